What follows belongs to an exercise in optimizing a design on an open flow for small area; a production flow would make more cautious choices. Only simulation tests tie the RTL to the original design; equivalence was not proved. Order is by start time. A run may have started before the one above it ended, and the first run may already hold edits. Not every run is shown, and edits may drop behaviour that the tests do not exercise. No driver is modelled on the clock port, so clock power and skew are understated where the tree is cut down; a real chip needs a root buffer or a tree.

## design/flow/design.v

```verilog
module tickGen #(
    parameter CLK_FREQ  = 100_000_000,     
    parameter TICK_FREQ = 1000             
)(
    input clk100Mhz, rst,
    output reg tick
    );
    localparam TICK_CNT = CLK_FREQ / TICK_FREQ;                
    localparam TICK_WIDTH = $clog2(TICK_CNT);                  
    localparam [TICK_WIDTH-1:0] TICK_MAX = TICK_CNT - 1;
    reg [TICK_WIDTH-1:0] cnt;
    always @(posedge clk100Mhz, posedge rst) begin
        if (rst) begin
            cnt <= 0;
            tick <= 0;
        end
        else begin
            if (cnt == TICK_MAX) begin
                cnt <= 0;
                tick <= 1'b1;              
            end
            else begin
                    cnt <= cnt + 1'b1;
                    tick <= 1'b0;
            end
        end
    end
endmodule
module debounce(
    input clk100Mhz, rst,
    input tick,
    input      [2:0] btnRaw,
    output reg [2:0] btnDb
    );
    localparam CNT_MAX = 10;     
    reg [3:0] cnt;
    always @(posedge clk100Mhz, posedge rst) begin
        if (rst) begin
            cnt <= 0;
            btnDb <= 0;
        end
        else if (tick) begin
            if (btnRaw == btnDb) begin
                cnt <= 0;
            end
            else begin
                cnt <= cnt + 1'b1;
                if (cnt >= CNT_MAX-1) begin     
                    btnDb <= btnRaw;
                    cnt <= 0;
                end
            end
        end
    end
endmodule
module cmdCtrl(
    input clk100Mhz, rst,
    input tick,
    input [2:0] btnDb,
    output             idle,
    output reg [15:13] led,
    output      [13:0] segData
    );
    localparam [1:0] IDLE=0, WAIT=1, CNT=2, STOP=3;
    reg [1:0] cState, nState;
    reg [2:0] btnPrev;
    wire [2:0] btnRise = btnDb & ~btnPrev;
    reg [8:0] stopCnt;
    wire stopTimeout = (stopCnt == 499);
    always @(posedge clk100Mhz, posedge rst) begin
        if (rst) btnPrev <= 0;
        else btnPrev <= btnDb;
    end
    always @(posedge clk100Mhz, posedge rst) begin
        if (rst) cState <= IDLE;
        else cState <= nState;
    end
    always @(*) begin
        nState = cState;
        case (cState)
            IDLE: if (btnRise[0]) nState = WAIT;
            WAIT: if (btnRise[1])      nState = CNT;
                  else if (btnRise[2]) nState = WAIT;
            CNT: if (btnRise[1])      nState = STOP;
                 else if (btnRise[2]) nState = WAIT;
            STOP: if (btnRise[1])      nState = CNT;
                  else if (btnRise[2]) nState = WAIT;
                  else if (stopTimeout) nState = IDLE;
            default: nState = IDLE;
        endcase
    end
    always @(*) begin
        case (cState)
            IDLE: led[15:13] = 3'b000;
            WAIT: led[15:13] = 3'b100;
            CNT:  led[15:13] = 3'b010;
            STOP: led[15:13] = 3'b001;
            default: led[15:13] = 3'b000;
        endcase
    end
    reg [3:0] tickCnt;
    reg pulse;
    always @(posedge clk100Mhz, posedge rst) begin
        if (rst) begin
            tickCnt <= 0;
            pulse <= 0;
        end
        else if (tick) begin
            if (tickCnt == 9) begin
                tickCnt <= 0;
                pulse <= 1'b1;                 
            end
            else begin
                tickCnt <= tickCnt + 1'b1;
                pulse <= 1'b0;
            end
        end
        else begin
            pulse <= 1'b0;
        end
    end
    reg [13:0] secCnt;
    always @(posedge clk100Mhz, posedge rst) begin
        if (rst) begin
            secCnt <= 0;
        end
        else if (pulse) begin
            case (cState)
                WAIT: secCnt <= 0;
                CNT:  secCnt <= secCnt + 1;
            endcase
        end
    end
    assign segData = secCnt;
    always @(posedge clk100Mhz, posedge rst) begin
        if (rst) begin
            stopCnt <= 0;
        end
        else if (cState == STOP) begin
            if (pulse) begin
                if (stopCnt == 499) stopCnt <= 0;
                else stopCnt <= stopCnt + 1'b1;
            end
        end
        else begin
            stopCnt <= 0;
        end
    end
    assign idle = (cState == IDLE);
endmodule
module fndCtrlIdle(
    input clk100Mhz, rst,
    input flag,
    output reg [3:0] an,
    output reg [6:0] seg
    );
    reg  [7:0] cnt;     
    reg  [3:0] step;
    always @(posedge clk100Mhz, posedge rst) begin
        if (rst) begin
            cnt <= 0;
            step <= 0;
        end
        else if (flag) begin
            if (cnt == 250 - 1) begin
                cnt <= 0;
                step <= step + 1'b1;
            end
            else begin
                cnt <= cnt + 1'b1;
            end
        end
        else begin
            cnt <= 0;
            step <= 0;
        end
    end
    always @(*) begin
        case (step)
            4'd0:  begin an = 4'b1110; seg = 7'b111_1110; end     
            4'd1:  begin an = 4'b1100; seg = 7'b111_1110; end
            4'd2:  begin an = 4'b1001; seg = 7'b111_1110; end
            4'd3:  begin an = 4'b0011; seg = 7'b111_1110; end
            4'd4:  begin an = 4'b0111; seg = 7'b101_1110; end     
            4'd5:  begin an = 4'b0111; seg = 7'b100_1111; end     
            4'd6:  begin an = 4'b0111; seg = 7'b110_0111; end     
            4'd7:  begin an = 4'b0011; seg = 7'b111_0111; end     
            4'd8:  begin an = 4'b1001; seg = 7'b111_0111; end
            4'd9:  begin an = 4'b1100; seg = 7'b111_0111; end
            4'd10: begin an = 4'b1110; seg = 7'b111_0011; end     
            4'd11: begin an = 4'b1110; seg = 7'b111_1001; end     
            4'd12: begin an = 4'b1110; seg = 7'b111_1101; end     
            default: begin an = 4'b1111; seg = 7'b111_1111; end
        endcase
    end
endmodule
module fndCtrl(
    input clk100Mhz, rst,
    input tick,
    input [13:0] segData,
    input        idle,
    output reg [3:0] an,
    output reg [6:0] seg,
    output           dp
    );
    wire [3:0] anIdle;
    wire [6:0] segIdle;
    fndCtrlIdle u_fndCtrlIdle (.clk100Mhz(clk100Mhz), .rst(rst), .flag(idle), .an(anIdle), .seg(segIdle));
    reg [3:0] anSW;
    reg [6:0] segSW;
    always @(*) begin
        if (idle) begin
            an = anIdle;
            seg = segIdle;
        end
        else begin
            an = anSW;
            seg = segSW;
        end
    end
    wire [3:0] d0, d1, d2, d3;
    assign d0 = (segData / 10) % 10;
    assign d1 = (segData / 100) % 10;
    assign d2 = (segData / 1000) % 6;
    assign d3 = (segData / 6000) % 10;
    reg [1:0] sel;
    always @(posedge clk100Mhz, posedge rst) begin
        if (rst) sel <= 0;
        else if (tick) sel <= sel + 1'b1;
    end
    reg [3:0] digit;
    always @(*) begin
        case (sel)
            2'd0: begin anSW = 4'b1110; digit = d0; end
            2'd1: begin anSW = 4'b1101; digit = d1; end
            2'd2: begin anSW = 4'b1011; digit = d2; end
            2'd3: begin anSW = 4'b0111; digit = d3; end
            default: begin anSW = 4'b1111; digit = 0; end
        endcase
    end
    always @(*) begin
        case (digit)
            4'd0: segSW = 7'b100_0000;
            4'd1: segSW = 7'b111_1001;
            4'd2: segSW = 7'b010_0100;
            4'd3: segSW = 7'b011_0000;
            4'd4: segSW = 7'b001_1001;
            4'd5: segSW = 7'b001_0010;
            4'd6: segSW = 7'b000_0010;
            4'd7: segSW = 7'b111_1000;
            4'd8: segSW = 7'b000_0000;
            4'd9: segSW = 7'b001_0000;
            default: segSW = 7'b111_1111;
        endcase
    end
    assign dp = idle || (an[1] && an[3]);
endmodule
module top(
    input clk100Mhz, rst,
    input [2:0] btnRaw,
    output [15:13] led,
    output   [3:0] an,
    output   [6:0] seg,
    output         dp
    );
    wire tick;
    wire [2:0] btnDb;
    wire idle;
    wire [1:0] state;
    wire [13:0] segData;
    tickGen #(
        .CLK_FREQ(100_000_000),
        .TICK_FREQ(10_000_000)     
    ) u_tick (.clk100Mhz(clk100Mhz), .rst(rst), .tick(tick));
    debounce u_debounce (.clk100Mhz(clk100Mhz), .rst(rst), .tick(tick), .btnRaw(btnRaw), .btnDb(btnDb));
    cmdCtrl u_cmdCtrl (.clk100Mhz(clk100Mhz), .rst(rst), .tick(tick), .btnDb(btnDb),
                       .idle(idle), .led(led), .segData(segData));
    fndCtrl u_fndCtrl (.clk100Mhz(clk100Mhz), .rst(rst), .tick(tick), .segData(segData), .idle(idle),
                       .an(an), .seg(seg), .dp(dp));
endmodule
```

## design/flow/run.sh

```bash
#!/bin/bash
# synth_recipe.tcl (not shown) runs the flow's synth.tcl, then flattens the netlist and writes it again
# the make line also repeats each setting of config.mk as NAME=value (left out here)
make -C /OpenROAD-flow-scripts/flow DESIGN_CONFIG=/design/flow/config.mk WORK_HOME=/design/flow/orfs CLKGATE_MAP_FILE= SYNTH_SCRIPT=/design/flow/synth_recipe.tcl finish
```

## design/flow/config.mk

```make
export PLATFORM = sky130hd
export DESIGN_NAME = top
export DESIGN_NICKNAME = top
export VERILOG_FILES = /design/flow/design.v
export SDC_FILE = /design/flow/constraint.sdc
export NUM_CORES = 4
export LEC_CHECK = 0
export CAP_MARGIN = 20
export CORE_MARGIN = 2
export CORE_UTILIZATION = 40
export PLACE_DENSITY = 0.6
export SLEW_MARGIN = 20
```

## design/flow/constraint.sdc

```tcl
create_clock -name core_clock -period 120.0 [get_ports {clk100Mhz}]
set_input_delay 24.0000 -clock core_clock [delete_from_list [all_inputs] [get_ports {clk100Mhz}]]
set_output_delay 24.0000 -clock core_clock [all_outputs]
set_load 0.01 [all_outputs]
```

==> metrics.yaml, run 1 <==
clock_tree:
  clk_path_buf_depth: 2
  cts_sinks: 59
  cts_tree: "done"
  clk_latency_ps: 340
  cts_max_level: 3
  cts_buffers: 9
  hold_buffers: 0
  clk_pin_slew_ps: 60
  cts_root_buf: "clkbuf_16"
synthesis:
  ys_top_cells_by_area: "ha_1 (14%), nor2_1 (5.6%), dfrtp_1 (5.4%)"
  synth_seq_cells: 59
  synth.top_cell.area_share: 0.1352
  syn_area_per_cell_um2: 7.062
  synthCells: 3879
  yosys_warnings: 5
  synth_edf_count: 0
  synth_largest_area_cell: "ha_1"
  synth_area_um2: 27390
  synthFlopType: "dfrtp_1"
  yosysSeqAreaShare: 0.05390
  synthMostInstantiatedCell: "nor2_1"
  synth_commonest_cells: "nor2_1 (410), nand2_1 (339), ha_1 (296)"
  async_reset_ff_frac: 1.000
  ys_types: 157
cells_and_area:
  drive_gt1_frac: 0.08414
  final_nets: 4111
  area_delta_synth_final_pct: 4.088
min_path:
  holdCritPathClass: "register to register"
  min_to: "u_cmdCtrl.btnPrev[0]"
  holdPathStages: 0
  hold_path_startpoint: "u_debounce.btnDb[0]"
grt:
  grt_first_pass_wirelength_um: 134500
  globalRouteOverflowTotal: 0
  grt_pass1_vias: 26203
  grt_antenna_before_repair: 0
  grt_max_degree: 60
  grt_usage: 0.2213
setup_path:
  cpPeakStageDelay_ps: 640
  path_max_fanout: 31
  regToRegEndpoint: "u_cmdCtrl.secCnt[13]"
  path_class: "register to output port"
  worst_path_most_repeated_cell: "o21a_1"
  rr_startpoint: "u_cmdCtrl.secCnt[6]"
  critPathArrivalTime_ps: 87680
  r2r_slack_ps: 117780
  required_ps: 96000
  critPathSlowestCell: "a221oi_2"
  end_kind: "output port"
  cp-start-kind: "register"
  reg2reg_depth: 6
floorplanning:
  fp-row-count: 95
  die_w_um: 265.7
  dieArea_um2: 70590
  io_pins: 20
  coreArea_um2: 67510
  die_h_um: 265.7
  start_util: 0.4057
timing:
  slew_violations: 0
  fin_crit_sh: 0.9307
  setup_viol: 0
  layout_min_cycle_time_ps: 111680
  hold_violations: 0
  rsz0062_at_grt: "false"
  relSlewSlack: 0.2690
  tns_ps: 0
  fmax_mhz: 8.954
  worstMarginPinSlew_ps: 1097
  finClkSkew_ps: 8.823
placement:
  post-dp-hpwl_um: 64320
  gp_congestion: 0.9119
  port_buffers: 19
run:
  maxCapViolCount: 0
drt:
  drt_wl_total_um: 81090
  vias: 28864
  ant_nets: 0
  via_per_inst: 6.156
  drc: 0
  drtIter0Drc: 2490
  avgRoutedWirePerCell_um: 17.29
  drtPass1Iterations: 6
outcome:
  status: "complete, no violations"
-- kinds of logic after synthesis --
family | after synthesis | synth area share
compound gates | 1300 | 0.3423
xor+xnor | 222 | 0.07126
fa+ha+maj | 300 | 0.1367
buf+inv | 282 | 0.05189
flops | 59 | 0.05390
mux | 92 | 0.03613
other cells | 1 | 0.0001369
simple gates | 1623 | 0.3077
-- flip-flops by register name, summed over array words and instances (netlist names) --
name / flops
u_cmdCtrl.secCnt: 14
u_cmdCtrl.stopCnt: 9
u_fndCtrl.u_fndCtrlIdle.cnt: 8
u_cmdCtrl.tickCnt: 4
u_debounce.cnt: 4
u_fndCtrl.u_fndCtrlIdle.step: 4
u_tick.cnt: 4
u_cmdCtrl.btnPrev: 3
u_debounce.btnDb: 3
u_cmdCtrl.cState: 2
u_fndCtrl.sel: 2
u_cmdCtrl.pulse: 1
u_tick.tick: 1
-- worst max path at each step --
stage | from | to | slack [ps] | depth (start not counted)
2_1_floorplan | u_fndCtrl.sel[1] | seg[2] | 15670 | 421
3_3_place_gp | u_fndCtrl.sel[0] | seg[2] | 9850 | 376
3_5_place_dp | u_fndCtrl.sel[0] | seg[2] | 8090 | 376
4_1_cts | u_fndCtrl.sel[0] | seg[2] | 7430 | 376
5_1_grt | u_fndCtrl.sel[0] | seg[0] | 260 | 382
6_report | u_fndCtrl.sel[0] | seg[0] | 8320 | 374
-- routing by layer --
metal	part of all wire	track usage
met4	0.011	0.03249
met5	0	0
met1	0.50	0.3239
met2	0.45	0.3642
met3	0.035	0.01100
-- stage by stage --
stage	hold slack [ps]	std cells	util	setup WS (ps)	cell area (µm²)
3_5_place_dp	416.4	4667	0.4158	8093	28070
3_3_place_gp	418.9	4667	0.4158	9850	28070
4_1_cts	429.8	4683	0.4213	7430	28440
6_report	424.3	4689	0.4223	8318	28510
5_1_grt	439.3	4688	0.4223	262.3	28510
2_1_floorplan	393.1	3896	-	15670	27460
-- layout make-up --
| class | instances | area, µm² |
|---|---|---|
| Tap cell | 873 | 1092 |
| Antenna cell | 1 | 2.502 |
| Sequential cell | 59 | 1476 |
| Clock inverter | 7 | 146.4 |
| Fill cell | 7069 | 39000 |
| Timing Repair Buffer | 58 | 483.0 |
| Multi-Input combinational cell | 3555 | 24600 |
| Clock buffer | 9 | 225.2 |
| Inverter | 127 | 485.5 |
-- repair_timing --
item | in CTS | in global routing
hold endpoints to repair | 0 | 0
gates resized for setup | 0 | 6
setup buffers | 0 | 5
endpoints found under the setup margin | 0 | 7
-- worst max-delay path: cells and delay by family, from the launching register on --
family                   cells  cell delay (ps)
multiplexers                 2              660
buffers and inverters       18             3880
XOR/XNOR                     1              210
flip-flops                   1              470
adder cells (fa/ha/maj)     32             9940
AO/OA/AOI/OAI              200            43430
AND/OR/NAND/NOR            121            28590
-- cell usage in the layout (no fill, tap or decap), drive strengths merged, types with 19 or more instances in the layout --
master	count
nand4	52
clkdlybuf4s50	19
a211oi	74
xor2	71
or4	27
nand2	340
and3	51
nand3	144
buf	39
nor4	41
o31ai	103
xnor2	151
a21oi	256
o211ai	47
nand2b	46
dfrtp	59
nor2b	37
o21ai	222
or2	48
mux2i	49
nor2	419
ha	296
o21a	132
o31a	19
nor3	214
a21boi	24
a31oi	54
inv	127
and2	56
a21o	72
o22ai	20
mux2	43
or3	53
Power of run 1 is not shown: the default activity estimate is doubtful for this run.
==> run 2: changes to the inputs <==
==> design/flow/design.v (replaced) <==
module top(
    input clk100Mhz, rst,
    input [2:0] btnRaw,
    output [15:13] led,
    output   [3:0] an,
    output   [6:0] seg,
    output         dp
    );
    localparam [1:0] IDLE=0, WAIT=1, CNT=2, STOP=3;
    reg [3:0] ph;
    wire tick = (ph == 4'd10);
    always @(posedge clk100Mhz, posedge rst) begin
        if (rst) ph <= 0;
        else if (tick) ph <= 1;
        else ph <= ph + 1'b1;
    end
    reg [4:0] tc;
    always @(posedge clk100Mhz, posedge rst) begin
        if (rst) tc <= 5'd20;
        else if (tick) begin
            if (tc == 5'd19) tc <= 0;
            else if (tc == 5'd20) tc <= 1;
            else tc <= tc + 1'b1;
        end
    end
    wire [1:0] sel = tc[1:0];
    wire pulse = (ph == 4'd1) && (tc == 5'd0 || tc == 5'd10);
    reg [3:0] dcnt;
    reg [2:0] btnDb;
    always @(posedge clk100Mhz, posedge rst) begin
        if (rst) begin
            dcnt <= 0;
            btnDb <= 0;
        end
        else if (tick) begin
            if (btnRaw == btnDb) dcnt <= 0;
            else if (dcnt >= 9) begin
                btnDb <= btnRaw;
                dcnt <= 0;
            end
            else dcnt <= dcnt + 1'b1;
        end
    end
    reg [2:0] btnPrev;
    always @(posedge clk100Mhz, posedge rst) begin
        if (rst) btnPrev <= 0;
        else btnPrev <= btnDb;
    end
    wire [2:0] btnRise = btnDb & ~btnPrev;
    reg [3:0] step;
    reg [7:0] icnt;
    reg [1:0] cState, nState;
    wire stopTimeout = (cState == STOP) && (step == 4'd1) && (icnt == 8'd249);
    always @(*) begin
        nState = cState;
        case (cState)
            IDLE: if (btnRise[0]) nState = WAIT;
            WAIT: if (btnRise[1]) nState = CNT;
            CNT:  if (btnRise[1]) nState = STOP;
                  else if (btnRise[2]) nState = WAIT;
            STOP: if (btnRise[1]) nState = CNT;
                  else if (btnRise[2]) nState = WAIT;
                  else if (stopTimeout) nState = IDLE;
        endcase
    end
    always @(posedge clk100Mhz, posedge rst) begin
        if (rst) cState <= IDLE;
        else cState <= nState;
    end
    wire idle = (cState == IDLE);
    wire inc = idle || (cState == STOP && pulse);
    always @(posedge clk100Mhz, posedge rst) begin
        if (rst) begin
            icnt <= 0;
            step <= 0;
        end
        else if (!(idle || cState == STOP) || stopTimeout) begin
            icnt <= 0;
            step <= 0;
        end
        else if (inc) begin
            if (icnt == 8'd249) begin
                icnt <= 0;
                step <= step + 1'b1;
            end
            else icnt <= icnt + 1'b1;
        end
    end
    assign led = (cState == WAIT) ? 3'b100 : (cState == CNT) ? 3'b010 :
                 (cState == STOP) ? 3'b001 : 3'b000;
    reg [3:0] u, d0, d1;
    reg [2:0] d2;
    reg [1:0] d3;
    wire wrap = (d3 == 2'd2) && (d2 == 3'd4) && (d1 == 4'd3) && (d0 == 4'd8) && (u == 4'd3);
    always @(posedge clk100Mhz, posedge rst) begin
        if (rst) begin
            u <= 0; d0 <= 0; d1 <= 0; d2 <= 0; d3 <= 0;
        end
        else if (pulse) begin
            if (cState == WAIT || (cState == CNT && wrap)) begin
                u <= 0; d0 <= 0; d1 <= 0; d2 <= 0; d3 <= 0;
            end
            else if (cState == CNT) begin
                if (u == 9) begin
                    u <= 0;
                    if (d0 == 9) begin
                        d0 <= 0;
                        if (d1 == 9) begin
                            d1 <= 0;
                            if (d2 == 5) begin
                                d2 <= 0;
                                d3 <= d3 + 1'b1;
                            end
                            else d2 <= d2 + 1'b1;
                        end
                        else d1 <= d1 + 1'b1;
                    end
                    else d0 <= d0 + 1'b1;
                end
                else u <= u + 1'b1;
            end
        end
    end
    reg [3:0] digit;
    always @(*) begin
        case (sel)
            2'd0: digit = d0;
            2'd1: digit = d1;
            2'd2: digit = {1'b0, d2};
            default: digit = {2'b00, d3};
        endcase
    end
    reg [6:0] segSW;
    always @(*) begin
        case (digit)
            4'd0: segSW = 7'b100_0000;
            4'd1: segSW = 7'b111_1001;
            4'd2: segSW = 7'b010_0100;
            4'd3: segSW = 7'b011_0000;
            4'd4: segSW = 7'b001_1001;
            4'd5: segSW = 7'b001_0010;
            4'd6: segSW = 7'b000_0010;
            4'd7: segSW = 7'b111_1000;
            4'd8: segSW = 7'b000_0000;
            4'd9: segSW = 7'b001_0000;
            default: segSW = 7'b111_1111;
        endcase
    end
    reg [3:0] anIdle;
    reg [6:0] segIdle;
    always @(*) begin
        case (step)
            4'd0:  begin anIdle = 4'b1110; segIdle = 7'b111_1110; end
            4'd1:  begin anIdle = 4'b1100; segIdle = 7'b111_1110; end
            4'd2:  begin anIdle = 4'b1001; segIdle = 7'b111_1110; end
            4'd3:  begin anIdle = 4'b0011; segIdle = 7'b111_1110; end
            4'd4:  begin anIdle = 4'b0111; segIdle = 7'b101_1110; end
            4'd5:  begin anIdle = 4'b0111; segIdle = 7'b100_1111; end
            4'd6:  begin anIdle = 4'b0111; segIdle = 7'b110_0111; end
            4'd7:  begin anIdle = 4'b0011; segIdle = 7'b111_0111; end
            4'd8:  begin anIdle = 4'b1001; segIdle = 7'b111_0111; end
            4'd9:  begin anIdle = 4'b1100; segIdle = 7'b111_0111; end
            4'd10: begin anIdle = 4'b1110; segIdle = 7'b111_0011; end
            4'd11: begin anIdle = 4'b1110; segIdle = 7'b111_1001; end
            4'd12: begin anIdle = 4'b1110; segIdle = 7'b111_1101; end
            default: begin anIdle = 4'b1111; segIdle = 7'b111_1111; end
        endcase
    end
    wire [3:0] anSW = ~(4'b0001 << sel);
    assign an  = idle ? anIdle : anSW;
    assign seg = idle ? segIdle : segSW;
    assign dp  = idle || !sel[0];
endmodule
==> run 2 against run 1 <==
  * Synthesized area shrank 87%
  * Critical path depth shrank 364
  * Utilization increased by 3.9 points
  * Non-clock buffer count fell by 38
  * Cell count decreased by 89%
  * Final area is 87% lower
  * Maximum frequency grew to 4.1 times the previous value
  * Hold slack better by 2.0 ps
  * Via count down 90%
  * Setup slack gained 85000 ps
  * Wire length is 91% lower
  * Die area decreased by 87%
  * Critical path type unchanged
==> metrics.yaml, run 2 <==
outcome:
  status: "complete, no violations"
placement:
  post-dp-hpwl_um: 5331
  gp_congestion: 0.8619
  place_inst: 492
  port_buffers: 19
  place_area_um2: 3721
grt:
  grt_max_degree: 51
  grt_usage: 0.1578
  globalRouteOverflowTotal: 0
  grt_first_pass_wirelength_um: 12630
  grt_antenna_before_repair: 0
  grt_pass1_vias: 2694
synthesis:
  syn_area_per_cell_um2: 9.036
  yosys_warnings: 1
  synthMostInstantiatedCell: "dfrtp_1"
  synth_commonest_cells: "dfrtp_1 (48), nand2_1 (35), o21ai_0 (31)"
  synthCells: 383
  synth.top_cell.area_share: 0.3471
  async_reset_ff_frac: 1.000
  ys_types: 63
  synth_edf_count: 0
  synth_seq_cells: 50
  ys_top_cells_by_area: "dfrtp_1 (35%), ha_1 (11%), o21ai_0 (4.5%)"
  yosysSeqAreaShare: 0.3623
  synthFlopType: "dfrtp_1"
  synth_area_um2: 3461
  synth_largest_area_cell: "dfrtp_1"
floorplanning:
  start_util: 0.4170
  io_pins: 20
  dieArea_um2: 9412
  die_h_um: 97.02
  die_w_um: 97.02
  coreArea_um2: 8299
  fp-row-count: 33
cells_and_area:
  fin_area_um2: 3831
  final_cell_count_no_fill: 500
  mostFrequentLayoutCell: "dfrtp_1"
  layout_common_cells: "dfrtp_1 (48), nand2_1 (35), o21ai_0 (31)"
  area_delta_synth_final_pct: 10.70
  regMostFlops: "icnt"
  final_util: 0.4616
  antennaDiodeCount: 0
  largest_reg_flops: 8
  drive_gt1_frac: 0.08608
  top_regs: "icnt: 8 flops, tc: 5 flops"
  final_nets: 429
drt:
  vias: 2798
  via_per_inst: 5.596
  drtPass1Iterations: 4
  drc: 0
  avgRoutedWirePerCell_um: 14.39
  ant_nets: 0
  drtIter0Drc: 109
  drt_wl_total_um: 7196
timing:
  rsz0062_at_grt: "false"
  hold_violations: 0
  slew_violations: 0
  layout_min_cycle_time_ps: 27050
  fmax_mhz: 36.97
  worstMarginPinSlew_ps: 907.9
  relSlewSlack: 0.3919
  setup_viol: 0
  tns_ps: 0
  fin_crit_sh: 0.2254
  finClkSkew_ps: 7.936
clock_tree:
  cts_buffers: 5
  cts_resized: 0
  hold_buffers: 0
  cts_sinks: 50
  clk_pin_slew_ps: 90
  cts_tree: "done"
  clk_latency_ps: 300
  cts_root_buf: "clkbuf_8"
  post_cts_buffers: 0
  cts_max_level: 2
  clk_path_buf_depth: 2
setup_path:
  required_ps: 96000
  end_kind: "output port"
  path_cells: "inv_1 -> ha_1 -> a222oi_1 -> mux2_2 -> inv_1 -> ha_1 -> nand2_1 -> a21oi_1 -> a2bb2oi_1 -> clkdlybuf4s50_1"
  cpPeakStageDelay_ps: 550
  crit_family: "buffers and inverters"
  critPathSlowestCell: "clkdlybuf4s50_1"
  path_max_fanout: 7
  path_class: "register to output port"
  critPathArrivalTime_ps: 3050
  cp-start-kind: "register"
  cp.buffers_inverters: 3
min_path:
  holdCritPathClass: "register to register"
run:
  maxCapViolCount: 0
-- run 2: cell types whose count changed after synthesis, moves of 165 or more --
cell | previous run | this run
a21oi_1 | 249 | 23
nand2_1 | 339 | 35
ha_1 | 296 | 30
nor3_1 | 200 | 5
nor2_1 | 410 | 26
o21ai_0 | 196 | 31
-- run 2: layer usage --
metal | track usage | wire (µm)
met2 | 0.2719 | 3437
met3 | 0.02601 | 160
met4 | 0.03142 | 83
met5 | 0 | 0
met1 | 0.2099 | 3516
-- run 2: worst paths after layout --
| kind | from | cells after the start | slack [ps] | end |
|---|---|---|---|---|
| min | btnDb[0] | 0 | 430 | btnPrev[0] |
| max reg2reg | tc[0] | 6 | 117450 | d0[0] |
| min reg2reg | btnDb[0] | 0 | 430 | btnPrev[0] |
| max in group asynchronous | rst | 3 | 95370 | d0[0] |
| max | tc[0] | 10 | 92950 | seg[3] |
| min in group asynchronous | rst | 3 | 24190 | dcnt[1] |
-- run 2: cell families after synthesis --
logic type | share of synthesized area
AO/OA/AOI/OAI | 0.1999
XOR/XNOR | 0.03543
adder cells (fa/ha/maj) | 0.1085
buffers and inverters | 0.04917
flip-flops | 0.3623
multiplexers | 0.04266
AND/OR/NAND/NOR | 0.2021
-- run 2: area by class of cell --
| type | instances | area [µm²] |
|---|---|---|
| Inverter | 27 | 101.3 |
| Timing Repair Buffer | 20 | 197.7 |
| Clock buffer | 8 | 110.1 |
| Sequential cell | 50 | 1254 |
| Fill cell | 799 | 4468 |
| Tap cell | 105 | 131.4 |
| Multi-Input combinational cell | 290 | 2037 |
-- run 2: metrics by stage --
| stage | setup WS [ps] | hold WS, ps |
|---|---|---|
| floorplan | 93950 | 392.9 |
| global placement | 93380 | 399.4 |
| detailed placement | 93290 | 408.4 |
| CTS | 92920 | 430.2 |
| global route | 92700 | 456.6 |
| finish | 92950 | 426.4 |
Power of run 2 is not shown: the default activity estimate is doubtful for this run.
==> run 3: changes to the inputs <==
--- a/design/flow/design.v
+++ b/design/flow/design.v
@@ -10,21 +10,29 @@
     reg [3:0] ph;
-    wire tick = (ph == 4'd10);
+    wire phf = ph[3] ? (~ph[1] & ~ph[0]) : (ph[0] | (~ph[2] & ~ph[1]));
     always @(posedge clk100Mhz, posedge rst) begin
         if (rst) ph <= 0;
-        else if (tick) ph <= 1;
-        else ph <= ph + 1'b1;
+        else ph <= {ph[2:0], phf};
     end
-    reg [4:0] tc;
+    wire tick = ph[3] & ~ph[2] & ~ph[0];    
+    wire ph1  = ~ph[3] & ~ph[1] & ph[0];    
+    wire ph2  = ~ph[2] & ph[1] & ph[0];     
+    wire ph9  = ~ph[3] & ph[2] & ~ph[1];    
+    reg [1:0] sel;
+    reg [2:0] q;
+    wire qf = ~q[1] | (~q[2] & q[0]);
     always @(posedge clk100Mhz, posedge rst) begin
-        if (rst) tc <= 5'd20;
+        if (rst) begin
+            sel <= 0;
+            q <= 0;
+        end
         else if (tick) begin
-            if (tc == 5'd19) tc <= 0;
-            else if (tc == 5'd20) tc <= 1;
-            else tc <= tc + 1'b1;
+            sel <= sel + 1'b1;
+            q <= {q[1:0], qf};
         end
     end
-    wire [1:0] sel = tc[1:0];
-    wire pulse = (ph == 4'd1) && (tc == 5'd0 || tc == 5'd10);
+    wire pulse = ph1 & q[2] & ~q[1] & ~sel[0];
     reg [3:0] dcnt;
     reg [2:0] btnDb;
+    wire diff = (btnRaw != btnDb);
+    wire upd = tick & diff & (dcnt == 4'd9);
     always @(posedge clk100Mhz, posedge rst) begin
@@ -35,30 +43,25 @@
         else if (tick) begin
-            if (btnRaw == btnDb) dcnt <= 0;
-            else if (dcnt >= 9) begin
-                btnDb <= btnRaw;
-                dcnt <= 0;
-            end
+            if (!diff || dcnt == 4'd9) dcnt <= 0;
             else dcnt <= dcnt + 1'b1;
+            if (upd) btnDb <= btnRaw;
         end
     end
-    reg [2:0] btnPrev;
-    always @(posedge clk100Mhz, posedge rst) begin
-        if (rst) btnPrev <= 0;
-        else btnPrev <= btnDb;
-    end
-    wire [2:0] btnRise = btnDb & ~btnPrev;
+    wire [2:0] rise = upd ? (btnRaw & ~btnDb) : 3'b000;
+    reg [1:0] nxt, cState;
+    reg       E;
     reg [3:0] step;
-    reg [7:0] icnt;
-    reg [1:0] cState, nState;
-    wire stopTimeout = (cState == STOP) && (step == 4'd1) && (icnt == 8'd249);
+    reg [4:0] k;
+    wire kEnd = (k == 5'd24);
+    wire toNext = (cState == STOP) && (nxt == STOP) && pulse && E && (step == 4'd3) && (k == 5'd23);
+    reg [1:0] nxtN;
     always @(*) begin
-        nState = cState;
-        case (cState)
-            IDLE: if (btnRise[0]) nState = WAIT;
-            WAIT: if (btnRise[1]) nState = CNT;
-            CNT:  if (btnRise[1]) nState = STOP;
-                  else if (btnRise[2]) nState = WAIT;
-            STOP: if (btnRise[1]) nState = CNT;
-                  else if (btnRise[2]) nState = WAIT;
-                  else if (stopTimeout) nState = IDLE;
+        nxtN = nxt;
+        case (nxt)
+            IDLE: if (rise[0]) nxtN = WAIT;
+            WAIT: if (rise[1]) nxtN = CNT;
+            CNT:  if (rise[1]) nxtN = STOP;
+                  else if (rise[2]) nxtN = WAIT;
+            STOP: if (rise[1]) nxtN = CNT;
+                  else if (rise[2]) nxtN = WAIT;
+                  else if (toNext) nxtN = IDLE;
         endcase
@@ -66,26 +69,35 @@
     always @(posedge clk100Mhz, posedge rst) begin
-        if (rst) cState <= IDLE;
-        else cState <= nState;
+        if (rst) begin
+            nxt <= IDLE;
+            cState <= IDLE;
+        end
+        else begin
+            nxt <= nxtN;
+            cState <= nxt;
+        end
     end
     wire idle = (cState == IDLE);
-    wire inc = idle || (cState == STOP && pulse);
+    wire stop = (cState == STOP);
+    wire timeout = stop && E && (step == 4'd3) && kEnd;
+    wire kInc = idle ? (E ? ph2 : ph9) : pulse;
     always @(posedge clk100Mhz, posedge rst) begin
         if (rst) begin
-            icnt <= 0;
-            step <= 0;
+            E <= 0; step <= 0; k <= 0;
         end
-        else if (!(idle || cState == STOP) || stopTimeout) begin
-            icnt <= 0;
-            step <= 0;
+        else if (!(idle || stop)) begin
+            E <= 0; step <= 0; k <= 0;
         end
-        else if (inc) begin
-            if (icnt == 8'd249) begin
-                icnt <= 0;
+        else if (timeout) begin
+            step <= 0; k <= 0;
+        end
+        else if (kInc) begin
+            if (kEnd) begin
+                k <= 0;
                 step <= step + 1'b1;
+                if (stop && step == 4'd15) E <= 1'b1;
             end
-            else icnt <= icnt + 1'b1;
+            else k <= k + 1'b1;
         end
     end
-    assign led = (cState == WAIT) ? 3'b100 : (cState == CNT) ? 3'b010 :
-                 (cState == STOP) ? 3'b001 : 3'b000;
+    assign led = {cState == WAIT, cState == CNT, stop};
     reg [3:0] u, d0, d1;
==> design/flow/flow/run.sh (new file) <==
#!/bin/bash
# Standard synthesis, then an area re-mapping of the combinational logic (flip-flops
# untouched), then the standard layout with a minimum-size buffer on each port.
set -euo pipefail
W=$(pwd)
R=$W/orfs/results/$FLOW_PLATFORM/top/base
LIB=$FLOW_HOME/platforms/$FLOW_PLATFORM/lib/sky130_fd_sc_hd__tt_025C_1v80.lib
bash standard.sh synth > $W/synth.log 2>&1
cp $R/1_2_yosys.v $W/std_netlist.v
LIBF=$LIB INV=$W/std_netlist.v OUTV=$W/reopt_netlist.v ABCS=$W/flow/area.abc \
  yosys -c $W/flow/reopt.tcl > $W/reopt.log 2>&1
cp $W/reopt_netlist.v $R/1_2_yosys.v
rm -f $R/1_synth.odb $R/1_synth.sdc
export BUFFER_PORTS_ARGS="-buffer_cell sky130_fd_sc_hd__buf_1"
bash standard.sh > $W/layout.log 2>&1
==> design/flow/flow/area.abc (new file) <==
strash
dch -f
amap
topo
==> design/flow/flow/reopt.tcl (new file) <==
# Re-map the combinational logic of the standard synthesis for area.
# The flip-flops are kept as they are (same instances, names and cell types).
set lib $::env(LIBF)
yosys read_liberty -ignore_miss_func -ignore_miss_dir $lib
yosys read_verilog $::env(INV)
yosys hierarchy -top top
yosys setattr -mod -set keep_hierarchy 1 sky130_fd_sc_hd__df*
yosys flatten
yosys opt -purge
yosys setundef -zero
yosys abc -liberty $lib -dont_use sky130_fd_sc_hd__probe_p_8 -dont_use sky130_fd_sc_hd__probec_p_8 -dont_use sky130_fd_sc_hd__lpflow_bleeder_1 -dont_use sky130_fd_sc_hd__lpflow_clkbufkapwr_1 -dont_use sky130_fd_sc_hd__lpflow_clkbufkapwr_16 -dont_use sky130_fd_sc_hd__lpflow_clkbufkapwr_2 -dont_use sky130_fd_sc_hd__lpflow_clkbufkapwr_4 -dont_use sky130_fd_sc_hd__lpflow_clkbufkapwr_8 -dont_use sky130_fd_sc_hd__lpflow_clkinvkapwr_1 -dont_use sky130_fd_sc_hd__lpflow_clkinvkapwr_16 -dont_use sky130_fd_sc_hd__lpflow_clkinvkapwr_2 -dont_use sky130_fd_sc_hd__lpflow_clkinvkapwr_4 -dont_use sky130_fd_sc_hd__lpflow_clkinvkapwr_8 -dont_use sky130_fd_sc_hd__lpflow_decapkapwr_12 -dont_use sky130_fd_sc_hd__lpflow_decapkapwr_3 -dont_use sky130_fd_sc_hd__lpflow_decapkapwr_4 -dont_use sky130_fd_sc_hd__lpflow_decapkapwr_6 -dont_use sky130_fd_sc_hd__lpflow_decapkapwr_8 -dont_use sky130_fd_sc_hd__lpflow_inputiso0n_1 -dont_use sky130_fd_sc_hd__lpflow_inputiso0p_1 -dont_use sky130_fd_sc_hd__lpflow_inputiso1n_1 -dont_use sky130_fd_sc_hd__lpflow_inputiso1p_1 -dont_use sky130_fd_sc_hd__lpflow_inputisolatch_1 -dont_use sky130_fd_sc_hd__lpflow_isobufsrc_1 -dont_use sky130_fd_sc_hd__lpflow_isobufsrc_16 -dont_use sky130_fd_sc_hd__lpflow_isobufsrc_2 -dont_use sky130_fd_sc_hd__lpflow_isobufsrc_4 -dont_use sky130_fd_sc_hd__lpflow_isobufsrc_8 -dont_use sky130_fd_sc_hd__lpflow_isobufsrckapwr_16 -dont_use sky130_fd_sc_hd__lpflow_lsbuf_lh_hl_isowell_tap_1 -dont_use sky130_fd_sc_hd__lpflow_lsbuf_lh_hl_isowell_tap_2 -dont_use sky130_fd_sc_hd__lpflow_lsbuf_lh_hl_isowell_tap_4 -dont_use sky130_fd_sc_hd__lpflow_lsbuf_lh_isowell_4 -dont_use sky130_fd_sc_hd__lpflow_lsbuf_lh_isowell_tap_1 -dont_use sky130_fd_sc_hd__lpflow_lsbuf_lh_isowell_tap_2 -dont_use sky130_fd_sc_hd__lpflow_lsbuf_lh_isowell_tap_4  -script $::env(ABCS)
yosys opt_clean -purge
yosys hilomap -singleton -hicell sky130_fd_sc_hd__conb_1 HI -locell sky130_fd_sc_hd__conb_1 LO
yosys splitnets
yosys opt_clean -purge
yosys tee -o $::env(OUTV).stat stat -liberty $lib
yosys select -module top
yosys write_verilog -noattr -selected $::env(OUTV)
==> design/flow/standard.sh (new file) <==
#!/bin/bash
# synth_recipe.tcl (not shown) runs the flow's synth.tcl, then flattens the netlist and writes it again
# the make line also repeats each setting of config.mk as NAME=value (left out here)
make -C /OpenROAD-flow-scripts/flow DESIGN_CONFIG=/design/flow/config.mk WORK_HOME=/design/flow/orfs CLKGATE_MAP_FILE= SYNTH_SCRIPT=/design/flow/synth_recipe.tcl "${@:-finish}"
removed: design/flow/run.sh
==> run 3 against run 2 <==
  * Clock skew down 3.4 ps
  * Cell count down 13%
  * Via count down 14%
  * Sequential share of layout area up 7.8 points
  * Final area down 24%
  * Global-route usage up 1.9 points
  * Register-to-register slack worse by 740 ps
  * Critical endpoint is now seg[1]
  * Highest routed layer unchanged
==> metrics.yaml, run 3 <==
outcome:
  status: "complete, no violations"
setup_path:
  cp-start-kind: "register"
  path_max_fanout: 6
  path_class: "register to output port"
  cp.buffers_inverters: 2
  critPathSlowestCell: "a222oi_1"
  end_kind: "output port"
  rr_startpoint: "d2[0]"
  r2r_slack_ps: 116710
  cpPeakStageDelay_ps: 770
  crit_family: "compound AO/OA/AOI/OAI gates"
  crit_start: "sel[1]"
  critPathArrivalTime_ps: 3140
  path_cells: "nor2b_1 -> a222oi_1 -> clkinv_1 -> nor2_1 -> o21ai_0 -> a22o_1 -> or3_1 -> buf_1"
  required_ps: 96000
  reg2reg_depth: 10
  regToRegEndpoint: "d2[2]"
cells_and_area:
  drive_gt1_frac: 0.02514
  largest_reg_flops: 5
  antennaDiodeCount: 0
  regMostFlops: "k"
  final_util: 0.4575
  area_delta_synth_final_pct: 10.94
  layout_common_cells: "nor2_1 (64), clkinv_1 (55), dfrtp_1 (47)"
  mostFrequentLayoutCell: "nor2_1"
  final_nets: 362
  final_cell_count_no_fill: 435
grt:
  grt_antenna_before_repair: 0
  globalRouteOverflowTotal: 0
  grt_usage: 0.1772
  grt_pass1_vias: 2173
  grt_max_degree: 48
  grt_first_pass_wirelength_um: 10370
clock_tree:
  hold_buffers: 0
  cts_resized: 0
  clk_latency_ps: 300
  cts_sinks: 47
  post_cts_buffers: 0
  cts_max_level: 2
  clk_path_buf_depth: 2
  cts_root_buf: "clkbuf_8"
  cts_tree: "done"
  cts_buffers: 5
  clk_pin_slew_ps: 90
floorplanning:
  io_pins: 20
  dieArea_um2: 7210
  coreArea_um2: 6350
  die_w_um: 84.91
  fp-row-count: 29
  die_h_um: 84.91
  start_util: 0.4124
min_path:
  hold_path_startpoint: "ph[1]"
  min_to: "ph[2]"
  holdCritPathClass: "register to register"
  holdPathStages: 0
timing:
  fin_crit_sh: 0.2262
  layout_min_cycle_time_ps: 27140
  setup_viol: 0
  slew_violations: 0
  fin_ws_ps: 92860
  relSlewSlack: 0.4511
  worstMarginPinSlew_ps: 823.3
  fmax_mhz: 36.84
  hold_violations: 0
  rsz0062_at_grt: "false"
  finClkSkew_ps: 4.584
  tns_ps: 0
placement:
  port_buffers: 19
  place_inst: 427
  pre_cts_ws_ps: 93250
  post-dp-hpwl_um: 4574
  gp_congestion: 0.9081
synthesis:
  synth_area_um2: 2619
  synthCells: 331
  syn_area_per_cell_um2: 7.912
  yosys_warnings: 1
drt:
  vias: 2411
  drtIter0Drc: 197
  drtPass1Iterations: 5
  drt_wl_total_um: 6057
  drc: 0
  via_per_inst: 5.543
  ant_nets: 0
  avgRoutedWirePerCell_um: 13.92
run:
  maxCapViolCount: 0
==> run 3: cell types whose count changed in the layout (fill, tap and decap cells not counted), moves of 19 or more <==
cell / delta
clkdlybuf4s50_1: -19
nor2_1: +38
ha_1: -30
inv_1: -26
buf_1: +19
clkinv_1: +55
==> run 3: final cells by class <==
| type | count | area, µm² |
|---|---|---|
| clock buffers | 6 | 82.58 |
| multi-input cells | 228 | 1232 |
| repair buffers | 19 | 71.32 |
| flip-flops and latches | 47 | 1176 |
| inverters | 56 | 211.5 |
| fillers | 632 | 3445 |
| well taps | 77 | 96.34 |
| clock inverters | 2 | 35.03 |
==> run 3: how the worst max path moves through the flow <==
stage                     cells past startpoint  slack [ps]      to
after floorplan                               7       93660  seg[1]
after global placement                        8       93290  seg[1]
after detailed placement                      8       93250  seg[1]
after CTS                                     8       92890  seg[1]
after global routing                          9       92590  seg[1]
final                                         8       92860  seg[1]
==> run 3: per-layer routing <==
metal	global-route usage	routed length, µm	part of all wire	up-vias
li1	-	-	-	1237
met1	0.2557	3035	0.50	1102
met2	0.2684	2651	0.44	61
met3	0.03405	264	0.044	11
met4	0.05916	106	0.018	0
met5	0	0	0	-
==> run 3: per-stage QoR <==
step / hold WS, ps / cell area [µm²]
5_1_grt: 409.9 / 2905
2_1_floorplan: 360.9 / 2619
6_report: 391.3 / 2905
4_1_cts: 396.6 / 2904
3_5_place_dp: 376.4 / 2786
3_3_place_gp: 367.3 / 2786
Power of run 3 is not shown: the default activity estimate is doubtful for this run.
==> run 4: changes to the inputs <==
--- a/design/flow/flow/run.sh
+++ b/design/flow/flow/run.sh
@@ -14,2 +14,3 @@
 export BUFFER_PORTS_ARGS="-buffer_cell sky130_fd_sc_hd__buf_1"
+export CTS_ARGS="-sink_clustering_enable -repair_clock_nets -dont_use_dummy_load -buf_list sky130_fd_sc_hd__clkbuf_8 -sink_clustering_size 24 -sink_clustering_max_diameter 200"
 bash standard.sh > $W/layout.log 2>&1
==> design/flow/flow/area.abc (replaced) <==
strash
&get -n
&deepsyn -T 30
&put
dch -f
amap
topo
==> run 4 against run 3 <==
  * First-iteration DRC count is 48% lower
  * Critical path depth is 6 higher
  * Utilization is 0.78 points lower
  * Non-clock buffer count unchanged
  * Critical endpoint unchanged
  * Clock skew grew 13 ps
  * Maximum frequency is essentially flat
  * Hold slack lost 3.9 ps
  * Synthesized cell count fell by 11%
  * Count of clock-buffer cells in the layout is 1 lower
  * Critical path type unchanged
  * Synthesized area down 8.5%
==> metrics.yaml, run 4 <==
placement:
  post-dp-hpwl_um: 3864
  pre_cts_ws_ps: 93200
  gp_congestion: 0.8724
  place_area_um2: 2561
  port_buffers: 19
cells_and_area:
  final_nets: 327
  fillCellCount: 585
  regMostFlops: "k"
  final_util: 0.4497
  area_delta_synth_final_pct: 9.817
  layout_common_cells: "nor2_1 (56), clkinv_1 (49), dfrtp_1 (47)"
  fin_area_um2: 2631
  largest_reg_flops: 5
  antennaDiodeCount: 0
  drive_gt1_frac: 0.01875
  mostFrequentLayoutCell: "nor2_1"
min_path:
  min_to: "ph[3]"
  hold_path_startpoint: "ph[2]"
  holdPathStages: 0
  holdCritPathClass: "register to register"
clock_tree:
  cts_root_buf: "clkbuf_8"
  cts_buffers: 5
  clk_latency_ps: 290
  post_cts_buffers: 0
  clk_path_buf_depth: 2
  cts_resized: 0
  hold_buffers: 0
  clk_pin_slew_ps: 80
  cts_tree: "done"
  cts_max_level: 2
  cts_sinks: 47
grt:
  grt_max_degree: 48
  grt_antenna_before_repair: 0
  globalRouteOverflowTotal: 0
  grt_first_pass_wirelength_um: 8466
  grt_pass1_vias: 1931
  grt_usage: 0.1652
drt:
  met3_length_um: 166
  vias: 2109
  avgRoutedWirePerCell_um: 12.79
  wl_met1_um: 2535
  via_per_inst: 5.339
  drtIter0Drc: 103
  highest_layer: "met4"
  drtPass1Iterations: 4
  met2WireLength_um: 2295
  drc: 0
  ant_nets: 0
  drt_wl_total_um: 5051
floorplanning:
  fp-row-count: 28
  die_h_um: 81.40
  dieArea_um2: 6625
  io_pins: 20
  coreArea_um2: 5851
  start_util: 0.4095
  die_w_um: 81.40
timing:
  rsz0062_at_grt: "false"
  fin_ws_ps: 92840
  fmax_mhz: 36.82
  hold_violations: 0
  setup_viol: 0
  layout_min_cycle_time_ps: 27160
  relSlewSlack: 0.4569
  slew_violations: 0
  worstMarginPinSlew_ps: 813.7
  finClkSkew_ps: 18.06
  fin_crit_sh: 0.2263
  tns_ps: 0
setup_path:
  cp-start-kind: "register"
  rr_startpoint: "ph[0]"
  path_max_fanout: 6
  critPathArrivalTime_ps: 3160
  reg2reg_depth: 19
  crit_start: "sel[0]"
  end_kind: "output port"
  required_ps: 96000
  path_class: "register to output port"
  r2r_slack_ps: 115970
  regToRegEndpoint: "d3[1]"
run:
  maxCapViolCount: 0
synthesis:
  synthCells: 296
  synth_area_um2: 2396
  syn_area_per_cell_um2: 8.095
  yosys_warnings: 1
outcome:
  status: "complete, no violations"
==> run 4: worst max path at each step <==
| stage | to | slack [ps] |
|---|---|---|
| CTS | seg[1] | 92860 |
| detailed placement | seg[1] | 93200 |
| finish | seg[1] | 92840 |
| floorplan | seg[1] | 93430 |
| global route | seg[1] | 92500 |
| global placement | seg[1] | 93340 |
==> run 4: metal layers <==
metal,track usage,up-vias
li1,-,1089
met1,0.2213,982
met2,0.2664,34
met3,0.03333,4
met4,0.05593,0
met5,0,-
==> run 4: cell type report <==
cell class | instances | area (µm²) | area share
clock buffer | 5 | 68.82 | 0.02615
inverter | 50 | 188.9 | 0.07180
multi-input combinational | 199 | 1032 | 0.3923
sequential | 47 | 1176 | 0.4470
tap | 75 | 93.84 | 0.03566
timing repair buffer | 19 | 71.32 | 0.02710
==> run 4: stage by stage <==
stage / hold slack, ps / std cells
floorplan: 360.9 / 296
global placement: 364.7 / 390
detailed placement: 367.5 / 390
CTS: 393.9 / 395
global route: 418.5 / 395
finish: 387.4 / 395
==> run 4: worst max-delay path, cell delays in order, from the launching register on <==
cell      delay, ps
dfrtp_1         440
clkinv_1        190
nand2_1         170
o22ai_1          80
a31oi_1         310
clkinv_1        170
nor3_1          290
o21bai_1        170
o31ai_1         120
nor2_1          130
a21oi_1          60
o21ai_0         300
nor2_1          110
a22oi_1         150
buf_1           170
Power of run 4 is not shown: the default activity estimate is doubtful for this run.
==> run 5: changes to the inputs <==
--- a/design/flow/flow/run.sh
+++ b/design/flow/flow/run.sh
@@ -14,3 +14,3 @@
 export BUFFER_PORTS_ARGS="-buffer_cell sky130_fd_sc_hd__buf_1"
-export CTS_ARGS="-sink_clustering_enable -repair_clock_nets -dont_use_dummy_load -buf_list sky130_fd_sc_hd__clkbuf_8 -sink_clustering_size 24 -sink_clustering_max_diameter 200"
+export CTS_ARGS="-repair_clock_nets -dont_use_dummy_load -buf_list sky130_fd_sc_hd__clkbuf_16 -root_buf sky130_fd_sc_hd__clkbuf_16 -sink_clustering_enable -sink_clustering_size 50 -sink_clustering_max_diameter 1000"
 bash standard.sh > $W/layout.log 2>&1
==> design/flow/flow/area.abc (replaced) <==
strash
&get -n
&deepsyn -T 30
&put
dch -f
amap
strash
dch -f
amap
topo
==> run 5 against run 4 <==
  * Flip-flop and latch count is the same
  * Utilization up 1.2 points
  * Maximum frequency up 1.5%
  * Critical path depth is 3 lower
  * Register-to-register slack better by 690 ps
  * Non-clock buffer count rose by 1
  * Via count rose by 2.2%
  * Global-route usage grew 1.5 points
  * Wire length up 2.1%
  * Critical path type unchanged
  * Final area is 2.8% higher
  * Synthesized cell count rose by 1.0%
==> metrics.yaml, run 5 <==
setup_path:
  critPathSlowestCell: "a221oi_1"
  path_cells: "clkinv_1 -> nand2_1 -> nor2_1 -> nor3_1 -> clkinv_1 -> o21ai_0 -> o21ai_0 -> a221oi_1 -> o211ai_1 -> o21ai_0 -> buf_1"
  worst_path_most_repeated_cell: "o21ai_0"
  cp-start-kind: "register"
  reg2reg_depth: 14
  cpPeakStageDelay_ps: 410
  critPathArrivalTime_ps: 2750
  path_class: "register to output port"
  r2r_slack_ps: 116660
  rr_startpoint: "ph[0]"
  required_ps: 96000
  regToRegEndpoint: "d3[1]"
  path_max_fanout: 5
  end_kind: "output port"
clock_tree:
  cts_sinks: 47
  clk_path_buf_depth: 2
  cts_buffers: 5
  cts_max_level: 2
  cts_tree: "done"
  hold_buffers: 0
  clk_pin_slew_ps: 50
  cts_resized: 0
  clk_latency_ps: 280
  post_cts_buffers: 0
  cts_root_buf: "clkbuf_16"
timing:
  fin_ws_ps: 93250
  setup_viol: 0
  layout_min_cycle_time_ps: 26750
  slew_violations: 0
  worstMarginPinSlew_ps: 806.0
  hold_violations: 0
  finClkSkew_ps: 8.730
  fmax_mhz: 37.38
  relSlewSlack: 0.4627
  rsz0062_at_grt: "false"
  fin_crit_sh: 0.2229
  tns_ps: 0
cells_and_area:
  area_delta_synth_final_pct: 12.43
  mostFrequentLayoutCell: "nor2_1"
  regMostFlops: "k"
  antennaDiodeCount: 0
  drive_gt1_frac: 0.02160
  layout_common_cells: "nor2_1 (62), dfrtp_1 (47), clkinv_1 (46)"
  final_nets: 331
  largest_reg_flops: 5
floorplanning:
  start_util: 0.4110
  die_w_um: 81.54
  io_pins: 20
  die_h_um: 81.54
  dieArea_um2: 6648
  coreArea_um2: 5851
  fp-row-count: 28
drt:
  vias: 2155
  via_per_inst: 5.401
  drc: 0
  drtIter0Drc: 113
  ant_nets: 0
  avgRoutedWirePerCell_um: 12.93
  drt_wl_total_um: 5159
  drtPass1Iterations: 6
grt:
  grt_use_met3: 0.04396
  grt_antenna_before_repair: 0
  grt_util_met1: 0.2414
  grt_first_pass_wirelength_um: 9328
  grt_usage: 0.1805
  met2_usage: 0.2959
  grt_pass1_vias: 2089
  globalRouteOverflowTotal: 0
  grt_max_degree: 48
  grt_busiest_layer: "met2"
run:
  maxCapViolCount: 0
placement:
  pre_cts_ws_ps: 93560
  gp_congestion: 0.8458
  port_buffers: 19
  post-dp-hpwl_um: 3816
min_path:
  holdPathStages: 0
  min_to: "ph[3]"
  holdCritPathClass: "register to register"
  hold_path_startpoint: "ph[2]"
synthesis:
  syn_area_per_cell_um2: 8.043
  synth_area_um2: 2405
  synthCells: 299
  yosys_warnings: 1
outcome:
  status: "complete, no violations"
-- run 5: area by class of cell --
class | count | area [µm²]
fillers | 574 | 3147
flip-flops and latches | 47 | 1176
multi-input cells | 205 | 1052
inverters | 47 | 177.7
clock buffers | 5 | 125.1
well taps | 75 | 93.84
repair buffers | 20 | 78.83
-- run 5: through the flow --
stage               std cells  utilization  hold slack, ps  area [µm²]
finish                    399       0.4621           397.6        2704
global route              399       0.4621           401.7        2704
CTS                       399       0.4619           402.2        2703
detailed placement        394       0.4405           396.7        2577
global placement          394       0.4405           366.8        2577
floorplan                 299            -           360.9        2405
-- run 5: how the worst max path moves through the flow --
stage | start | endpoint | slack, ps | cells past startpoint
floorplan | sel[1] | seg[1] | 93790 | 10
global placement | sel[1] | seg[1] | 93720 | 11
detailed placement | sel[1] | seg[1] | 93560 | 11
CTS | sel[1] | seg[1] | 93260 | 11
global route | sel[1] | seg[1] | 92870 | 11
finish | sel[1] | seg[1] | 93250 | 11
-- run 5: critical path: cells and delay by family, from the launching register on --
family | cells | cell delay, ps
flops | 1 | 390
buf+inv | 3 | 520
simple gates | 3 | 510
compound gates | 5 | 1040
-- run 5: layer usage --
layer / wire length (µm) / part of all wire / vias to the layer above
li1: - / - / 1100
met1: 2468 / 0.48 / 1016
met2: 2451 / 0.48 / 37
met3: 214 / 0.041 / 2
met4: 25 / 0.0048 / 0
met5: 0 / 0 / -
Power of run 5 is not shown: the default activity estimate is doubtful for this run.
==> run 6: changes to the inputs <==
--- a/design/flow/flow/run.sh
+++ b/design/flow/flow/run.sh
@@ -14,3 +14,3 @@
 export BUFFER_PORTS_ARGS="-buffer_cell sky130_fd_sc_hd__buf_1"
-export CTS_ARGS="-repair_clock_nets -dont_use_dummy_load -buf_list sky130_fd_sc_hd__clkbuf_16 -root_buf sky130_fd_sc_hd__clkbuf_16 -sink_clustering_enable -sink_clustering_size 50 -sink_clustering_max_diameter 1000"
+export CTS_ARGS="-repair_clock_nets -dont_use_dummy_load -buf_list sky130_fd_sc_hd__clkbuf_8 -root_buf sky130_fd_sc_hd__clkbuf_8 -sink_clustering_enable -sink_clustering_size 50 -sink_clustering_max_diameter 1000"
 bash standard.sh > $W/layout.log 2>&1
==> run 6 against run 5 <==
  * Utilization down 1.2 points
  * Non-clock buffer count did not move
  * Global-route usage down 0.63 points
  * Wire length grew 2.8%
  * Synthesized cell count decreased by 2.7%
  * Clock skew rose by 8.6 ps
  * Critical path type unchanged
==> metrics.yaml, run 6 <==
floorplanning:
  io_pins: 20
  die_w_um: 81.32
  fp-row-count: 28
  dieArea_um2: 6612
  coreArea_um2: 5851
  start_util: 0.4087
  die_h_um: 81.32
cells_and_area:
  final_cell_count_no_fill: 391
  layout_common_cells: "nor2_1 (48), dfrtp_1 (47), clkinv_1 (45)"
  final_util: 0.4502
  area_delta_synth_final_pct: 10.15
  regMostFlops: "k"
  fin_area_um2: 2634
  drive_gt1_frac: 0.02215
  final_nets: 323
  mostFrequentLayoutCell: "nor2_1"
  largest_reg_flops: 5
  antennaDiodeCount: 0
timing:
  setup_viol: 0
  fmax_mhz: 36.61
  fin_crit_sh: 0.2276
  worstMarginPinSlew_ps: 835.5
  tns_ps: 0
  rsz0062_at_grt: "false"
  layout_min_cycle_time_ps: 27310
  hold_violations: 0
  slew_violations: 0
  finClkSkew_ps: 17.37
  relSlewSlack: 0.4387
clock_tree:
  cts_max_level: 2
  clk_pin_slew_ps: 90
  hold_buffers: 0
  cts_sinks: 47
  cts_resized: 0
  post_cts_buffers: 0
  cts_tree: "done"
  cts_root_buf: "clkbuf_8"
  clk_latency_ps: 300
  clk_path_buf_depth: 2
  cts_buffers: 5
drt:
  vias: 2138
  via_per_inst: 5.468
  drtIter0Drc: 118
  drc: 0
  drt_wl_total_um: 5304
  avgRoutedWirePerCell_um: 13.57
  ant_nets: 0
  drtPass1Iterations: 4
setup_path:
  cpPeakStageDelay_ps: 440
  critPathSlowestCell: "dfrtp_1"
  path_cells: "clkinv_1 -> nand2_1 -> o22ai_1 -> a31oi_1 -> clkinv_1 -> nor3_1 -> nor2_1 -> o31ai_1 -> nor2_1 -> a21oi_1 -> o21ai_0 -> nor2_1 -> o21ai_0 -> a21boi_0 -> buf_1"
  crit_family: "compound AO/OA/AOI/OAI gates"
  end_kind: "output port"
  worst_path_most_repeated_cell: "nor2_1"
  path_max_fanout: 6
  cp.buffers_inverters: 3
  required_ps: 96000
  cp-start-kind: "register"
  path_class: "register to output port"
  critPathArrivalTime_ps: 3310
synthesis:
  yosys_warnings: 1
  synth_area_um2: 2391
  syn_area_per_cell_um2: 8.217
  synthCells: 291
grt:
  grt_pass1_vias: 1981
  globalRouteOverflowTotal: 0
  grt_max_degree: 48
  grt_first_pass_wirelength_um: 9011
  grt_usage: 0.1743
  grt_antenna_before_repair: 0
run:
  maxCapViolCount: 0
min_path:
  holdCritPathClass: "register to register"
placement:
  port_buffers: 19
  place_inst: 386
  post-dp-hpwl_um: 4011
  place_area_um2: 2564
  gp_congestion: 0.8451
outcome:
  status: "complete, no violations"
-- run 6: final timing paths --
kind                       depth (start not counted)  slack, ps  endpoint    from
min in group asynchronous                          2      23810     ph[2]     rst
setup reg to reg                                  18     115650     d3[1]   ph[0]
hold / removal                                     0        430     ph[3]   ph[2]
max in group asynchronous                          2      95700     d0[1]     rst
hold reg to reg                                    0        430     ph[3]   ph[2]
setup / recovery                                  15      92690    seg[1]  sel[1]
-- run 6: routing by layer --
metal | GRT usage | up-vias | share of wire
met5 | 0 | - | 0
met4 | 0.04915 | 0 | 0.0087
met3 | 0.04000 | 4 | 0.040
met2 | 0.2664 | 42 | 0.45
met1 | 0.2472 | 1008 | 0.50
li1 | - | 1084 | -
-- run 6: final cells by class --
| cell class | instances | area [µm²] |
|---|---|---|
| well taps | 75 | 93.84 |
| clock buffers | 5 | 68.82 |
| inverters | 46 | 173.9 |
| fillers | 577 | 3217 |
| flip-flops and latches | 47 | 1176 |
| repair buffers | 20 | 78.83 |
| multi-input cells | 198 | 1042 |
-- run 6: per-stage QoR --
stage / hold WS [ps] / worst slack (ps)
global route: 441.6 / 92310
detailed placement: 411.7 / 93100
CTS: 424.0 / 92770
floorplan: 380.7 / 93380
finish: 426.2 / 92690
global placement: 390.9 / 93310
Power of run 6 is not shown: the default activity estimate is doubtful for this run.
==> run 7: changes to the inputs <==
--- a/design/flow/design.v
+++ b/design/flow/design.v
@@ -36,3 +36,4 @@
     wire diff = (btnRaw != btnDb);
-    wire upd = tick & diff & (dcnt == 4'd9);
+    wire dEnd = dcnt[3] & dcnt[0];    
+    wire upd = tick & diff & dEnd;
     always @(posedge clk100Mhz, posedge rst) begin
@@ -43,3 +44,3 @@
         else if (tick) begin
-            if (!diff || dcnt == 4'd9) dcnt <= 0;
+            if (!diff || dEnd) dcnt <= 0;
             else dcnt <= dcnt + 1'b1;
@@ -53,4 +54,4 @@
     reg [4:0] k;
-    wire kEnd = (k == 5'd24);
-    wire toNext = (cState == STOP) && (nxt == STOP) && pulse && E && (step == 4'd3) && (k == 5'd23);
+    wire kEnd = k[4] & k[3];    
+    wire toNext = (cState == STOP) && (nxt == STOP) && pulse && E && step[1] && step[0] && k[4] && k[2] && k[1] && k[0];
     reg [1:0] nxtN;
@@ -80,3 +81,3 @@
     wire stop = (cState == STOP);
-    wire timeout = stop && E && (step == 4'd3) && kEnd;
+    wire timeout = stop && E && step[1] && step[0] && kEnd;
     wire kInc = idle ? (E ? ph2 : ph9) : pulse;
@@ -105,3 +106,3 @@
     reg [1:0] d3;
-    wire wrap = (d3 == 2'd2) && (d2 == 3'd4) && (d1 == 4'd3) && (d0 == 4'd8) && (u == 4'd3);
+    wire wrap = d3[1] & d2[2] & d1[1] & d1[0] & d0[3] & u[1] & u[0];
     always @(posedge clk100Mhz, posedge rst) begin
@@ -115,9 +116,9 @@
             else if (cState == CNT) begin
-                if (u == 9) begin
+                if (u[3] & u[0]) begin
                     u <= 0;
-                    if (d0 == 9) begin
+                    if (d0[3] & d0[0]) begin
                         d0 <= 0;
-                        if (d1 == 9) begin
+                        if (d1[3] & d1[0]) begin
                             d1 <= 0;
-                            if (d2 == 5) begin
+                            if (d2[2] & d2[0]) begin
                                 d2 <= 0;
@@ -146,3 +147,5 @@
     always @(*) begin
-        case (digit)
+        casez (digit)
+            4'b1??0: segSW = 7'b000_0000;
+            4'b1??1: segSW = 7'b001_0000;
             4'd0: segSW = 7'b100_0000;
@@ -155,5 +158,3 @@
             4'd7: segSW = 7'b111_1000;
-            4'd8: segSW = 7'b000_0000;
-            4'd9: segSW = 7'b001_0000;
-            default: segSW = 7'b111_1111;
+            default: segSW = 7'b111_1000;
         endcase
--- a/design/flow/flow/run.sh
+++ b/design/flow/flow/run.sh
@@ -1,4 +1,5 @@
 #!/bin/bash
-# Standard synthesis, then an area re-mapping of the combinational logic (flip-flops
-# untouched), then the standard layout with a minimum-size buffer on each port.
+# Standard synthesis; then the combinational logic is re-mapped for area with ABC
+# (several random seeds, the smallest result kept; flip-flops untouched); then the
+# standard layout with a minimum-size buffer on each port and a one-buffer clock tree.
 set -euo pipefail
@@ -9,5 +10,14 @@
 cp $R/1_2_yosys.v $W/std_netlist.v
-LIBF=$LIB INV=$W/std_netlist.v OUTV=$W/reopt_netlist.v ABCS=$W/flow/area.abc \
-  yosys -c $W/flow/reopt.tcl > $W/reopt.log 2>&1
-cp $W/reopt_netlist.v $R/1_2_yosys.v
+mkdir -p $W/reopt
+for S in 0 1 2 3 4 5 6 7; do
+  sed "s/@S@/$S/; s/@T@/20/" $W/flow/area.abc.in > $W/reopt/area_$S.abc
+done
+ls $W/reopt/area_*.abc | sed 's/.*area_\([0-9]*\).abc/\1/' | \
+  xargs -P ${NUM_CORES:-4} -I{} env LIBF=$LIB INV=$W/std_netlist.v OUTV=$W/reopt/net_{}.v \
+  ABCS=$W/reopt/area_{}.abc sh -c 'yosys -c '$W'/flow/reopt.tcl > '$W'/reopt/log_{}.txt 2>&1 || true'
+BEST=$(for f in $W/reopt/net_*.v.stat; do
+  a=$(grep "Chip area" $f | head -1 | awk '{print $NF}'); echo "$a ${f%.stat}"; done | sort -g | head -1 | awk '{print $2}')
+echo "best re-mapping: $BEST" > $W/reopt.log
+cat $W/reopt/net_*.v.stat | grep "Chip area" >> $W/reopt.log
+cp $BEST $R/1_2_yosys.v
 rm -f $R/1_synth.odb $R/1_synth.sdc
==> design/flow/flow/area.abc.in (new file) <==
strash
&get -n
&deepsyn -T @T@ -S @S@
&put
dch -f
amap
strash
dch -f
amap
topo
removed: design/flow/flow/area.abc
==> run 7 against run 6 <==
  * Hold slack got worse by 16 ps
  * Non-clock buffer count decreased by 1
  * Highest routed layer unchanged
  * Largest cell class unchanged
  * Final area decreased by 4.5%
  * Die area decreased by 4.2%
  * Sequential share of layout area increased by 2.1 points
  * Maximum frequency increased by 2.0%
  * Flip-flop and latch count unchanged
  * Clock skew decreased by 2.3 ps
  * First-iteration DRC count decreased by 22%
  * Setup slack improved by 530 ps
  * Cell count decreased by 5.4%
==> metrics.yaml, run 7 <==
min_path:
  holdCritPathClass: "register to register"
  holdPathStages: 0
  min_to: "ph[1]"
  hold_path_startpoint: "ph[0]"
floorplanning:
  start_util: 0.4149
  die_w_um: 79.58
  io_pins: 20
  fp-row-count: 27
  coreArea_um2: 5507
  die_h_um: 79.58
  dieArea_um2: 6332
timing:
  finClkSkew_ps: 15.07
  hold_violations: 0
  worstMarginPinSlew_ps: 785.4
  rsz0062_at_grt: "false"
  fmax_mhz: 37.34
  slew_violations: 0
  setup_viol: 0
  fin_crit_sh: 0.2232
  tns_ps: 0
  layout_min_cycle_time_ps: 26780
  relSlewSlack: 0.4758
setup_path:
  path_cells: "nor2_1 -> clkinv_1 -> a2111oi_0 -> a211oi_1 -> o211ai_1 -> buf_1"
  critPathSlowestCell: "a2111oi_0"
  path_class: "register to output port"
  regToRegEndpoint: "d3[1]"
  reg2reg_depth: 15
  rr_startpoint: "ph[0]"
  required_ps: 96000
  end_kind: "output port"
  cpPeakStageDelay_ps: 670
  cp-start-kind: "register"
  path_max_fanout: 10
  r2r_slack_ps: 116390
  critPathArrivalTime_ps: 2780
placement:
  port_buffers: 19
  gp_congestion: 0.8539
  post-dp-hpwl_um: 3540
drt:
  vias: 1913
  avgRoutedWirePerCell_um: 12.66
  drt_wl_total_um: 4684
  drtPass1Iterations: 4
  via_per_inst: 5.170
  ant_nets: 0
  drtIter0Drc: 92
  drc: 0
cells_and_area:
  regMostFlops: "k"
  antennaDiodeCount: 0
  area_delta_synth_final_pct: 10.13
  layout_common_cells: "nor2_1 (65), dfrtp_1 (47), clkinv_1 (36)"
  final_nets: 305
  drive_gt1_frac: 0.02013
  mostFrequentLayoutCell: "nor2_1"
  fillCellCount: 556
  largest_reg_flops: 5
run:
  maxCapViolCount: 0
grt:
  grt_pass1_vias: 1857
  grt_util_met1: 0.2259
  grt_antenna_before_repair: 0
  met2_usage: 0.2731
  globalRouteOverflowTotal: 0
  grt_usage: 0.1684
  grt_max_degree: 48
  grt_use_met3: 0.03281
  grt_first_pass_wirelength_um: 8300
  grt_busiest_layer: "met2"
synthesis:
  synthCells: 274
  synth_area_um2: 2285
  syn_area_per_cell_um2: 8.338
  yosys_warnings: 1
clock_tree:
  clk_path_buf_depth: 2
  cts_root_buf: "clkbuf_8"
  cts_buffers: 5
  cts_sinks: 47
  cts_tree: "done"
  cts_max_level: 2
  clk_latency_ps: 300
  hold_buffers: 0
  post_cts_buffers: 0
  clk_pin_slew_ps: 90
  cts_resized: 0
outcome:
  status: "complete, no violations"
## run 7: worst max-delay path by stage
| stage | startpoint | to | slack (ps) | cells after the start |
|---|---|---|---|---|
| global placement | cState[0] | an[0] | 93730 | 6 |
| floorplan | cState[0] | an[0] | 94030 | 5 |
| finish | cState[0] | an[0] | 93220 | 6 |
| detailed placement | cState[0] | an[0] | 93580 | 6 |
| global route | cState[0] | an[0] | 93070 | 6 |
| CTS | cState[0] | an[0] | 93270 | 6 |
## run 7: per-layer routing
metal  share of wire  vias up
met1            0.49      873
met2            0.45       41
met4           0.010        0
met5               0        -
met3           0.045        5
li1                -      994
## run 7: cell type report
type                       instances  area, µm²  share of cell area
multi-input combinational        190      969.7              0.3854
clock buffer                       5      68.82             0.02735
timing repair buffer              19      71.32             0.02834
tap                               72      90.09             0.03580
inverter                          37      140.1             0.05569
sequential                        47       1176              0.4674
## run 7: worst max-delay path: cells and delay by family (launching register included)
family	cells	cell delay [ps]
compound gates	3	990
buf+inv	2	580
simple gates	1	500
flops	1	420
## run 7: stage by stage
step | utilization | worst slack [ps] | cell area [µm²] | std cells | hold slack [ps]
floorplan | - | 94030 | 2285 | 274 | 374.1
global placement | 0.4442 | 93730 | 2446 | 365 | 388.9
detailed placement | 0.4442 | 93580 | 2446 | 365 | 391.1
CTS | 0.4567 | 93270 | 2515 | 370 | 410.6
global route | 0.4569 | 93070 | 2516 | 370 | 426.2
finish | 0.4569 | 93220 | 2516 | 370 | 410.4
Power of run 7 is not shown: the default activity estimate is doubtful for this run.
==> run 8: changes to the inputs <==
--- a/design/flow/flow/run.sh
+++ b/design/flow/flow/run.sh
@@ -25,2 +25,4 @@
 export CTS_ARGS="-repair_clock_nets -dont_use_dummy_load -buf_list sky130_fd_sc_hd__clkbuf_8 -root_buf sky130_fd_sc_hd__clkbuf_8 -sink_clustering_enable -sink_clustering_size 50 -sink_clustering_max_diameter 1000"
+export POST_CTS_TCL=$W/flow/flat_clock.tcl
+export FLAT_CLOCK_BUF=sky130_fd_sc_hd__clkbuf_2
 bash standard.sh > $W/layout.log 2>&1
==> design/flow/flow/flat_clock.tcl (new file) <==
# POST_CTS hook: the root clock buffer only drives the few leaf buffers below it,
# so it is sized down to the smallest clock buffer.
set db [ord::get_db]
set block [ord::get_db_block]
set clk_net [$block findNet clk100Mhz]
foreach it [$clk_net getITerms] {
  set inst [$it getInst]
  if {[string match "*clkbuf*" [[$inst getMaster] getName]]} {
    $inst swapMaster [$db findMaster $::env(FLAT_CLOCK_BUF)]
    puts "root clock buffer [$inst getName] is now $::env(FLAT_CLOCK_BUF)"
  }
}
detailed_placement
check_placement -verbose
--- a/design/flow/config.mk
+++ b/design/flow/config.mk
@@ -9,4 +9,4 @@
 export CORE_MARGIN = 2
-export CORE_UTILIZATION = 40
-export PLACE_DENSITY = 0.6
+export CORE_UTILIZATION = 70
+export PLACE_DENSITY = 0.85
 export SLEW_MARGIN = 20
==> run 8 against run 7 <==
  * Setup slack improved by 24 ps
  * Hold slack got worse by 17 ps
  * Cell count decreased by 7.8%
  * Flip-flop and latch count unchanged
  * Count of clock-buffer cells in the layout unchanged
  * Clock skew decreased by 2.5 ps
  * Largest cell class unchanged
  * Highest routed layer unchanged
==> metrics.yaml, run 8 <==
timing:
  layout_min_cycle_time_ps: 26750
  rsz0062_at_grt: "false"
  setup_viol: 0
  worstMarginPinSlew_ps: 789.1
  finClkSkew_ps: 12.62
  holdWs_ps: 393.4
  tns_ps: 0
  relSlewSlack: 0.4733
  slew_violations: 0
  hold_violations: 0
  fmax_mhz: 37.38
  fin_crit_sh: 0.2230
floorplanning:
  die_w_um: 61.15
  fp-row-count: 20
  io_pins: 20
  dieArea_um2: 3739
  coreArea_um2: 3078
  die_h_um: 61.15
  start_util: 0.7427
drt:
  drt_wl_total_um: 4582
  avgRoutedWirePerCell_um: 13.44
  drtIter0Drc: 207
  vias: 1980
  drc: 0
  via_per_inst: 5.806
  ant_nets: 0
  drtPass1Iterations: 4
cells_and_area:
  mostFrequentLayoutCell: "nor2_1"
  final_nets: 304
  drive_gt1_frac: 0.02020
  regMostFlops: "k"
  fin_area_um2: 2474
  fillCellCount: 210
  layout_common_cells: "nor2_1 (61), dfrtp_1 (47), clkinv_1 (35)"
  area_delta_synth_final_pct: 8.210
  antennaDiodeCount: 0
  largest_reg_flops: 5
  final_util: 0.8037
clock_tree:
  cts_tree: "done"
  clk_latency_ps: 380
  clk_pin_slew_ps: 80
  cts_sinks: 47
synthesis:
  synthCells: 273
  yosys_warnings: 1
  syn_area_per_cell_um2: 8.373
  synth_area_um2: 2286
placement:
  gp_congestion: 0.8899
  post-dp-hpwl_um: 3381
  place_area_um2: 2412
  port_buffers: 19
grt:
  grt_pass1_vias: 1704
  grt_antenna_before_repair: 0
  grt_max_degree: 48
  globalRouteOverflowTotal: 0
  grt_usage: 0.2775
  grt_first_pass_wirelength_um: 7603
setup_path:
  reg2reg_depth: 13
  path_max_fanout: 9
  path_class: "register to output port"
  cp-start-kind: "register"
  critPathArrivalTime_ps: 2750
  end_kind: "output port"
  required_ps: 96000
min_path:
  holdCritPathClass: "register to register"
  holdPathStages: 0
outcome:
  status: "complete, no violations"
run:
  maxCapViolCount: 0
-- run 8: cell types whose count changed in the layout (fill, tap and decap cells not counted), sizes merged, moves of 2 or more --
| cell | before | now |
|---|---|---|
| and3 | 3 | 9 |
| nor2 | 65 | 61 |
| or2 | 4 | 6 |
| nor4 | 2 | 0 |
| nor3 | 10 | 21 |
| nand2b | 1 | 3 |
| o22ai | 1 | 6 |
| nand2 | 26 | 15 |
| a211oi | 10 | 8 |
-- run 8: worst paths after layout --
check,start,endpoint,slack [ps]
setup / recovery,sel[0],seg[1],93250
hold / removal,nxt[0],cState[0],390
setup reg to reg,ph[0],d3[1],116550
hold reg to reg,nxt[0],cState[0],390
max in group asynchronous,rst,k[3],95800
min in group asynchronous,rst,u[2],23720
-- run 8: through the flow --
step,cells,setup slack [ps]
5_1_grt,341,92940
2_1_floorplan,273,93860
6_report,341,93250
3_5_place_dp,336,93680
3_3_place_gp,336,93780
-- run 8: worst max-delay path, stage by stage (launching register included) --
cell      delay, ps
dfrtp_1         470
clkinv_1        250
nand2_1         200
o32ai_1         120
a31oi_1         250
o21a_1          190
nor2_1           50
nor3_1          300
clkinv_1         90
o21ai_0         160
o21a_1          140
buf_1           150
-- run 8: cell type report --
| type | instances | area, µm² | share of cell area |
|---|---|---|---|
| sequential | 47 | 1176 | 0.4755 |
| multi-input combinational | 190 | 974.7 | 0.3940 |
| inverter | 36 | 136.4 | 0.05513 |
| timing repair buffer | 19 | 71.32 | 0.02883 |
| clock buffer | 5 | 60.06 | 0.02428 |
| tap | 44 | 55.05 | 0.02226 |
-- run 8: metal layers --
metal	global-route usage	wire length, µm
met1	0.4073	2110
met2	0.4225	2145
met3	0.06723	285
met4	0.06522	40
met5	0	0
Power of run 8 is not shown: the default activity estimate is doubtful for this run.
==> run 9: changes to the inputs <==
==> design/flow/flow/flat_clock.tcl (replaced) <==
# POST_CTS hook: the root clock buffer only drives the few leaf buffers below it,
# so it is sized down to the smallest clock buffer; and the leaf buffer with the
# fewest sinks is merged into the nearest other leaf.
set db [ord::get_db]
set block [ord::get_db_block]
set clk_net [$block findNet clk100Mhz]
set root ""
foreach it [$clk_net getITerms] {
  set inst [$it getInst]
  if {[string match "*clkbuf*" [[$inst getMaster] getName]]} { set root $inst }
}
if {$root == ""} { error "no root clock buffer" }
$root swapMaster [$db findMaster $::env(FLAT_CLOCK_BUF)]
set root_net [[$root findITerm X] getNet]
set leaves {}
foreach it [$root_net getITerms] {
  set inst [$it getInst]
  if {$inst != $root && [string match "*clkbuf*" [[$inst getMaster] getName]]} { lappend leaves $inst }
}
if {[llength $leaves] > 1} {
  set small ""
  set nmin 100000
  foreach leaf $leaves {
    set n [llength [[[$leaf findITerm X] getNet] getITerms]]
    if {$n < $nmin} { set nmin $n; set small $leaf }
  }
  set sx [lindex [$small getLocation] 0]
  set sy [lindex [$small getLocation] 1]
  set best ""
  set dmin 1e18
  foreach leaf $leaves {
    if {$leaf == $small} { continue }
    set d [expr {abs([lindex [$leaf getLocation] 0] - $sx) + abs([lindex [$leaf getLocation] 1] - $sy)}]
    if {$d < $dmin} { set dmin $d; set best $leaf }
  }
  set small_net [[$small findITerm X] getNet]
  set best_net [[$best findITerm X] getNet]
  foreach it [$small_net getITerms] {
    if {[$it getInst] == $small} { continue }
    $it disconnect
    $it connect $best_net
  }
  odb::dbInst_destroy $small
  odb::dbNet_destroy $small_net
  $best_net setNonDefaultRule NULL
  puts "merged leaf clock buffer ([expr {$nmin - 1}] sinks) into [$best getName]"
}
detailed_placement
check_placement -verbose
==> run 9 against run 8 <==
  * Non-clock buffer count unchanged
  * Synthesized cell count is the same
  * Critical endpoint unchanged
  * Register-to-register slack lost 20 ps
  * Die area did not move
  * Hold slack improved by 5.5 ps
==> metrics.yaml, run 9 <==
floorplanning:
  die_w_um: 61.15
  io_pins: 20
  die_h_um: 61.15
  coreArea_um2: 3078
  fp-row-count: 20
  start_util: 0.7427
  dieArea_um2: 3739
cells_and_area:
  layout_common_cells: "nor2_1 (61), dfrtp_1 (47), clkinv_1 (35)"
  antennaDiodeCount: 0
  mostFrequentLayoutCell: "nor2_1"
  drive_gt1_frac: 0.01689
  final_nets: 303
  final_cell_count_no_fill: 340
  largest_reg_flops: 5
  fillCellCount: 210
  area_delta_synth_final_pct: 7.608
  regMostFlops: "k"
  final_util: 0.7992
grt:
  grt_pass1_vias: 1695
  grt_antenna_before_repair: 0
  grt_max_degree: 48
  globalRouteOverflowTotal: 0
  grt_usage: 0.2739
  grt_first_pass_wirelength_um: 7555
run:
  maxCapViolCount: 0
timing:
  finClkSkew_ps: 33.78
  fmax_mhz: 37.41
  slew_violations: 0
  rsz0062_at_grt: "false"
  fin_crit_sh: 0.2228
  fin_ws_ps: 93270
  relSlewSlack: 0.4846
  setup_viol: 0
  hold_violations: 0
  layout_min_cycle_time_ps: 26730
  worstMarginPinSlew_ps: 772.2
  tns_ps: 0
placement:
  post-dp-hpwl_um: 3381
  gp_congestion: 0.8899
  place_inst: 336
  port_buffers: 19
  pre_cts_ws_ps: 93680
setup_path:
  critPathSlowestCell: "nor2_1"
  rr_startpoint: "ph[0]"
  critPathArrivalTime_ps: 2730
  path_cells: "nor2_1 -> clkinv_1 -> a211oi_1 -> nand2b_1 -> o21a_1 -> o21ai_0 -> o21ai_0 -> o21a_1 -> buf_1"
  path_max_fanout: 12
  r2r_slack_ps: 116530
  crit_start: "cState[0]"
  path_class: "register to output port"
  required_ps: 96000
  cp-start-kind: "register"
  cpPeakStageDelay_ps: 580
  end_kind: "output port"
drt:
  ant_nets: 0
  via_per_inst: 5.894
  drtPass1Iterations: 5
  avgRoutedWirePerCell_um: 13.41
  drtIter0Drc: 191
  drt_wl_total_um: 4561
  drc: 0
  vias: 2004
outcome:
  status: "complete, no violations"
clock_tree:
  clk_latency_ps: 370
  clk_pin_slew_ps: 120
  cts_sinks: 47
synthesis:
  syn_area_per_cell_um2: 8.373
  synthCells: 273
  synth_area_um2: 2286
  yosys_warnings: 1
min_path:
  holdCritPathClass: "register to register"
  hold_path_startpoint: "nxt[0]"
run 9: cell type report:
| type | instances | area (µm²) | share of cell area |
|---|---|---|---|
| Clock buffer | 4 | 46.29 | 0.01882 |
| Tap cell | 44 | 55.05 | 0.02238 |
| Inverter | 36 | 136.4 | 0.05544 |
| Timing Repair Buffer | 19 | 71.32 | 0.02899 |
| Multi-Input combinational cell | 190 | 974.7 | 0.3962 |
| Sequential cell | 47 | 1176 | 0.4781 |
run 9: worst max-delay path: cells and delay by family, from the launching register on:
family | cells | cell delay [ps]
AOI/OAI and AO/OA | 5 | 750
buffers and inverters | 2 | 420
DFF | 1 | 440
and+or+nand+nor | 2 | 750
run 9: final timing paths:
kind	depth (start not counted)	to
max in group asynchronous	2	d3[0]
min in group asynchronous	2	ph[2]
hold / removal	0	cState[0]
setup / recovery	9	seg[1]
hold reg to reg	0	cState[0]
setup reg to reg	13	d3[1]
run 9: per-stage QoR:
stage	instance area, µm²	hold WS, ps
final	2460	398.9
after global routing	2460	423.9
after detailed placement	2412	374.8
after global placement	2412	366.9
after floorplan	2286	360.9
run 9: per-layer routing:
| layer | share of wire | up-vias | GRT usage |
|---|---|---|---|
| li1 | - | 995 | - |
| met1 | 0.47 | 946 | 0.4073 |
| met2 | 0.46 | 56 | 0.4195 |
| met3 | 0.060 | 7 | 0.05462 |
| met4 | 0.0096 | 0 | 0.06522 |
| met5 | 0 | - | 0 |
Power of run 9 is not shown: the default activity estimate is doubtful for this run.
==> run 10: changes to the inputs <==
--- a/design/flow/flow/run.sh
+++ b/design/flow/flow/run.sh
@@ -11,3 +11,3 @@
 mkdir -p $W/reopt
-for S in 0 1 2 3 4 5 6 7; do
+for S in 0 1 2 3 4 5 6 7 8 9 10 11 12 13 14 15; do
   sed "s/@S@/$S/; s/@T@/20/" $W/flow/area.abc.in > $W/reopt/area_$S.abc
==> run 10 against run 9 <==
  * Synthesized area is the same
  * Cell count unchanged
  * First-iteration DRC count stayed put
  * Setup slack did not move
  * Maximum frequency unchanged
  * Clock skew did not move
  * Wire length is the same
  * Sequential share of layout area stayed put
  * Non-clock buffer count unchanged
  * Critical path type unchanged
  * Largest cell class unchanged
  * Highest routed layer unchanged
==> metrics.yaml, run 10 <==
placement:
  gp_congestion: 0.8899
  port_buffers: 19
  post-dp-hpwl_um: 3381
  place_area_um2: 2412
drt:
  drtIter0Drc: 191
  highest_layer: "met4"
  drc: 0
  wl_met1_um: 2124
  met2WireLength_um: 2119
  drt_wl_total_um: 4561
  met3_length_um: 273
  drtPass1Iterations: 5
  avgRoutedWirePerCell_um: 13.41
  via_per_inst: 5.894
  ant_nets: 0
  vias: 2004
setup_path:
  path_cells: "nor2_1 -> clkinv_1 -> a211oi_1 -> nand2b_1 -> o21a_1 -> o21ai_0 -> o21ai_0 -> o21a_1 -> buf_1"
  critPathSlowestCell: "nor2_1"
  cpPeakStageDelay_ps: 580
  worstSetupPathDepth: 9
  end_kind: "output port"
  crit_family: "simple AND/OR/NAND/NOR gates"
  cp.buffers_inverters: 2
  reg2reg_depth: 13
  path_class: "register to output port"
  rr_startpoint: "ph[0]"
  required_ps: 96000
  path_max_fanout: 12
  r2r_slack_ps: 116530
  cp-start-kind: "register"
  worstSetupEndpoint: "seg[1]"
  critPathArrivalTime_ps: 2730
  crit_start: "cState[0]"
  regToRegEndpoint: "d3[1]"
synthesis:
  synthCells: 273
  yosys_warnings: 1
  synth_area_um2: 2286
  syn_area_per_cell_um2: 8.373
cells_and_area:
  fillCellCount: 210
  fin_area_um2: 2460
  layout_common_cells: "nor2_1 (61), dfrtp_1 (47), clkinv_1 (35)"
  final_util: 0.7992
  antennaDiodeCount: 0
  regMostFlops: "k"
  largest_reg_flops: 5
  drive_gt1_frac: 0.01689
  area_delta_synth_final_pct: 7.608
  mostFrequentLayoutCell: "nor2_1"
  final_nets: 303
floorplanning:
  dieArea_um2: 3739
  start_util: 0.7427
  die_w_um: 61.15
  die_h_um: 61.15
  fp-row-count: 20
  coreArea_um2: 3078
  io_pins: 20
outcome:
  status: "complete, no violations"
timing:
  tns_ps: 0
  fmax_mhz: 37.41
  layout_min_cycle_time_ps: 26730
  fin_crit_sh: 0.2228
  finClkSkew_ps: 33.78
  hold_violations: 0
  rsz0062_at_grt: "false"
  relSlewSlack: 0.4846
  worstMarginPinSlew_ps: 772.2
  slew_violations: 0
  holdWs_ps: 398.9
  setup_viol: 0
min_path:
  holdCritPathClass: "register to register"
clock_tree:
  clk_latency_ps: 370
  cts_sinks: 47
  clk_pin_slew_ps: 120
grt:
  grt_max_degree: 48
  grt_usage: 0.2739
  grt_pass1_vias: 1695
  grt_first_pass_wirelength_um: 7555
  grt_antenna_before_repair: 0
  globalRouteOverflowTotal: 0
run:
  maxCapViolCount: 0
==> run 10: how the worst min path moves through the flow <==
stage                 from        end  slack (ps)  cells after the start
floorplan           nxt[0]  cState[0]         360                      0
global placement    nxt[0]  cState[0]         370                      0
detailed placement  nxt[0]  cState[0]         370                      0
global route         ph[1]      ph[2]         420                      0
finish              nxt[0]  cState[0]         400                      0
==> run 10: layout make-up <==
cell class	instances	area [µm²]	area share
Tap cell	44	55.05	0.02238
Inverter	36	136.4	0.05544
Sequential cell	47	1176	0.4781
Clock buffer	4	46.29	0.01882
Multi-Input combinational cell	190	974.7	0.3962
Timing Repair Buffer	19	71.32	0.02899
==> run 10: metrics by stage <==
stage                     setup WS (ps)  instances
after global routing              92940        340
final                             93270        340
after global placement            93780        336
after floorplan                   93860        273
after detailed placement          93680        336
==> run 10: layer usage <==
layer | track usage | up-vias
met1 | 0.4073 | 946
met3 | 0.05462 | 7
met5 | 0 | -
met2 | 0.4195 | 56
met4 | 0.06522 | 0
li1 | - | 995
==> run 10: worst register-to-register path, stage by stage, from the launching register on <==
cell and delay [ps]:
dfrtp_1 420, clkinv_1 120, or4_1 520, nor3_1 420, and3_1 370, and2_0 240, nand2_1 110, clkinv_1 100
and3_1 250, nand2_1 140, nor2_1 160, and3_1 230, nor2_1 60, a211oi_1 220
Power of run 10 is not shown: the default activity estimate is doubtful for this run.

## re-timing with driven ports
The flow's constraints put no driver on any port. The routed layouts listed below were extracted and timed again, unchanged, in two steps.
Step 1 assumes that a clkbuf_16 drives the clock port and a buf_2 every other input.
Step 2 times the ports against the registers' clock, not the clock port: input delays grow and output delays shrink by t, the midpoint of the rising clock arrivals with the driver on.
a / b / c = ideal ports / drivers / drivers and shift; a / b = the first two.
run | t, ns | setup WS [ns] | clock arrival spread, ns | slew at the worst register clock pin (ns)
run 1 | 0.372 | 8.318 / 8.278 / 8.650 | 0.012 / 0.012 | 0.06 / 0.06
run 2 | 0.327 | 92.950 / 92.919 / 93.246 | 0.008 / 0.008 | 0.10 / 0.10
run 3 | 0.330 | 92.855 / 92.826 / 93.156 | 0.005 / 0.005 | 0.09 / 0.09
run 4 | 0.315 | 92.840 / 92.811 / 93.126 | 0.018 / 0.018 | 0.08 / 0.08
run 5 | 0.311 | 93.249 / 93.215 / 93.526 | 0.008 / 0.009 | 0.06 / 0.06
run 6 | 0.314 | 92.687 / 92.660 / 92.974 | 0.017 / 0.018 | 0.09 / 0.09
run 7 | 0.318 | 93.222 / 93.195 / 93.513 | 0.016 / 0.015 | 0.09 / 0.09
run 8 | 0.393 | 93.246 / 93.225 / 93.618 | 0.013 / 0.012 | 0.08 / 0.08
run 9 | 0.375 | 93.269 / 93.248 / 93.623 | 0.034 / 0.034 | 0.12 / 0.12
run 10 | 0.375 | 93.269 / 93.248 / 93.623 | 0.034 / 0.034 | 0.12 / 0.12
After both steps every run listed still meets setup and hold.
